Context: an optimization exercise on an open-source flow, tuned for small area. The choices shown serve that exercise and are no tape-out recipe. Only simulation tests tie the RTL to the original design; equivalence was not proved. Order is by start time. A run may have started before the one above it ended, and the first run may already hold edits. Some runs may be left out. An edit can pass the tests and still lose a function that they never use. Power figures rest on the tool's default switching activity, not on a simulated workload. The clock port is modelled as an ideal driver; clocking choices that lean on that would not hold on a real chip.

<file path="flow/design.v">
module decoder (
    input  logic [31:0] instr,
    output logic [4:0]  rs1,
    output logic [4:0]  rs2,
    output logic [4:0]  rd,
    output logic [31:0] imm,
    output logic        reg_write,    
    output logic        alu_src_imm,   
    output logic [3:0]  alu_op         
);
    logic [6:0] opcode;
    logic [2:0] funct3;
    logic [6:0] funct7;
    assign opcode = instr[6:0];
    assign rd     = instr[11:7];
    assign funct3 = instr[14:12];
    assign rs1    = instr[19:15];
    assign rs2    = instr[24:20];
    assign funct7 = instr[31:25];
    localparam logic [3:0]
        ALU_ADD  = 4'h0,
        ALU_SUB  = 4'h1,
        ALU_AND  = 4'h2,
        ALU_OR   = 4'h3,
        ALU_XOR  = 4'h4,
        ALU_SLL  = 4'h5,
        ALU_SRL  = 4'h6,
        ALU_SRA  = 4'h7,
        ALU_SLT  = 4'h8,
        ALU_SLTU = 4'h9;
    always_comb begin
        imm        = 32'd0;
        reg_write  = 1'b0;
        alu_src_imm= 1'b0;
        alu_op     = ALU_ADD;
        unique case (opcode)
            7'b0110011: begin
                reg_write   = 1'b1;
                alu_src_imm = 1'b0;
                unique case (funct3)
                    3'b000: alu_op = (funct7 == 7'b0100000) ? ALU_SUB : ALU_ADD;  
                    3'b111: alu_op = ALU_AND;
                    3'b110: alu_op = ALU_OR;
                    3'b100: alu_op = ALU_XOR;
                    3'b001: alu_op = ALU_SLL;
                    3'b101: alu_op = (funct7 == 7'b0100000) ? ALU_SRA : ALU_SRL;  
                    3'b010: alu_op = ALU_SLT;
                    3'b011: alu_op = ALU_SLTU;
                    default: alu_op = ALU_ADD;
                endcase
            end
            7'b0010011: begin
                reg_write   = 1'b1;
                alu_src_imm = 1'b1;
                imm = {{20{instr[31]}}, instr[31:20]};
                unique case (funct3)
                    3'b000: alu_op = ALU_ADD;    
                    3'b111: alu_op = ALU_AND;    
                    3'b110: alu_op = ALU_OR;     
                    3'b100: alu_op = ALU_XOR;    
                    3'b010: alu_op = ALU_SLT;    
                    3'b011: alu_op = ALU_SLTU;   
                    3'b001: begin                
                        alu_op = ALU_SLL;
                        imm    = {27'd0, instr[24:20]};  
                    end
                    3'b101: begin
                        alu_op = (funct7 == 7'b0100000) ? ALU_SRA : ALU_SRL;  
                        imm    = {27'd0, instr[24:20]};  
                    end
                    default: alu_op = ALU_ADD;
                endcase
            end
            default: begin
                reg_write   = 1'b0;
                alu_src_imm = 1'b0;
                alu_op      = ALU_ADD;
                imm         = 32'd0;
            end
        endcase
    end
endmodule
module regfile (
    input  logic        clk,
    input  logic        write_enable,             
    input  logic [4:0]  read_register1,                      
    input  logic [4:0]  read_register2,                      
    input  logic [4:0]  write_register,           
    input  logic [31:0] write_data,                       
    output logic [31:0] read_data1,                 
    output logic [31:0] read_data2                  
);
    logic [31:0] regs [31:0];
    assign read_data1 = (read_register1 == 0) ? 32'b0 : regs[read_register1];
    assign read_data2 = (read_register2 == 0) ? 32'b0 : regs[read_register2];
    always_ff @(posedge clk) begin
        if (write_enable && (write_register != 0)) begin
            regs[write_register] <= write_data;
        end
    end
endmodule
module alu (
    input  logic [31:0] a,
    input  logic [31:0] b,
    input  logic [3:0]  alu_op,
    output logic [31:0] result,
    output logic        zero
);
    localparam logic [3:0]
        ALU_ADD  = 4'h0,
        ALU_SUB  = 4'h1,
        ALU_AND  = 4'h2,
        ALU_OR   = 4'h3,
        ALU_XOR  = 4'h4,
        ALU_SLL  = 4'h5,
        ALU_SRL  = 4'h6,
        ALU_SRA  = 4'h7,
        ALU_SLT  = 4'h8,
        ALU_SLTU = 4'h9;
    logic signed [31:0] as, bs;
    always_comb begin
        as = a;
        bs = b;
        case (alu_op)
            ALU_ADD:  result = a + b;
            ALU_SUB:  result = a - b;
            ALU_AND:  result = a & b;
            ALU_OR:   result = a | b;
            ALU_XOR:  result = a ^ b;
            ALU_SLL:  result = a << b[4:0];
            ALU_SRL:  result = a >> b[4:0];
            ALU_SRA:  result = as >>> b[4:0];
            ALU_SLT:  result = (as < bs) ? 32'd1 : 32'd0;
            ALU_SLTU: result = (a  < b ) ? 32'd1 : 32'd0;
            default:  result = 32'd0;
        endcase
    end
    assign zero = (result == 32'd0);
endmodule
module core (
    input  logic        clk,
    input  logic        rst,       
    input  logic [31:0] instr,     
    output logic [4:0]  dbg_rs1,
    output logic [4:0]  dbg_rs2,
    output logic [4:0]  dbg_rd,
    output logic [31:0] dbg_imm,
    output logic [3:0]  dbg_alu_op,
    output logic        dbg_reg_write,
    output logic        dbg_alu_src_imm,
    output logic [31:0] dbg_rs1_data,
    output logic [31:0] dbg_rs2_data,
    output logic [31:0] dbg_alu_b,
    output logic [31:0] dbg_alu_result
);
    logic [4:0]  rs1, rs2, rd;
    logic [31:0] imm;
    logic        reg_write;
    logic        alu_src_imm;
    logic [3:0]  alu_op;
    decoder u_dec (
        .instr(instr),
        .rs1(rs1),
        .rs2(rs2),
        .rd(rd),
        .imm(imm),
        .reg_write(reg_write),
        .alu_src_imm(alu_src_imm),
        .alu_op(alu_op)
    );
    logic [31:0] rs1_data, rs2_data;
    logic [31:0] wd;
    logic        we;
    assign wd = dbg_alu_result;
    assign we = reg_write;
    regfile u_rf (
        .clk(clk),
        .write_enable(we),
        .read_register1(rs1),
        .read_register2(rs2),
        .write_register(rd),
        .write_data(wd),
        .read_data1(rs1_data),
        .read_data2(rs2_data)
    );
    logic [31:0] alu_b;
    assign alu_b = (alu_src_imm) ? imm : rs2_data;
    logic [31:0] alu_result;
    logic        alu_zero;
    alu u_alu (
        .a(rs1_data),
        .b(alu_b),
        .alu_op(alu_op),
        .result(alu_result),
        .zero(alu_zero)
    );
    assign dbg_rs1        = rs1;
    assign dbg_rs2        = rs2;
    assign dbg_rd         = rd;
    assign dbg_imm        = imm;
    assign dbg_alu_op     = alu_op;
    assign dbg_reg_write  = reg_write;
    assign dbg_alu_src_imm= alu_src_imm;
    assign dbg_rs1_data   = rs1_data;
    assign dbg_rs2_data   = rs2_data;
    assign dbg_alu_b      = alu_b;
    assign dbg_alu_result = alu_result;
endmodule
</file>
<file path="flow/constraint.sdc">
create_clock -name core_clock -period 11.0 [get_ports {clk}]
set_input_delay 2.2000 -clock core_clock [delete_from_list [all_inputs] [get_ports {clk}]]
set_output_delay 2.2000 -clock core_clock [all_outputs]
set_load 0.01 [all_outputs]
</file>
<file path="flow/config.mk">
export PLATFORM = sky130hd
export DESIGN_NAME = core
export DESIGN_NICKNAME = core
export VERILOG_FILES = /design/flow/design.v
export SDC_FILE = /design/flow/constraint.sdc
export NUM_CORES = 4
export LEC_CHECK = 0
export CAP_MARGIN = 20
export CORE_MARGIN = 2
export CORE_UTILIZATION = 55
export SETUP_SLACK_MARGIN = 0.3
export SLEW_MARGIN = 20
</file>
<file path="flow/run.sh">
#!/bin/bash
# synth_recipe.tcl (not shown) runs the flow's synth.tcl, then flattens the netlist and writes it again
# the make line also repeats each setting of config.mk as NAME=value (left out here)
make -C /OpenROAD-flow-scripts/flow DESIGN_CONFIG=/design/flow/config.mk WORK_HOME=/design/flow/orfs CLKGATE_MAP_FILE= SYNTH_SCRIPT=/design/flow/synth_recipe.tcl finish
</file>
==> reports/metrics.yaml, run 1 <==
status: "finished clean"
largest_register: "u_rf.regs"
maxCapViolCount: 0
via_per_inst: 7.76
fin_setup_tns_ns: 0
gp_congestion: 1.04
hold_path.class: "register to register"
drive_gt1_frac: 0.310
drc: 0
synth_top_area_cell: "edfxtp_1"
setup_viol: 0
critPathKind: "input port to output pin"
wirelength_um: 247000
max_slew_margin: 0.247
cp-end-kind: "output pin"
clk_path_buf_depth: 3
synth.area.top_cells: "edfxtp_1 54%, mux4_2 23%, mux2i_1 3.2%"
ant_nets: 0
cpPeakStageDelay_ns: 0.51
netlist_instances: 3710
vias: 43800
synth_area_sq_um: 56800
hold_viol: 0
io_buffers: 213
dpl.hpwl_um: 153000
synth-async-reset-ratio: 0
die_y_um: 325
antenna_found_initial: 14
grt_start_max_net_pins: 76
power_uw: 11700
power.density_nw_per_um2: 175
yosysSeqAreaShare: 0.541
dieArea_sq_um: 106000
min_period_over_period: 0.970
syn_area_per_cell_sq_um: 15.3
post-route-util: 0.656
fmax_ghz: 0.0937
place_area_sq_um: 63200
slew_viol_final: 0
path_clk_slew_ns: 0.06
ios: 215
crit_path_top_delay_cell: "clkdlybuf4s50_1"
critPathRequiredTime_ns: 8.80
cts_buffers: 99
rr_worst_depth: 19
overflow: 0
worst-path-max-fanout: 40
grt_first_pass_wirelength_um: 336000
largest_register_ffs: 1024
final_area_sq_um: 67000
synth_edf_count: 1024
arrival_ns: 8.47
ctsHoldBuffers: 0
wl_per_cell_um: 43.6
power.leakage_uw: 0.0229
grt_pass1_vias: 42900
core_sq_um: 102000
grt.total_usage: 0.459
fin_skew_ns: 0.0430
dieWidth_um: 325
layout.nets: 4325
area_delta_synth_final_pct: 17.9
whs_ns: 1.78
rsz0062_at_grt: "true"
clock_sinks: 1024
cp-start-kind: "input port"
hold_end: "u_rf.regs[24][3]$_DFFE_PP_"
yosys_warnings: 3
drt_iter0_drc: 8140
r2r-start: "u_rf.regs[23][8]$_DFFE_PP_"
tightest_slew_ns: 1.13
cts-root-buf: "clkbuf_16"
synth_seq_cells: 1024
htreeDepth: 3
period_needed_ns: 10.67
clock_latency_ns: 0.70
fill_cells: 6856
hold_start: "u_rf.regs[23][3]$_DFFE_PP_"
synth_ff_type: "edfxtp_1"
vdd_ir_drop_max_v: 0.000226
holdPathStages: 10
initial_core_util: 0.557
drt_first_pass_iters: 8
cts_tree: "built"
synth.top_cell.area_share: 0.541
r2r-end: "u_rf.regs[4][25]$_DFFE_PP_"
ys_types: 96
crit_path_frequent_cell: "buf_4"
largestRegisters: "u_rf.regs (1024)"
r2r_setup_slack_ns: 4.82
row_count: 117
-- Yosys cell counts (20+ instances only) --
cell / number
edfxtp_1: 1024
mux4_2: 571
nand2_1: 243
nor2_1: 232
a21oi_1: 205
mux2i_1: 181
clkbuf_1: 136
o21ai_0: 109
inv_1: 98
ha_1: 96
buf_2: 69
buf_4: 52
o211ai_1: 44
buf_1: 40
mux2_2: 35
nand3_1: 35
o22ai_1: 35
nor3_1: 34
a22oi_1: 31
o221ai_1: 23
a211oi_1: 22
xnor2_1: 21
o21ai_1: 20
-- repair_timing --
item	CTS	global route
resized for setup	19	21
setup endpoints to repair	12	17
cloned	2	1
pin swaps	1	2
buffers inserted	1	25
-- worst max-delay path by stage --
stage,startpoint,endpoint,slack (ns)
floorplan,instr[20],dbg_alu_result[27],0.34
finish,instr[16],dbg_alu_result[25],0.33
global route,instr[16],dbg_alu_result[25],0.21
global placement,instr[15],dbg_alu_result[25],0.07
CTS,instr[22],dbg_alu_result[24],0.27
detailed placement,instr[15],dbg_alu_result[30],0.12
-- per-layer routing --
| layer | global-route usage | share of wire | wire length, um | up-vias |
|---|---|---|---|---|
| li1 | - | - | - | 16100 |
| met1 | 0.577 | 0.32 | 78900 | 21800 |
| met2 | 0.691 | 0.44 | 109000 | 4805 |
| met3 | 0.147 | 0.15 | 37700 | 1141 |
| met4 | 0.293 | 0.084 | 20800 | 14 |
| met5 | 0 | 0.00037 | 90 | - |
-- area by class of cell --
cell class	count	area (sq um)	share of cell area
clock inverters	61	598	0.00893
multi-input cells	2296	24600	0.368
diodes	10	25.0	0.000374
clock buffers	122	2630	0.0392
repair buffers	666	6200	0.0925
well taps	1368	1710	0.0256
flip-flops and latches	1024	30700	0.459
inverters	106	409	0.00611
-- power by group --
part	internal (uW)	switching (uW)
combinational	1170	2170
clock	1900	1560
sequential	4890	25.7
total	7960	3760
-- metrics by stage --
step                      setup WS (ns)  instances
after floorplan                   0.337       3741
after global placement           0.0659       5430
after detailed placement          0.122       5430
after CTS                         0.273       5616
after global routing              0.213       5644
final                             0.329       5653
-- cells in the final DEF, fill, tap and decap left out, drive strengths merged, types with 9 or more instances in the layout --
master / n
nand3: 35
o221ai: 23
a211oi: 24
conb: 32
nor4: 16
o21bai: 12
diode: 10
buf: 457
o21ai: 129
or3: 16
inv: 104
nand2b: 16
o21a: 10
o22ai: 35
a211o: 14
nand4: 11
a21o: 16
mux2i: 182
nor3: 34
mux2: 35
and3: 16
a31oi: 17
a22oi: 33
edfxtp: 1024
xnor2: 21
a221oi: 12
clkdlybuf4s50: 204
clkbuf: 123
o211ai: 45
o31ai: 15
or2: 9
ha: 96
mux4: 571
nor2: 233
a21oi: 208
clkinv: 49
nor2b: 16
nand2: 243
-- kinds of logic (layout without fill, tap and decap cells) --
kind of cell             Yosys count  count (layout)  share of synthesized area
AO/OA/AOI/OAI                    676             676                     0.0784
XOR/XNOR                          27              27                    0.00416
adder cells (fa/ha/maj)           98              98                     0.0219
buffers and inverters            421             955                     0.0354
flip-flops                      1024            1024                      0.541
multiplexers                     788             788                      0.266
other                              1              42                  0.0000660
AND/OR/NAND/NOR                  675             675                     0.0530
-- worst max-delay path: cells and delay by family --
family,cells,cell delay (ns)
simple gates,2,0.29
buf+inv,11,2.56
xor+xnor,1,0.13
mux,2,0.47
compound gates,9,2.33
fa+ha+maj,1,0.32
==> run 2: changes to the inputs <==
==> flow/design.v (replaced) <==
module decoder (
    input  logic [31:0] instr,
    output logic [4:0]  rs1,
    output logic [4:0]  rs2,
    output logic [4:0]  rd,
    output logic [31:0] imm,
    output logic        reg_write,
    output logic        alu_src_imm,
    output logic [3:0]  alu_op,
    output logic        sub,        
    output logic        sel_sum,    
    output logic        sel_p,      
    output logic        sel_g,      
    output logic        sel_sr,     
    output logic        sel_sl,     
    output logic        sel_slt,    
    output logic        sel_sltu,   
    output logic        sra         
);
    logic [6:0] opcode;
    logic [2:0] f3;
    logic       is_r, is_i, rw, f7sub, shimm;
    assign opcode = instr[6:0];
    assign rd     = instr[11:7];
    assign f3     = instr[14:12];
    assign rs1    = instr[19:15];
    assign rs2    = instr[24:20];
    assign is_r  = (opcode == 7'b0110011);
    assign is_i  = (opcode == 7'b0010011);
    assign rw    = is_r | is_i;
    assign f7sub = (instr[31:25] == 7'b0100000);
    assign shimm = (f3[1:0] == 2'b01);
    assign reg_write   = rw;
    assign alu_src_imm = is_i;
    assign imm[4:0]   = {5{is_i}} & instr[24:20];
    assign imm[10:5]  = {6{is_i & ~shimm}} & instr[30:25];
    assign imm[31:11] = {21{is_i & ~shimm & instr[31]}};
    always_comb begin
        alu_op = 4'h0;
        if (rw) begin
            case (f3)
                3'b000: alu_op = (is_r & f7sub) ? 4'h1 : 4'h0;
                3'b111: alu_op = 4'h2;
                3'b110: alu_op = 4'h3;
                3'b100: alu_op = 4'h4;
                3'b001: alu_op = 4'h5;
                3'b101: alu_op = f7sub ? 4'h7 : 4'h6;
                3'b010: alu_op = 4'h8;
                default: alu_op = 4'h9;
            endcase
        end
    end
    assign sub      = rw & ((f3 == 3'b000 & is_r & f7sub) | (f3[2:1] == 2'b01));
    assign sel_sum  = ~rw | (f3 == 3'b000);
    assign sel_p    = rw & (f3 == 3'b100 | f3 == 3'b110);
    assign sel_g    = rw & (f3 == 3'b111 | f3 == 3'b110);
    assign sel_sr   = rw & (f3 == 3'b101);
    assign sel_sl   = rw & (f3 == 3'b001);
    assign sel_slt  = rw & (f3 == 3'b010);
    assign sel_sltu = rw & (f3 == 3'b011);
    assign sra      = f7sub;
endmodule
module regfile (
    input  logic        clk,
    input  logic        write_enable,
    input  logic [4:0]  read_register1,
    input  logic [4:0]  read_register2,
    input  logic [4:0]  write_register,
    input  logic [31:0] write_data,
    output logic [31:0] read_data1,
    output logic [31:0] read_data2
);
    logic [31:0] regs [1:31];
    logic [32*32-1:32] q;       
    logic [31:1] rsel1, rsel2;
    always_comb begin
        for (int r = 1; r < 32; r++) begin
            rsel1[r] = (read_register1 == 5'(r));
            rsel2[r] = (read_register2 == 5'(r));
            q[32*r +: 32] = regs[r];
        end
    end
    always_ff @(posedge clk) begin
        if (write_enable && write_register != 5'd0) regs[write_register] <= write_data;
    end
    rf_read u_rd1 (.sel(rsel1), .q(q), .data(read_data1));
    rf_read u_rd2 (.sel(rsel2), .q(q), .data(read_data2));
endmodule
module rf_read (
    input  logic [31:1]       sel,
    input  logic [32*32-1:32] q,
    output logic [31:0]       data
);
    always_comb begin
        data = 32'd0;
        for (int r = 1; r < 32; r++) data = data | (q[32*r +: 32] & {32{sel[r]}});
    end
endmodule
module alu (
    input  logic [31:0] a,
    input  logic [31:0] b,
    input  logic        sub,
    input  logic        sel_sum,
    input  logic        sel_p,
    input  logic        sel_g,
    input  logic        sel_sr,
    input  logic        sel_sl,
    input  logic        sel_slt,
    input  logic        sel_sltu,
    input  logic        sra,
    output logic [31:0] result
);
    logic [31:0] bx, p, g;
    assign bx = b ^ {32{sub}};
    assign p  = a ^ bx;
    assign g  = a & bx;
    logic [31:0] G, P;
    logic [32:0] c;
    always_comb begin
        G = g;
        P = p;
        G[0] = g[0] | (p[0] & sub);
        for (int d = 1; d < 32; d = d * 2) begin
            for (int i = 2 * d - 1; i < 32; i = i + 2 * d) begin
                G[i] = G[i] | (P[i] & G[i - d]);
                P[i] = P[i] & P[i - d];
            end
        end
        for (int d = 8; d >= 1; d = d / 2) begin
            for (int i = 3 * d - 1; i < 32; i = i + 2 * d) begin
                G[i] = G[i] | (P[i] & G[i - d]);
                P[i] = P[i] & P[i - d];
            end
        end
        c[0] = sub;
        for (int i = 0; i < 32; i++) c[i + 1] = G[i];
    end
    logic [31:0] sum;
    assign sum = p ^ c[31:0];
    logic slt, sltu;
    assign slt  = p[31] ^ c[32];
    assign sltu = ~c[32];
    logic [31:0] ar, s0, s1, s2, s3, s4, s5;
    logic        fill;
    always_comb begin
        for (int i = 0; i < 32; i++) ar[i] = sel_sl ? a[31 - i] : a[i];
    end
    assign fill = sra & a[31] & ~sel_sl;
    assign s0 = ar;
    always_comb begin
        for (int i = 0; i < 32; i++) begin
            s1[i] = b[0] ? ((i + 1  < 32) ? s0[(i + 1) % 32]  : fill) : s0[i];
        end
        for (int i = 0; i < 32; i++) begin
            s2[i] = b[1] ? ((i + 2  < 32) ? s1[(i + 2) % 32]  : fill) : s1[i];
        end
        for (int i = 0; i < 32; i++) begin
            s3[i] = b[2] ? ((i + 4  < 32) ? s2[(i + 4) % 32]  : fill) : s2[i];
        end
        for (int i = 0; i < 32; i++) begin
            s4[i] = b[3] ? ((i + 8  < 32) ? s3[(i + 8) % 32]  : fill) : s3[i];
        end
        for (int i = 0; i < 32; i++) begin
            s5[i] = b[4] ? ((i + 16 < 32) ? s4[(i + 16) % 32] : fill) : s4[i];
        end
    end
    always_comb begin
        for (int i = 0; i < 32; i++) begin
            result[i] = (sel_sum & sum[i]) | (sel_p & p[i]) | (sel_g & g[i]) |
                        (sel_sr & s5[i]) | (sel_sl & s5[31 - i]);
        end
        result[0] = result[0] | (sel_slt & slt) | (sel_sltu & sltu);
    end
endmodule
module core (
    input  logic        clk,
    input  logic        rst,       
    input  logic [31:0] instr,
    output logic [4:0]  dbg_rs1,
    output logic [4:0]  dbg_rs2,
    output logic [4:0]  dbg_rd,
    output logic [31:0] dbg_imm,
    output logic [3:0]  dbg_alu_op,
    output logic        dbg_reg_write,
    output logic        dbg_alu_src_imm,
    output logic [31:0] dbg_rs1_data,
    output logic [31:0] dbg_rs2_data,
    output logic [31:0] dbg_alu_b,
    output logic [31:0] dbg_alu_result
);
    logic [4:0]  rs1, rs2, rd;
    logic [31:0] imm;
    logic        reg_write, alu_src_imm;
    logic [3:0]  alu_op;
    logic        sub, sel_sum, sel_p, sel_g, sel_sr, sel_sl, sel_slt, sel_sltu, sra;
    decoder u_dec (
        .instr(instr), .rs1(rs1), .rs2(rs2), .rd(rd), .imm(imm),
        .reg_write(reg_write), .alu_src_imm(alu_src_imm), .alu_op(alu_op),
        .sub(sub), .sel_sum(sel_sum), .sel_p(sel_p), .sel_g(sel_g),
        .sel_sr(sel_sr), .sel_sl(sel_sl), .sel_slt(sel_slt), .sel_sltu(sel_sltu),
        .sra(sra)
    );
    logic [31:0] rs1_data, rs2_data, alu_b, alu_result;
    regfile u_rf (
        .clk(clk),
        .write_enable(reg_write),
        .read_register1(rs1),
        .read_register2(rs2),
        .write_register(rd),
        .write_data(alu_result),
        .read_data1(rs1_data),
        .read_data2(rs2_data)
    );
    assign alu_b = alu_src_imm ? imm : rs2_data;
    alu u_alu (
        .a(rs1_data), .b(alu_b),
        .sub(sub), .sel_sum(sel_sum), .sel_p(sel_p), .sel_g(sel_g),
        .sel_sr(sel_sr), .sel_sl(sel_sl), .sel_slt(sel_slt), .sel_sltu(sel_sltu),
        .sra(sra), .result(alu_result)
    );
    assign dbg_rs1         = rs1;
    assign dbg_rs2         = rs2;
    assign dbg_rd          = rd;
    assign dbg_imm         = imm;
    assign dbg_alu_op      = alu_op;
    assign dbg_reg_write   = reg_write;
    assign dbg_alu_src_imm = alu_src_imm;
    assign dbg_rs1_data    = rs1_data;
    assign dbg_rs2_data    = rs2_data;
    assign dbg_alu_b       = alu_b;
    assign dbg_alu_result  = alu_result;
endmodule
--- a/flow/config.mk
+++ b/flow/config.mk
@@ -10,3 +10,5 @@
 export CORE_UTILIZATION = 55
 export SETUP_SLACK_MARGIN = 0.3
 export SLEW_MARGIN = 20
+export SYNTH_HIERARCHICAL = 1
+export SYNTH_MINIMUM_KEEP_SIZE = 0
==> run 2 against run 1 <==
Effect of this change: worst hold slack worse by 0.14 ns; worst setup slack better by 0.047 ns; wire length decreased by 22%; clock skew decreased by 0.012 ns; sequential share of layout area up 5.4 points; highest routed layer unchanged; critical path depth is 1 lower; count of clock-buffer cells in the layout decreased by 3; still clean on timing, DRC and antenna; critical path type unchanged; largest cell class unchanged.
==> reports/metrics.yaml, run 2 <==
area_delta_synth_final_pct: 22.5
r2r-start: "u_rf.regs[2][5]$_DFFE_PP_"
rr_worst_depth: 23
clock_sinks: 992
period_needed_ns: 10.62
vias: 38600
cts_tree: "built"
hold_end: "u_rf.regs[28][16]$_DFFE_PP_"
fin_cells: 5147
synthTopCellsByCount: "992 x edfxtp_1, 770 x a22oi_1, 200 x clkbuf_1"
p_comb_frac: 0.254
grt_pass1_vias: 36600
ys_types: 77
io_buffers: 213
synth_edf_count: 992
drive_gt1_frac: 0.244
place_inst: 4927
yosys_warnings: 10
wl_per_cell_um: 37.1
worst-path-max-fanout: 14
p_clk_frac: 0.309
post-synth-top-count-cell: "edfxtp_1"
netlist_instances: 3388
clock_latency_ns: 0.68
power.density_nw_per_um2: 190
dpl.hpwl_um: 130000
internal_power_uw: 7710
status: "finished clean"
synth.top_cell.area_share: 0.628
cp-start-kind: "input port"
layout.nets: 3997
fin_skew_ns: 0.0312
largestRegisters: "u_rf.regs (992)"
cts_buffers: 100
setup_viol: 0
htreeDepth: 3
synth_top_area_cell: "edfxtp_1"
power.leakage_uw: 0.0196
drt_iter0_drc: 7115
core_sq_um: 85300
multi_input_area_sq_um: 17100
antenna_found_initial: 5
grt_first_pass_wirelength_um: 266000
ant_nets: 0
drt_first_pass_iters: 14
row_count: 107
synth_ff_type: "edfxtp_1"
gp_congestion: 1.02
post-route-util: 0.681
fmax_ghz: 0.0941
dieArea_sq_um: 88600
p_switching_uw: 3320
layout_common_cells: "992 x edfxtp_1, 768 x a22oi_1, 457 x buf_4"
holdPathStages: 9
largest_register: "u_rf.regs"
regArea_sq_um: 29800
p_sw_frac: 0.301
min_period_over_period: 0.966
hold_start: "u_rf.regs[30][16]$_DFFE_PP_"
dieWidth_um: 298
ios: 215
wirelength_um: 191000
critPathKind: "input port to output pin"
critPathRequiredTime_ns: 8.80
final_common_cell: "edfxtp_1"
via_per_inst: 7.50
vdd_ir_drop_max_v: 0.000254
max_slew_margin: 0.246
synth_area_sq_um: 47400
rsz0062_at_grt: "true"
cp-end-kind: "output pin"
r2r_setup_slack_ns: 4.71
initial_core_util: 0.556
die_y_um: 298
power_frac_seq: 0.436
hold_viol: 0
grt_start_max_net_pins: 71
clk_path_buf_depth: 3
r2r-end: "u_rf.regs[3][20]$_DFFE_PP_"
cts-root-buf: "clkbuf_16"
path_clk_slew_ns: 0.06
synth-async-reset-ratio: 0
arrival_ns: 8.42
grt.total_usage: 0.419
yosysSeqAreaShare: 0.628
synth_seq_cells: 992
largest_register_ffs: 992
overflow: 0
syn_area_per_cell_sq_um: 14.0
maxCapViolCount: 0
synth.area.top_cells: "edfxtp_1 63%, a22oi_1 12%, a222oi_1 2.0%"
ctsHoldBuffers: 0
hold_path.class: "register to register"
fill_cells: 6022
drc: 0
slew_viol_final: 0
tightest_slew_ns: 1.12
## run 2: changes by cell type after synthesis, moves of 81 or more
cell and change:
a222oi_1 +89, nand2_1 -171, a21oi_1 -153, nand4_1 +124
nor2_1 -81, mux4_2 -543, a22oi_1 +739, mux2i_1 -144
nand3_1 +106
## run 2: through the flow
step / setup TNS [ns] / cell area (sq um) / hold slack (ns) / total power [uW] / setup slack, ns
after floorplan: 0 / 47400 / 1.69 / 6070 / 0.483
after global placement: -3.02 / 54000 / 1.59 / 7510 / -0.609
after detailed placement: -3.11 / 54000 / 1.62 / 7580 / -0.569
after CTS: 0 / 57600 / 1.63 / 10900 / 0.302
after global routing: 0 / 58100 / 1.70 / 11300 / 0.255
final: 0 / 58100 / 1.64 / 11000 / 0.376
## run 2: worst max-delay path by stage
| stage | slack, ns | end | start |
|---|---|---|---|
| final | 0.38 | dbg_alu_result[29] | instr[22] |
| after global routing | 0.26 | dbg_alu_result[29] | instr[22] |
| after CTS | 0.30 | dbg_alu_result[20] | instr[17] |
| after detailed placement | -0.57 | dbg_alu_result[20] | instr[20] |
| after global placement | -0.61 | dbg_alu_result[20] | instr[20] |
| after floorplan | 0.48 | dbg_alu_result[22] | instr[24] |
## run 2: per-layer routing
metal | global-route usage | vias up | routed length [um] | share of wire
met2 | 0.608 | 3386 | 81800 | 0.43
met3 | 0.101 | 630 | 26900 | 0.14
met5 | 0 | - | 17 | 0.000089
met1 | 0.562 | 19200 | 66900 | 0.35
li1 | - | 15400 | - | -
met4 | 0.281 | 2 | 15500 | 0.081
## run 2: per-module statistics from Yosys, one instance, submodules excluded
module	flops+latches	area, sq um
regfile	992	30400
decoder	0	641
alu	0	5130
rf_read	0	5330
core	0	544
## run 2: kinds of logic (layout without fill, tap and decap cells)
group | after synthesis | count (layout) | synth area share
adder cells (fa/ha/maj) | 48 | 48 | 0.0152
multiplexers | 114 | 114 | 0.0373
AO/OA/AOI/OAI | 1192 | 1192 | 0.200
buffers and inverters | 340 | 948 | 0.0349
XOR/XNOR | 49 | 49 | 0.00905
AND/OR/NAND/NOR | 653 | 657 | 0.0753
other | 0 | 3 | 0
flip-flops | 992 | 992 | 0.628
## run 2: timing repair
action / CTS / global route
setup endpoints to repair: 25 / 18
gates cloned: 1 / 3
resized for setup: 68 / 61
pin swaps: 25 / 44
buffers inserted: 8 / 14
## run 2: cell type report
type	count	share of cell area
clock buffers	119	0.0458
diodes	3	0.000129
multi-input cells	2060	0.294
inverters	48	0.00319
well taps	1144	0.0247
flip-flops and latches	992	0.513
repair buffers	713	0.109
clock inverters	68	0.0103
## run 2: power groups by stage
stage               sequential (uW)  clock, uW  combinational (uW)
finish                         4810       3410                2810
global route                   4810       3570                2910
CTS                            4810       3420                2710
detailed placement             4890          0                2690
global placement               4890          0                2620
floorplan                      4940          0                1130
## run 2: critical path: stages
cell and delay [ns]:
buf_2 0.15, buf_4 0.15, or3b_4 0.28, nor2_4 0.11, buf_4 0.25, a221oi_2 0.27, nand3_1 0.30, or4_1 0.73
mux2_4 0.33, xor2_1 0.14, ha_1 0.35, a21oi_1 0.15, o21a_1 0.20, o22ai_1 0.11, nor3_2 0.20, a21boi_2 0.10
o2111ai_2 0.26, nand2_2 0.10, fa_1 0.39, xor2_1 0.17, a222oi_1 0.36, o221a_2 0.26, o211ai_1 0.27, buf_4 0.25
dlygate4sd2_1 0.28
==> run 3: changes to the inputs <==
--- a/flow/design.v
+++ b/flow/design.v
@@ -91,10 +91,35 @@
     input  logic [32*32-1:32] q,
     output logic [31:0]       data
 );
-    always_comb begin
-        data = 32'd0;
-        for (int r = 1; r < 32; r++) data = data | (q[32*r +: 32] & {32{sel[r]}});
-    end
+    genvar b, k;
+    generate
+        for (b = 0; b < 32; b++) begin : gen_bit
+            logic [9:0] t;
+            for (k = 0; k < 10; k++) begin : gen_aoi
+                rf_aoi222 u_aoi (
+                    .s0(sel[3*k+1]), .d0(q[32*(3*k+1)+b]),
+                    .s1(sel[3*k+2]), .d1(q[32*(3*k+2)+b]),
+                    .s2(sel[3*k+3]), .d2(q[32*(3*k+3)+b]),
+                    .y (t[k])
+                );
+            end
+            rf_or u_or (.t(t), .s(sel[31]), .d(q[32*31+b]), .y(data[b]));
+        end
+    endgenerate
+endmodule
+module rf_aoi222 (
+    input  logic s0, d0, s1, d1, s2, d2,
+    output logic y
+);
+    assign y = ~((s0 & d0) | (s1 & d1) | (s2 & d2));
+endmodule
+module rf_or (
+    input  logic [9:0] t,
+    input  logic       s,
+    input  logic       d,
+    output logic       y
+);
+    assign y = ~(&t) | (s & d);
 endmodule
 module alu (
     input  logic [31:0] a,
==> run 3 against run 2 <==
Effect of this change: sequential share of layout area grew 0.40 points; critical path depth increased by 6; wire length shrank 2.0%; clock power shrank 2%; die area decreased by 5.2%; largest cell class unchanged; highest routed layer unchanged.
==> reports/metrics.yaml, run 3 <==
status: "finished clean"
critPathTopFamily: "compound AO/OA/AOI/OAI gates"
grt_pass1_vias: 36500
synth_ff_type: "edfxtp_1"
cts-root-buf: "clkbuf_16"
holdPathStages: 4
period_needed_ns: 10.65
core_sq_um: 80700
drt_first_pass_iters: 14
rsz0062_at_grt: "true"
wl_per_cell_um: 39.3
power_uw: 11000
synth.area.top_cells: "edfxtp_1 66%, a222oi_1 15%, nand4_1 1.9%"
crit_path_frequent_cell: "buf_4"
p_clk_frac: 0.304
p_switching_uw: 3340
synth_top_area_cell: "edfxtp_1"
vdd_ir_drop_max_v: 0.000219
maxCapViolCount: 0
synth.top_cell.area_share: 0.663
cpPeakStageDelay_ns: 0.51
syn_area_per_cell_sq_um: 15.9
setup_viol: 0
critPathKind: "input port to output pin"
vias: 38200
ios: 215
largestRegisters: "u_rf.regs (992)"
fin_skew_ns: 0.0511
die_y_um: 290
antenna_found_initial: 9
power.density_nw_per_um2: 192
clock_sinks: 992
slew_viol_final: 0
final_area_sq_um: 57600
largest_register: "u_rf.regs"
hold_viol: 0
crit_path_top_delay_cell: "fa_1"
synthTopCellsByCount: "992 x edfxtp_1, 671 x a222oi_1, 151 x nor2_1"
hold_path.class: "register to register"
layout_common_cells: "992 x edfxtp_1, 671 x a222oi_1, 503 x buf_4"
rr_worst_depth: 25
dieArea_sq_um: 84000
hold_start: "u_rf.regs[31][31]$_DFFE_PP_"
cts_tree: "built"
worst-path-max-fanout: 8
synth_edf_count: 992
arrival_ns: 8.45
dpl.hpwl_um: 125000
place_area_sq_um: 53600
post-synth-top-count-cell: "edfxtp_1"
r2r-start: "u_rf.regs[13][1]$_DFFE_PP_"
tightest_slew_ns: 0.892
cp-start-kind: "input port"
ctsHoldBuffers: 0
clk_path_buf_depth: 3
largest_register_ffs: 992
grt_start_max_net_pins: 71
htreeDepth: 3
yosysSeqAreaShare: 0.663
drc: 0
path_clk_slew_ns: 0.06
wirelength_um: 187000
io_buffers: 213
area_delta_synth_final_pct: 28.3
dieWidth_um: 290
timing.critical_path.buf_inv: 11
grt_first_pass_wirelength_um: 258000
synth_seq_cells: 992
synth-async-reset-ratio: 0
p_sw_frac: 0.302
final_common_cell: "edfxtp_1"
cts_buffers: 98
yosys_warnings: 9
power_frac_seq: 0.436
initial_core_util: 0.557
overflow: 0
p_comb_frac: 0.261
hold_end: "u_rf.regs[7][0]$_DFFE_PP_"
gp_congestion: 0.978
ys_types: 75
ant_nets: 0
fmax_ghz: 0.0939
netlist_instances: 2816
r2r_setup_slack_ns: 4.72
min_period_over_period: 0.968
grt.total_usage: 0.435
r2r-end: "u_rf.regs[4][22]$_DFFE_PP_"
clock_latency_ns: 0.68
via_per_inst: 8.01
cp-end-kind: "output pin"
whs_ns: 1.47
internal_power_uw: 7700
row_count: 104
max_slew_margin: 0.405
drt_iter0_drc: 10100
synth_area_sq_um: 44900
critPathRequiredTime_ns: 8.80
power.leakage_uw: 0.0199
layout.nets: 3715
drive_gt1_frac: 0.266
[run 3: worst min-delay path, stage by stage, from the launching register on]
cell,delay [ns]
edfxtp_1,0.35
a2111o_1,0.37
ha_1,0.26
a211o_1,0.12
o21ai_2,0.14
[run 3: final cells by class]
type,instances,area (sq um)
fillers,5266,23100
well taps,1060,1330
repair buffers,821,7840
diodes,4,10.0
inverters,47,181
multi-input cells,1673,15300
clock buffers,115,2540
flip-flops and latches,992,29800
clock inverters,57,659
[run 3: worst max-delay path by stage]
stage	from	depth (start not counted)	slack, ns	endpoint
2_1_floorplan	instr[20]	26	0.31	dbg_alu_result[22]
3_3_place_gp	instr[24]	29	-0.53	dbg_alu_result[22]
3_5_place_dp	instr[24]	27	-0.59	dbg_alu_result[20]
4_1_cts	instr[20]	29	0.29	dbg_alu_result[22]
5_1_grt	instr[20]	29	0.24	dbg_alu_result[20]
6_report	instr[20]	31	0.35	dbg_alu_result[22]
[run 3: power groups by stage]
stage	Combinational, uW	Clock [uW]	Sequential, uW
after floorplan	1130	0	4940
after global placement	2640	0	4890
after detailed placement	2710	0	4890
after CTS	2740	3350	4810
after global routing	2980	3490	4810
final	2880	3350	4810
[run 3: cells by family (layout without fill, tap and decap cells)]
kind of cell | Yosys count | count (layout) | synth area share
flip-flops | 992 | 992 | 0.663
AND/OR/NAND/NOR | 523 | 525 | 0.0597
adder cells (fa/ha/maj) | 48 | 48 | 0.0160
multiplexers | 114 | 114 | 0.0395
AO/OA/AOI/OAI | 937 | 937 | 0.193
other | 0 | 4 | 0
buffers and inverters | 153 | 1040 | 0.0184
XOR/XNOR | 49 | 49 | 0.00956
[run 3: timing repair]
| action | 4_1_cts | 5_1_grt |
|---|---|---|
| hold endpoints to repair | 0 | 0 |
| endpoints found under the setup margin | 20 | 20 |
| gates resized for setup | 68 | 78 |
| pin swaps | 36 | 70 |
| setup buffers | 17 | 25 |
| cloned | 2 | 2 |
[run 3: modules after synthesis (local to each module, per instance), excerpt]
module / area [sq um] / copies in the design
regfile: 30400 / 1
alu: 5120 / 1
decoder: 641 / 1
core: 544 / 1
rf_or: 27.5 / 64
rf_aoi222: 10.0 / 640
[run 3: stage by stage]
step / util / TNS, ns / setup WS (ns) / instances
3_3_place_gp: 0.664 / -2.63 / -0.535 / 4547
2_1_floorplan: - / 0 / 0.314 / 2816
6_report: 0.714 / 0 / 0.351 / 4769
4_1_cts: 0.708 / 0 / 0.294 / 4738
3_5_place_dp: 0.664 / -2.87 / -0.593 / 4547
5_1_grt: 0.714 / 0 / 0.238 / 4765
[run 3: layer usage]
layer | vias up | global-route usage | share of wire
li1 | 14900 | - | -
met3 | 754 | 0.154 | 0.17
met1 | 18700 | 0.550 | 0.32
met5 | - | 0.0261 | 0.0021
met4 | 14 | 0.228 | 0.062
met2 | 3931 | 0.663 | 0.45
==> run 4: changes to the inputs <==
--- a/flow/design.v
+++ b/flow/design.v
@@ -236,7 +236,7 @@
         .read_data1(rs1_data),
         .read_data2(rs2_data)
     );
-    assign alu_b = alu_src_imm ? imm : rs2_data;
+    alu_bsel u_bsel (.is_imm(alu_src_imm), .imm(imm), .rs2(rs2_data), .b(alu_b));
     alu u_alu (
         .a(rs1_data), .b(alu_b),
         .sub(sub), .sel_sum(sel_sum), .sel_p(sel_p), .sel_g(sel_g),
@@ -255,3 +255,11 @@
     assign dbg_alu_b       = alu_b;
     assign dbg_alu_result  = alu_result;
 endmodule
+module alu_bsel (
+    input  logic        is_imm,
+    input  logic [31:0] imm,
+    input  logic [31:0] rs2,
+    output logic [31:0] b
+);
+    assign b = (rs2 & {32{~is_imm}}) | imm;
+endmodule
==> flow/flow/run.sh (new file) <==
#!/bin/bash
# The standard layout (standard.sh), with three changes:
#  - ports are buffered with the smallest buffer (buf_1) instead of clkdlybuf4s50_1,
#  - CTS inserts no dummy loads,
#  - after global routing, gates with positive slack are downsized (RECOVER_POWER).
# ORFS's own logs stay under orfs/logs; standard.sh's output goes to standard.log.
set -e
export BUFFER_PORTS_ARGS="-inputs -outputs -buffer_cell sky130_fd_sc_hd__buf_1"
export CTS_ARGS="-sink_clustering_enable -repair_clock_nets -dont_use_dummy_load -buf_list {sky130_fd_sc_hd__clkbuf_4 sky130_fd_sc_hd__clkbuf_8}"
export RECOVER_POWER=100
bash standard.sh > standard.log 2>&1
==> flow/standard.sh (new file) <==
#!/bin/bash
# synth_recipe.tcl (not shown) runs the flow's synth.tcl, then flattens the netlist and writes it again
# the make line also repeats each setting of config.mk as NAME=value (left out here)
make -C /OpenROAD-flow-scripts/flow DESIGN_CONFIG=/design/flow/config.mk WORK_HOME=/design/flow/orfs CLKGATE_MAP_FILE= SYNTH_SCRIPT=/design/flow/synth_recipe.tcl "${@:-finish}"
==> flow/config.mk (replaced) <==
export PLATFORM = sky130hd
export DESIGN_NAME = core
export DESIGN_NICKNAME = core
export VERILOG_FILES = /design/flow/design.v
export SDC_FILE = /design/flow/constraint.sdc
export NUM_CORES = 4
export LEC_CHECK = 0
export CAP_MARGIN = 10
export CORE_MARGIN = 2
export CORE_UTILIZATION = 65
export SETUP_SLACK_MARGIN = 0.15
export SLEW_MARGIN = 10
export SYNTH_HIERARCHICAL = 1
export SYNTH_MINIMUM_KEEP_SIZE = 0
removed: flow/run.sh
==> run 4 against run 3 <==
Effect of this change: now fails the layout checks on max-capacitance violations, max-slew violations; cell area shrank 12%; critical path type unchanged; cell count is 11% lower; flip-flop and latch count unchanged; largest power group unchanged; synthesized cell count is the same.
==> reports/metrics.yaml, run 4 <==
largest_register_ffs: 992
fin_setup_tns_ns: 0
yosysSeqAreaShare: 0.667
antenna_found_initial: 15
power.density_nw_per_um2: 192
gp_congestion: 1.06
arrival_ns: 8.67
post-synth-top-count-cell: "edfxtp_1"
via_per_inst: 8.85
overflow: 0
path_clk_slew_ns: 0.06
core_sq_um: 68300
status: "failed layout checks"
synth.top_cell.area_share: 0.667
cts_buffers: 151
cts-root-buf: "clkbuf_8"
ant_nets: 0
drc: 0
vias: 37700
fmax_ghz: 0.0920
hold_path.class: "register to register"
largestRegisters: "u_rf.regs (992)"
synth_area_sq_um: 44600
min_period_over_period: 0.988
ys_types: 74
io_buffers: 213
initial_core_util: 0.653
drt_first_pass_iters: 17
maxCapViolCount: 41
die_y_um: 266
p_clk_frac: 0.253
worst-path-max-fanout: 29
dieWidth_um: 266
power.leakage_uw: 0.0166
synth_ff_type: "edfxtp_1"
dieArea_sq_um: 70800
area_delta_synth_final_pct: 14.1
synth.area.top_cells: "edfxtp_1 67%, a222oi_1 15%, nand4_1 1.9%"
row_count: 96
slew_viol_final: 1261
tightest_slew_ns: 3.28
grt_start_max_net_pins: 71
drt_iter0_drc: 12100
vdd_ir_drop_max_v: 0.000203
grt.total_usage: 0.505
period_needed_ns: 10.87
critPathRequiredTime_ns: 8.80
synth_top_area_cell: "edfxtp_1"
grt_first_pass_wirelength_um: 249000
synth_seq_cells: 992
hold_viol: 0
layout.nets: 3459
p_comb_frac: 0.251
fin_skew_ns: 0.146
cp-end-kind: "output pin"
cts_tree: "built"
wirelength_um: 182000
clock_sinks: 992
layout_common_cells: "992 x edfxtp_1, 671 x a222oi_1, 193 x buf_1"
synth-async-reset-ratio: 0
power_frac_seq: 0.496
place_area_sq_um: 49300
drive_gt1_frac: 0.151
p_switching_uw: 3140
post-route-util: 0.745
wl_per_cell_um: 42.8
max_slew_margin: -1.19
htreeDepth: 4
netlist_instances: 2816
internal_power_uw: 6660
rsz0062_at_grt: "false"
setup_viol: 0
synthTopCellsByCount: "992 x edfxtp_1, 671 x a222oi_1, 151 x nor2_1"
syn_area_per_cell_sq_um: 15.9
ctsHoldBuffers: 0
synth_edf_count: 992
critPathKind: "input port to output pin"
final_common_cell: "edfxtp_1"
clock_latency_ns: 0.85
cp-start-kind: "input port"
grt_pass1_vias: 34900
dpl.hpwl_um: 119000
yosys_warnings: 9
clk_path_buf_depth: 3
final_area_sq_um: 50900
rr_worst_depth: 20
so_faults: "max-capacitance violations, max-slew violations"
holdPathStages: 5
p_sw_frac: 0.320
largest_register: "u_rf.regs"
ios: 215
## run 4: changes by cell type after synthesis
cell	previous run	this run
a21o_1	12	42
a21o_2	0	2
buf_12	3	0
buf_6	6	8
inv_2	3	4
mux2_2	11	9
mux2_4	30	0
## run 4: per-stage QoR
step / setup WS (ns) / power [uW] / hold slack [ns] / std cells
finish: 0.133 / 9800 / 1.69 / 4263
detailed placement: 0.0157 / 7300 / 1.56 / 4100
CTS: 0.225 / 9680 / 1.52 / 4251
floorplan: 0.176 / 6070 / 1.61 / 2816
global placement: 0.109 / 7210 / 1.53 / 4100
global route: 0.0764 / 9980 / 1.76 / 4260
## run 4: cells by family (layout without fill, tap and decap cells)
logic type               count (synthesis)  count (layout)  synth area share
AO/OA/AOI/OAI                          969             969             0.200
XOR/XNOR                                49              49           0.00961
adder cells (fa/ha/maj)                 48              48            0.0161
buffers and inverters                  153             712            0.0178
flip-flops                             992             992             0.667
multiplexers                            82              82            0.0291
other                                    0               6                 0
AND/OR/NAND/NOR                        523             523            0.0601
## run 4: timing repair
item / in CTS / in global routing
resized for setup: 4 / 15
setup endpoints to repair: 4 / 7
buffers inserted: 0 / 6
pin swaps: 0 / 10
## run 4: critical path, stage by stage
cell and delay [ns]:
buf_2 0.19, nand2_1 0.09, buf_4 0.27, nor2_4 0.08
buf_4 0.31, a222oi_1 0.41, nand4_1 0.47, a2111o_1 0.67
a21o_1 0.24, xor2_1 0.18, ha_1 0.35, o211ai_1 0.10
a21o_1 0.26, a21oi_1 0.25, or2_2 0.17, a21oi_1 0.09
o21ai_2 0.17, a31oi_1 0.13, fa_1 0.49, inv_1 0.04
a222oi_1 0.43, o21ai_0 0.18, a31oi_1 0.29, o221ai_4 0.25
buf_12 0.21, buf_1 0.13
## run 4: final cells by class
class                   count  area, sq um
diodes                      6         15.0
clock buffers             151         2080
fillers                  4302        17400
inverters                  48          181
multi-input cells        1671        14700
flip-flops and latches    992        29800
well taps                 882         1100
repair buffers            513         3040
## run 4: per-module statistics from Yosys, one instance, submodules excluded, excerpt
module     copies in the design  area, sq um  flops+latches
regfile                       1        30400            992
alu_bsel                      1          280              0
rf_aoi222                   640         10.0              0
decoder                       1          641              0
rf_or                        64         27.5              0
alu                           1         5120              0
## run 4: power by group through the flow
stage                     sequential, uW  clock, uW  combinational (uW)
final                               4860       2480                2450
after CTS                           4820       2450                2400
after global routing                4860       2600                2510
after detailed placement            4900          0                2400
after global placement              4890          0                2320
after floorplan                     4940          0                1130
## run 4: path summary, 6_finish.rpt
kind / slack [ns] / to / startpoint
hold reg to reg: 1.69 / u_rf.regs[26][5]$_DFFE_PP_ / u_rf.regs[31][5]$_DFFE_PP_
setup reg to reg: 3.76 / u_rf.regs[11][20]$_DFFE_PP_ / u_rf.regs[22][4]$_DFFE_PP_
hold / removal: 1.69 / u_rf.regs[26][5]$_DFFE_PP_ / u_rf.regs[31][5]$_DFFE_PP_
setup / recovery: 0.13 / dbg_alu_result[22] / instr[24]
## run 4: routing by layer
layer / share of wire / up-vias / track usage
met3: 0.21 / 991 / 0.249
li1: - / 14200 / -
met4: 0.084 / 20 / 0.291
met2: 0.40 / 4676 / 0.701
met5: 0.0020 / - / 0.0263
met1: 0.30 / 17800 / 0.642
==> run 5: changes to the inputs <==
--- a/flow/design.v
+++ b/flow/design.v
@@ -135,7 +135,24 @@
     input  logic        sra,
     output logic [31:0] result
 );
-    logic [31:0] bx, p, g;
+    logic [31:0] p, g, sum, s5;
+    logic        cout;
+    alu_add u_add (.a(a), .b(b), .sub(sub), .p(p), .g(g), .sum(sum), .cout(cout));
+    alu_shift u_sh (.a(a), .shamt(b[4:0]), .sel_sl(sel_sl), .sra(sra), .s(s5));
+    alu_res u_res (.sum(sum), .p(p), .g(g), .s(s5), .cout(cout),
+                   .sel_sum(sel_sum), .sel_p(sel_p), .sel_g(sel_g), .sel_sr(sel_sr),
+                   .sel_sl(sel_sl), .sel_slt(sel_slt), .sel_sltu(sel_sltu), .result(result));
+endmodule
+module alu_add (
+    input  logic [31:0] a,
+    input  logic [31:0] b,
+    input  logic        sub,
+    output logic [31:0] p,
+    output logic [31:0] g,
+    output logic [31:0] sum,
+    output logic        cout
+);
+    logic [31:0] bx;
     assign bx = b ^ {32{sub}};
     assign p  = a ^ bx;
     assign g  = a & bx;
@@ -160,39 +177,78 @@
         c[0] = sub;
         for (int i = 0; i < 32; i++) c[i + 1] = G[i];
     end
-    logic [31:0] sum;
-    assign sum = p ^ c[31:0];
+    assign sum  = p ^ c[31:0];
+    assign cout = c[32];
+endmodule
+module alu_shift (
+    input  logic [31:0] a,
+    input  logic [4:0]  shamt,
+    input  logic        sel_sl,
+    input  logic        sra,
+    output logic [31:0] s
+);
+    logic [5:0][31:0] st;    
+    logic        fill;
+    logic [4:0]  fk, nsh, sf;
+    assign fill = sra & a[31] & ~sel_sl;
+    genvar i, k;
+    generate
+        for (i = 0; i < 32; i++) begin : gen_rev
+            sh_mux2i u_m (.s(sel_sl), .d0(a[i]), .d1(a[31 - i]), .y(st[0][i]));
+        end
+        for (k = 0; k < 5; k++) begin : gen_stage
+            assign fk[k]  = (k % 2 == 0) ? ~fill : fill;
+            assign nsh[k] = ~shamt[k];
+            assign sf[k]  = shamt[k] & fk[k];
+            for (i = 0; i < 32; i++) begin : gen_bit
+                if (i + (1 << k) < 32) begin : g_mux
+                    sh_mux2i u_m (.s(shamt[k]), .d0(st[k][i]), .d1(st[k][i + (1 << k)]), .y(st[k + 1][i]));
+                end else begin : g_fill
+                    sh_fill u_f (.ns(nsh[k]), .x(st[k][i]), .sf(sf[k]), .y(st[k + 1][i]));
+                end
+            end
+        end
+    endgenerate
+    assign s = st[5];
+endmodule
+module sh_mux2i (
+    input  logic s,
+    input  logic d0,
+    input  logic d1,
+    output logic y
+);
+    assign y = ~(s ? d1 : d0);
+endmodule
+module sh_fill (
+    input  logic ns,
+    input  logic x,
+    input  logic sf,
+    output logic y
+);
+    assign y = ~((ns & x) | sf);
+endmodule
+module alu_res (
+    input  logic [31:0] sum,
+    input  logic [31:0] p,
+    input  logic [31:0] g,
+    input  logic [31:0] s,
+    input  logic        cout,
+    input  logic        sel_sum,
+    input  logic        sel_p,
+    input  logic        sel_g,
+    input  logic        sel_sr,
+    input  logic        sel_sl,
+    input  logic        sel_slt,
+    input  logic        sel_sltu,
+    output logic [31:0] result
+);
     logic slt, sltu;
-    assign slt  = p[31] ^ c[32];
-    assign sltu = ~c[32];
-    logic [31:0] ar, s0, s1, s2, s3, s4, s5;
-    logic        fill;
-    always_comb begin
-        for (int i = 0; i < 32; i++) ar[i] = sel_sl ? a[31 - i] : a[i];
-    end
-    assign fill = sra & a[31] & ~sel_sl;
-    assign s0 = ar;
-    always_comb begin
-        for (int i = 0; i < 32; i++) begin
-            s1[i] = b[0] ? ((i + 1  < 32) ? s0[(i + 1) % 32]  : fill) : s0[i];
-        end
-        for (int i = 0; i < 32; i++) begin
-            s2[i] = b[1] ? ((i + 2  < 32) ? s1[(i + 2) % 32]  : fill) : s1[i];
-        end
-        for (int i = 0; i < 32; i++) begin
-            s3[i] = b[2] ? ((i + 4  < 32) ? s2[(i + 4) % 32]  : fill) : s2[i];
-        end
-        for (int i = 0; i < 32; i++) begin
-            s4[i] = b[3] ? ((i + 8  < 32) ? s3[(i + 8) % 32]  : fill) : s3[i];
-        end
-        for (int i = 0; i < 32; i++) begin
-            s5[i] = b[4] ? ((i + 16 < 32) ? s4[(i + 16) % 32] : fill) : s4[i];
-        end
-    end
+    assign slt  = p[31] ^ cout;
+    assign sltu = ~cout;
     always_comb begin
         for (int i = 0; i < 32; i++) begin
             result[i] = (sel_sum & sum[i]) | (sel_p & p[i]) | (sel_g & g[i]) |
-                        (sel_sr & s5[i]) | (sel_sl & s5[31 - i]);
+                        (sel_sr & s[i]) | (sel_sl & s[31 - i]);
         end
         result[0] = result[0] | (sel_slt & slt) | (sel_sltu & sltu);
     end
==> flow/flow/run.sh (replaced) <==
#!/bin/bash
# The standard layout (standard.sh), with two changes:
#  - ports are buffered with the smallest buffer (buf_1) instead of clkdlybuf4s50_1,
#  - CTS inserts no dummy loads.
# ORFS's own logs stay under orfs/logs; standard.sh's output goes to standard.log.
set -e
export BUFFER_PORTS_ARGS="-inputs -outputs -buffer_cell sky130_fd_sc_hd__buf_1"
CTS_EXTRA=""
[ -f flow/cts_extra.txt ] && CTS_EXTRA="$(cat flow/cts_extra.txt)"
export CTS_ARGS="-sink_clustering_enable -repair_clock_nets -dont_use_dummy_load $CTS_EXTRA"
bash standard.sh > standard.log 2>&1
==> flow/config.mk (replaced) <==
export PLATFORM = sky130hd
export DESIGN_NAME = core
export DESIGN_NICKNAME = core
export VERILOG_FILES = /design/flow/design.v
export SDC_FILE = /design/flow/constraint.sdc
export NUM_CORES = 4
export LEC_CHECK = 0
export CAP_MARGIN = 20
export CORE_MARGIN = 2
export CORE_UTILIZATION = 55
export SETUP_SLACK_MARGIN = 0.3
export SLEW_MARGIN = 20
export SYNTH_HIERARCHICAL = 1
export SYNTH_MINIMUM_KEEP_SIZE = 0
==> run 5 against run 4 <==
Effect of this change: the run now finishes clean; sequential power down 0.8%; clock skew down 0.053 ns; clock power up 15%; combinational power down 7%; via count down 9.4%; global-route usage down 8.9 points; cell area down 1.1%; power up 1.3%; flip-flop and latch count unchanged; register-to-register slack better by 1.3 ns; fmax up 2.6%.
==> reports/metrics.yaml, run 5 <==
status: "finished clean"
timing.critical_path.buf_inv: 6
critPathRequiredTime_ns: 8.80
regArea_sq_um: 29800
initial_core_util: 0.557
dpl.hpwl_um: 112000
wirelength_um: 175000
critPathTopFamily: "compound AO/OA/AOI/OAI gates"
synth-async-reset-ratio: 0
place_area_sq_um: 47800
via_per_inst: 8.23
rsz0062_at_grt: "false"
final_common_cell: "edfxtp_1"
min_period_over_period: 0.963
grt_pass1_vias: 32800
ys_types: 62
p_switching_uw: 3000
largest_register_ffs: 992
max_slew_margin: 0.411
synth.area.top_cells: "edfxtp_1 67%, a222oi_1 15%, mux2i_1 3.7%"
setup_viol: 0
area_delta_synth_final_pct: 14.1
largest_register: "u_rf.regs"
internal_power_uw: 6920
fmax_ghz: 0.0944
multi_input_area_sq_um: 14200
layout_common_cells: "992 x edfxtp_1, 672 x a222oi_1, 209 x buf_1"
critPathKind: "input port to output pin"
grt_first_pass_wirelength_um: 240000
largestRegisters: "u_rf.regs (992)"
overflow: 0
synth_ff_type: "edfxtp_1"
arrival_ns: 8.39
power_frac_seq: 0.486
hold_path.class: "register to register"
dieWidth_um: 287
synth.top_cell.area_share: 0.675
p_sw_frac: 0.303
top_layer: "met5"
gp_congestion: 0.936
core_sq_um: 79300
synth_edf_count: 992
crit_path_top_delay_cell: "a2111o_1"
path_clk_slew_ns: 0.05
synthTopCellsByCount: "992 x edfxtp_1, 672 x a222oi_1, 162 x mux2i_1"
fill_cells: 5813
ios: 215
hold_viol: 0
dr_wl_met2_um: 76100
drt_first_pass_iters: 14
ctsHoldBuffers: 0
layout.nets: 3186
wl_met1_um: 58300
io_buffers: 213
period_needed_ns: 10.59
wl_per_cell_um: 42.2
synth_area_sq_um: 44200
yosysSeqAreaShare: 0.675
clock_latency_ns: 0.70
worst-path-max-fanout: 17
row_count: 103
syn_area_per_cell_sq_um: 16.4
fin_setup_tns_ns: 0
cts-root-buf: "clkbuf_16"
vdd_ir_drop_max_v: 0.000244
drive_gt1_frac: 0.152
synth_top_area_cell: "edfxtp_1"
die_y_um: 287
crit_chain: "clkbuf_2 > or3b_4 > nor2_2 > buf_4 > buf_4 > a222oi_1 > nand4_1 > a2111o_1 > a21o_1 > xor2_1 > ha_1 > nand4_1 > o41ai_4 > buf_4 > a21oi_2 > o21a_1 > fa_1 > xnor2_1 > a222oi_1 > nand2_1 > buf_4 > buf_1"
cp-end-kind: "output pin"
p_clk_frac: 0.286
cts_tree: "built"
power_uw: 9920
antenna_found_initial: 10
r2r_setup_slack_ns: 5.08
clock_sinks: 992
cp-start-kind: "input port"
tightest_slew_ns: 0.881
power.density_nw_per_um2: 197
dieArea_sq_um: 82600
drt_iter0_drc: 8745
synth_seq_cells: 992
slew_viol_final: 0
fin_skew_ns: 0.0931
netlist_instances: 2684
yosys_warnings: 10
cpPeakStageDelay_ns: 0.62
maxCapViolCount: 0
grt_start_max_net_pins: 66
power.leakage_uw: 0.0165
p_comb_frac: 0.228
vias: 34200
crit_path_frequent_cell: "buf_4"
wl_met3_um: 30900
clk_path_buf_depth: 3
final_area_sq_um: 50400
cts_buffers: 98
htreeDepth: 3
ant_nets: 0
drc: 0
post-synth-top-count-cell: "edfxtp_1"
grt.total_usage: 0.416
==> run 5: cell count changes in the layout (fill, tap and decap cells not counted), sizes merged, moves of 10 or more <==
cell,before,now
buf,380,418
a22oi,2,33
o21ai,65,6
nor2,151,99
clkbuf,284,101
mux2,10,0
mux2i,38,162
mux4,34,0
o211ai,18,1
nand2,135,109
==> run 5: cell type report <==
type | count | share of cell area
clock buffer | 98 | 0.0487
multi-input combinational | 1554 | 0.282
tap | 1050 | 0.0261
sequential | 992 | 0.591
timing repair buffer | 421 | 0.0492
antenna | 3 | 0.000149
inverter | 37 | 0.00276
==> run 5: tightest hold or removal path: stages, from the launching register on <==
cell	delay (ns)
edfxtp_1	0.35
a2111o_1	0.26
ha_1	0.21
a22oi_1	0.07
nand2_1	0.26
==> run 5: stage by stage <==
step / util / hold WS (ns) / setup WS [ns] / instances
after floorplan: - / 1.49 / 0.288 / 2684
after global placement: 0.604 / 1.29 / 0.278 / 4048
after detailed placement: 0.604 / 1.32 / 0.228 / 4048
after CTS: 0.635 / 1.34 / 0.301 / 4150
after global routing: 0.636 / 1.38 / 0.294 / 4152
final: 0.636 / 1.35 / 0.412 / 4155
==> run 5: what timing repair did <==
action,CTS,global route
gates cloned,0,0
setup buffers,4,2
endpoints found under the setup margin,3,14
gates resized for setup,1,11
pin swaps,1,8
==> run 5: per-layer routing <==
layer	up-vias	global-route usage
met2	3229	0.622
met4	16	0.200
met3	599	0.161
met5	-	0
met1	16900	0.535
li1	13400	-
==> run 5: cell families after synthesis <==
family                   after synthesis  synth area share
AND/OR/NAND/NOR                      418            0.0496
buffers and inverters                138            0.0187
AO/OA/AOI/OAI                        877             0.194
multiplexers                         162            0.0367
flip-flops                           992             0.675
adder cells (fa/ha/maj)               48            0.0163
XOR/XNOR                              49           0.00972
==> run 5: modules after synthesis, one instance, submodules excluded, excerpt <==
module,cells inside,area (sq um),flip-flops and latches,copies in the design
alu_bsel,36,280,0,1
rf_aoi222,1,10.0,0,640
alu_shift,43,308,0,1
alu_res,114,777,0,1
sh_mux2i,1,10.0,0,161
alu_add,193,1720,0,1
rf_or,4,27.5,0,64
regfile,1130,30400,992,1
sh_fill,1,8.76,0,31
decoder,80,581,0,1
==> run 5: worst paths after layout <==
| kind | start | to | cells after the start |
|---|---|---|---|
| worst max-delay path | instr[22] | dbg_alu_result[31] | 22 |
| worst min-delay path | u_rf.regs[31][8]$_DFFE_PP_ | u_rf.regs[19][8]$_DFFE_PP_ | 4 |
| worst max register to register | u_rf.regs[16][3]$_DFFE_PP_ | u_rf.regs[22][31]$_DFFE_PP_ | 19 |
| worst min register to register | u_rf.regs[31][8]$_DFFE_PP_ | u_rf.regs[19][8]$_DFFE_PP_ | 4 |
==> run 5: power groups by stage <==
stage	Clock (uW)	Combinational, uW	Sequential (uW)
floorplan	0	1140	4920
global placement	0	2120	4890
detailed placement	0	2180	4900
CTS	2850	2190	4820
global route	2990	2380	4820
finish	2840	2270	4820
==> run 6: changes to the inputs <==
==> flow/flow/cts_extra.txt (new file) <==
-sink_clustering_size 20 -sink_clustering_max_diameter 100
==> flow/config.mk (replaced) <==
export PLATFORM = sky130hd
export DESIGN_NAME = core
export DESIGN_NICKNAME = core
export VERILOG_FILES = /design/flow/design.v
export SDC_FILE = /design/flow/constraint.sdc
export NUM_CORES = 4
export LEC_CHECK = 0
export CAP_MARGIN = 10
export CORE_MARGIN = 2
export CORE_UTILIZATION = 60
export SETUP_SLACK_MARGIN = 0.1
export SLEW_MARGIN = 10
export SYNTH_HIERARCHICAL = 1
export SYNTH_MINIMUM_KEEP_SIZE = 0
==> run 6 against run 5 <==
Effect of this change: first-iteration DRC count up 6.3%; cell count fell by 3.2%; critical path depth decreased by 1; critical path type unchanged; register-to-register slack worse by 0.23 ns; fmax shrank 1.3%.
==> reports/metrics.yaml, run 6 <==
status: "finished clean"
layout_common_cells: "992 x edfxtp_1, 672 x a222oi_1, 210 x buf_1"
arrival_ns: 8.53
drt_iter0_drc: 9297
dieWidth_um: 275
post-synth-top-count-cell: "edfxtp_1"
rr_worst_depth: 18
fmax_ghz: 0.0932
largestRegisters: "u_rf.regs (992)"
place_area_sq_um: 47700
area_delta_synth_final_pct: 11.2
ys_types: 62
r2r-start: "u_rf.regs[1][1]$_DFFE_PP_"
wirelength_um: 170000
setup_viol: 0
row_count: 99
vias: 34200
power.leakage_uw: 0.0159
drt_first_pass_iters: 14
clk_path_buf_depth: 3
fin_skew_ns: 0.0820
grt.total_usage: 0.436
rsz0062_at_grt: "false"
antenna_found_initial: 11
synth.top_cell.area_share: 0.675
cts_buffers: 55
gp_congestion: 1.02
worst-path-max-fanout: 13
synth_edf_count: 992
vdd_ir_drop_max_v: 0.000208
netlist_instances: 2684
final_area_sq_um: 49100
power.density_nw_per_um2: 184
overflow: 0
grt_first_pass_wirelength_um: 230000
cts_tree: "built"
drive_gt1_frac: 0.139
fill_cells: 5065
power_uw: 9050
initial_core_util: 0.605
ctsHoldBuffers: 0
synthAdderAreaFrac: 0.0163
max_slew_margin: 0.323
via_per_inst: 8.52
cts-root-buf: "clkbuf_16"
r2r_setup_slack_ns: 4.85
critPathRequiredTime_ns: 8.80
largest_register_ffs: 992
clock_sinks: 992
synth-async-reset-ratio: 0
maxCapViolCount: 0
cp-end-kind: "output pin"
fin_setup_tns_ns: 0
grt_pass1_vias: 32400
largest_register: "u_rf.regs"
critPathKind: "input port to output pin"
die_y_um: 275
path_clk_slew_ns: 0.09
synth-compound-area-share: 0.194
tightest_slew_ns: 1.01
grt_start_max_net_pins: 66
syn_area_per_cell_sq_um: 16.4
min_period_over_period: 0.975
crit_end: "dbg_alu_result[31]"
synth.area.top_cells: "edfxtp_1 67%, a222oi_1 15%, mux2i_1 3.7%"
period_needed_ns: 10.73
synthXorXnorAreaFrac: 0.00972
dieArea_sq_um: 75800
synth-simple-area-share: 0.0496
final_common_cell: "edfxtp_1"
layout.nets: 3139
io_buffers: 213
hold_viol: 0
ios: 215
crit_start: "instr[24]"
synth_top_family_by_area: "compound AO/OA/AOI/OAI gates"
muxShareOfSynthArea: 0.0367
synth_top_area_cell: "edfxtp_1"
synth_ff_type: "edfxtp_1"
htreeDepth: 2
cp-start-kind: "input port"
drc: 0
yosysSeqAreaShare: 0.675
ant_nets: 0
wl_per_cell_um: 42.2
hold_path.class: "register to register"
r2r-end: "u_rf.regs[15][30]$_DFFE_PP_"
slew_viol_final: 0
synth_seq_cells: 992
yosys_warnings: 10
cts_setup_buffers: 0
synthTopCellsByCount: "992 x edfxtp_1, 672 x a222oi_1, 162 x mux2i_1"
dpl.hpwl_um: 111000
synth_area_sq_um: 44200
core_sq_um: 73000
clock_latency_ns: 0.67
## run 6: per-module statistics from Yosys (local to each module, per instance), excerpt
module	flops+latches	area, sq um	cells	copies in the design
rf_aoi222	0	10.0	1	640
alu_res	0	777	114	1
regfile	992	30400	1130	1
alu_bsel	0	280	36	1
alu_shift	0	308	43	1
alu_add	0	1720	193	1
sh_fill	0	8.76	1	31
decoder	0	581	80	1
rf_or	0	27.5	4	64
sh_mux2i	0	10.0	1	161
## run 6: area by class of cell
| class | instances | area, sq um | share of cell area |
|---|---|---|---|
| well taps | 959 | 1200 | 0.0245 |
| repair buffers | 417 | 2370 | 0.0483 |
| clock buffers | 55 | 1380 | 0.0280 |
| multi-input cells | 1554 | 14200 | 0.289 |
| inverters | 37 | 139 | 0.00283 |
| diodes | 7 | 17.5 | 0.000357 |
| flip-flops and latches | 992 | 29800 | 0.607 |
## run 6: report_power, final
part / internal (uW) / switching (uW) / total (uW)
clock network: 885 / 1130 / 2020
logic: 519 / 1700 / 2220
registers: 4810 / 1.14 / 4810
## run 6: worst min-delay path by stage
stage,from,endpoint,depth (start not counted)
2_1_floorplan,u_rf.regs[31][1]$_DFFE_PP_,u_rf.regs[10][1]$_DFFE_PP_,4
3_3_place_gp,u_rf.regs[31][27]$_DFFE_PP_,u_rf.regs[8][27]$_DFFE_PP_,4
3_5_place_dp,u_rf.regs[31][27]$_DFFE_PP_,u_rf.regs[7][27]$_DFFE_PP_,4
4_1_cts,u_rf.regs[31][27]$_DFFE_PP_,u_rf.regs[9][27]$_DFFE_PP_,4
5_1_grt,u_rf.regs[31][27]$_DFFE_PP_,u_rf.regs[9][27]$_DFFE_PP_,4
6_report,u_rf.regs[31][27]$_DFFE_PP_,u_rf.regs[7][27]$_DFFE_PP_,4
## run 6: logic make-up after synthesis
logic type | count (synthesis)
buf+inv | 138
simple gates | 418
compound gates | 877
xor+xnor | 49
fa+ha+maj | 48
mux | 162
flops | 992
## run 6: timing repair
action	4_1_cts	5_1_grt
resized for setup	0	6
endpoints found under the setup margin	0	10
endpoints found under the hold margin	0	0
## run 6: through the flow
stage / hold slack [ns] / util / cells / setup WS (ns)
after floorplan: 1.49 / - / 2684 / 0.186
after global placement: 1.38 / 0.653 / 3959 / 0.296
after detailed placement: 1.40 / 0.653 / 3959 / 0.233
after CTS: 1.42 / 0.672 / 4014 / 0.238
after global routing: 1.49 / 0.672 / 4014 / 0.123
final: 1.45 / 0.673 / 4021 / 0.273
## run 6: metal layers
metal / wire, um / vias to the layer above / GRT usage
met5: 89 / - / 0
met4: 9730 / 14 / 0.215
met3: 30200 / 625 / 0.195
met2: 75200 / 3390 / 0.662
met1: 54500 / 16900 / 0.533
li1: - / 13300 / -
## run 6: critical path, stage by stage
cell and delay (ns):
buf_1 0.30, or2_2 0.43, nor2_4 0.19, a222oi_1 0.42, nand4_1 0.38, a2111o_1 0.53
a21o_2 0.27, xor2_1 0.20, inv_1 0.09, fa_1 0.42, nand2b_1 0.21, a21oi_4 0.19
o2111ai_4 0.21, o41ai_4 0.59, a21oi_2 0.21, o21a_1 0.25, fa_1 0.38, xnor2_1 0.13
a222oi_1 0.38, nand2_2 0.27, buf_1 0.22
==> run 7: changes to the inputs <==
==> flow/flow/cts_extra.txt (replaced) <==
-sink_clustering_size 32 -sink_clustering_max_diameter 150
==> run 7 against run 6 <==
Effect of this change: flip-flop and latch count is the same; wire length shrank 0.63%; count of clock-buffer cells in the layout shrank 19; cell count shrank 0.47%; critical path type unchanged; critical endpoint unchanged; highest routed layer unchanged.
==> reports/metrics.yaml, run 7 <==
status: "finished clean"
initial_core_util: 0.605
cpPeakStageDelay_ns: 0.59
largest_register_ffs: 992
grt_pass1_vias: 32300
io_buffers: 213
vias: 33900
synth.top_cell.area_share: 0.675
die_y_um: 275
synth_ff_type: "edfxtp_1"
crit_end: "dbg_alu_result[31]"
ys_types: 62
power.density_nw_per_um2: 179
gp_congestion: 1.02
crit_path_top_delay_cell: "o41ai_4"
crit_chain: "buf_1 > nand2b_1 > buf_4 > nor2_4 > buf_4 > a222oi_1 > nand4_1 > a2111o_1 > a21o_1 > xor2_1 > ha_1 > o21ai_0 > nand2b_1 > o2111ai_4 > o41ai_4 > a21oi_2 > o21a_1 > fa_1 > xnor2_1 > a222oi_1 > nand2_2 > buf_1"
layout.nets: 3120
p_switching_uw: 2760
fin_skew_ns: 0.0971
final_common_cell: "edfxtp_1"
synth_top_area_cell: "edfxtp_1"
post-synth-top-count-cell: "edfxtp_1"
post_cts_resized: 0
fmax_ghz: 0.0934
ios: 215
dieWidth_um: 275
timing.critical_path.buf_inv: 4
row_count: 99
wl_per_cell_um: 42.1
clk_path_buf_depth: 3
power_frac_seq: 0.554
drc: 0
worst-path-max-fanout: 22
r2r-end: "u_rf.regs[26][31]$_DFFE_PP_"
cts-root-buf: "clkbuf_16"
cts_buffers: 36
p_comb_frac: 0.255
largestRegisters: "u_rf.regs (992)"
fill_cells: 5115
synth-async-reset-ratio: 0
power.leakage_uw: 0.0157
cp-end-kind: "output pin"
setup_viol: 0
drt_iter0_drc: 8845
htreeDepth: 2
worst-path-stages: 22
rr_worst_depth: 18
wirelength_um: 169000
clock_latency_ns: 0.65
slew_viol_final: 0
hold_viol: 0
p_sw_frac: 0.318
yosys_warnings: 10
p_clk_frac: 0.191
max_slew_margin: 0.327
path_clk_slew_ns: 0.12
cts_setup_buffers: 0
layout_common_cells: "992 x edfxtp_1, 672 x a222oi_1, 210 x buf_1"
r2r_setup_slack_ns: 4.83
maxCapViolCount: 0
via_per_inst: 8.46
post-route-util: 0.666
drt_first_pass_iters: 14
grt.total_usage: 0.434
ctsHoldBuffers: 0
arrival_ns: 8.51
final_area_sq_um: 48600
core_sq_um: 73000
grt_first_pass_wirelength_um: 230000
tightest_slew_ns: 1.01
min_period_over_period: 0.973
place_area_sq_um: 47700
synth_edf_count: 992
power_uw: 8690
syn_area_per_cell_sq_um: 16.4
cp-start-kind: "input port"
dpl.hpwl_um: 111000
largest_register: "u_rf.regs"
hold_path.class: "register to register"
period_needed_ns: 10.71
overflow: 0
clock_sinks: 992
synth_area_sq_um: 44200
yosysSeqAreaShare: 0.675
drive_gt1_frac: 0.134
netlist_instances: 2684
synthTopCellsByCount: "992 x edfxtp_1, 672 x a222oi_1, 162 x mux2i_1"
internal_power_uw: 5930
dieArea_sq_um: 75800
antenna_found_initial: 9
vdd_ir_drop_max_v: 0.000227
r2r-start: "u_rf.regs[16][1]$_DFFE_PP_"
rsz0062_at_grt: "false"
critPathRequiredTime_ns: 8.80
synth_seq_cells: 992
fin_setup_tns_ns: 0
critPathTopFamily: "compound AO/OA/AOI/OAI gates"
ant_nets: 0
critPathKind: "input port to output pin"
cts_tree: "built"
crit_start: "instr[21]"
area_delta_synth_final_pct: 10.1
grt_start_max_net_pins: 66
synth.area.top_cells: "edfxtp_1 67%, a222oi_1 15%, mux2i_1 3.7%"
run 7: cell counts after synthesis:
Identical to the previous run, type by type.
run 7: cell type report:
class / instances / area [sq um] / share of cell area
multi-input cells: 1554 / 14200 / 0.292
flip-flops and latches: 992 / 29800 / 0.613
well taps: 959 / 1200 / 0.0247
repair buffers: 417 / 2370 / 0.0488
inverters: 37 / 139 / 0.00286
diodes: 7 / 17.5 / 0.000360
clock buffers: 36 / 901 / 0.0185
run 7: worst min-delay path, stage by stage (launching register included):
cell      delay (ns)
edfxtp_1        0.38
a2111o_1        0.31
ha_1            0.25
a22oi_1         0.09
nand2_1         0.26
run 7: worst min-delay path by stage:
stage	start	end	cells past startpoint	slack [ns]
after floorplan	u_rf.regs[31][1]$_DFFE_PP_	u_rf.regs[10][1]$_DFFE_PP_	4	1.49
after global placement	u_rf.regs[31][27]$_DFFE_PP_	u_rf.regs[8][27]$_DFFE_PP_	4	1.38
after detailed placement	u_rf.regs[31][27]$_DFFE_PP_	u_rf.regs[7][27]$_DFFE_PP_	4	1.40
after CTS	u_rf.regs[31][27]$_DFFE_PP_	u_rf.regs[9][27]$_DFFE_PP_	4	1.43
after global routing	u_rf.regs[31][27]$_DFFE_PP_	u_rf.regs[9][27]$_DFFE_PP_	4	1.50
final	u_rf.regs[31][27]$_DFFE_PP_	u_rf.regs[9][27]$_DFFE_PP_	4	1.46
run 7: logic make-up after synthesis:
family                   after synthesis  share of synthesized area
XOR/XNOR                              49                    0.00972
adder cells (fa/ha/maj)               48                     0.0163
AO/OA/AOI/OAI                        877                      0.194
multiplexers                         162                     0.0367
flip-flops                           992                      0.675
buffers and inverters                138                     0.0187
AND/OR/NAND/NOR                      418                     0.0496
run 7: metal layers:
metal / part of all wire / vias to the layer above / track usage / wire (um)
met1: 0.32 / 16700 / 0.532 / 54200
met4: 0.059 / 8 / 0.215 / 9990
li1: - / 13300 / - / -
met3: 0.18 / 626 / 0.194 / 30100
met2: 0.44 / 3294 / 0.657 / 74300
met5: 0.00049 / - / 0 / 82
run 7: power groups by stage:
stage	sequential [uW]	combinational [uW]	clock [uW]
global route	4810	2310	1770
global placement	4890	2040	0
floorplan	4920	1140	0
finish	4810	2210	1660
CTS	4810	2120	1660
detailed placement	4900	2110	0
run 7: through the flow:
| step | hold WS, ns | setup WS, ns | std cells |
|---|---|---|---|
| after detailed placement | 1.40 | 0.233 | 3959 |
| after global routing | 1.50 | 0.116 | 3995 |
| after global placement | 1.38 | 0.296 | 3959 |
| after floorplan | 1.49 | 0.186 | 2684 |
| after CTS | 1.43 | 0.239 | 3995 |
| final | 1.46 | 0.295 | 4002 |
run 7: Yosys stat by module (local to each module, per instance), a selection:
module     flops+latches  copies in the design
alu_add                0                     1
sh_fill                0                    31
alu_bsel               0                     1
rf_or                  0                    64
alu_res                0                     1
rf_aoi222              0                   640
regfile              992                     1
decoder                0                     1
alu_shift              0                     1
sh_mux2i               0                   161
==> run 8: changes to the inputs <==
==> flow/flow/cts_extra.txt (replaced) <==
-sink_clustering_size 24 -sink_clustering_max_diameter 120
==> run 8 against run 7 <==
Effect of this change: still clean; sequential share of layout area down 0.35 points; power up 2.3%; worst hold slack worse by 0.038 ns; register-to-register slack worse by 0.08 ns; count of clock-buffer cells in the layout up 11; sequential power about the same; wire length up 0.44%; utilization up 0.38 points; die area unchanged; critical path type unchanged; highest routed layer unchanged.
==> reports/metrics.yaml, run 8 <==
yosys_warnings: 10
setup_viol: 0
cts-root-buf: "clkbuf_16"
p_comb_frac: 0.249
rsz0062_at_grt: "false"
wirelength_um: 169000
hold_path.class: "register to register"
crit_chain: "buf_1 > nand2b_1 > buf_4 > nor2_4 > a222oi_1 > nand4_1 > a2111o_1 > a21o_2 > xor2_1 > inv_1 > fa_1 > nand2b_1 > a21oi_4 > o2111ai_4 > o41ai_4 > a21oi_2 > o21a_1 > fa_1 > xnor2_1 > a222oi_1 > nand2_2 > buf_1"
ios: 215
path_clk_slew_ns: 0.10
wl_met1_um: 54000
via_per_inst: 8.50
cpPeakStageDelay_ns: 0.60
place_ws_ns: 0.233
dpl.hpwl_um: 111000
layout_common_cells: "992 x edfxtp_1, 672 x a222oi_1, 210 x buf_1"
largestRegisters: "u_rf.regs (992)"
ys_types: 62
largest_register_ffs: 992
drive_gt1_frac: 0.137
r2r_setup_slack_ns: 4.75
cts_buffers: 47
dr_wl_met2_um: 74900
clock_sinks: 992
cts_setup_buffers: 0
setup_ws_ns: 0.249
synth_ff_type: "edfxtp_1"
grt.total_usage: 0.436
vdd_ir_drop_max_v: 0.000218
core_sq_um: 73000
synth_area_sq_um: 44200
cts_tree: "built"
holdPathStages: 4
row_count: 99
post-synth-top-count-cell: "edfxtp_1"
gp_congestion: 1.02
power.leakage_uw: 0.0158
vias: 34100
synth_seq_cells: 992
clk_path_buf_depth: 3
synth_top_area_cell: "edfxtp_1"
final_common_cell: "edfxtp_1"
fmax_ghz: 0.0930
slew_viol_final: 0
synth.area.top_cells: "edfxtp_1 67%, a222oi_1 15%, mux2i_1 3.7%"
synth_edf_count: 992
largest_register: "u_rf.regs"
antenna_found_initial: 11
arrival_ns: 8.55
power.density_nw_per_um2: 182
fin_skew_ns: 0.0810
max_slew_margin: 0.277
drc: 0
grt_start_max_net_pins: 66
ctsHoldBuffers: 0
rr_worst_depth: 18
tightest_slew_ns: 1.08
dieArea_sq_um: 75800
wl_met3_um: 30800
ant_nets: 0
synth.top_cell.area_share: 0.675
period_needed_ns: 10.75
layout.nets: 3131
wl_per_cell_um: 42.2
cp-end-kind: "output pin"
dieWidth_um: 275
grt_first_pass_wirelength_um: 230000
crit_path_top_delay_cell: "o41ai_4"
area_delta_synth_final_pct: 10.7
die_y_um: 275
fill_cells: 5081
p_clk_frac: 0.210
p_sw_frac: 0.314
htreeDepth: 2
grt_pass1_vias: 32400
min_period_over_period: 0.977
initial_core_util: 0.605
internal_power_uw: 6090
top_layer: "met5"
p_switching_uw: 2790
overflow: 0
io_buffers: 213
power_frac_seq: 0.541
drt_iter0_drc: 8934
worst-path-max-fanout: 11
drt_first_pass_iters: 14
netlist_instances: 2684
status: "finished clean"
hold_viol: 0
syn_area_per_cell_sq_um: 16.4
yosysSeqAreaShare: 0.675
synth-async-reset-ratio: 0
clock_latency_ns: 0.64
critPathRequiredTime_ns: 8.80
fin_setup_tns_ns: 0
maxCapViolCount: 0
critPathKind: "input port to output pin"
synthTopCellsByCount: "992 x edfxtp_1, 672 x a222oi_1, 162 x mux2i_1"
cp-start-kind: "input port"
-- run 8: cell counts after synthesis --
No cell type changed its count.
-- run 8: layout make-up --
cell class | count | area (sq um) | share of cell area
clock buffers | 47 | 1180 | 0.0241
multi-input cells | 1554 | 14200 | 0.290
diodes | 9 | 22.5 | 0.000461
well taps | 959 | 1200 | 0.0245
flip-flops and latches | 992 | 29800 | 0.609
repair buffers | 417 | 2370 | 0.0485
inverters | 37 | 139 | 0.00284
-- run 8: worst paths after layout --
check | start | endpoint
setup / recovery | instr[21] | dbg_alu_result[31]
hold / removal | u_rf.regs[31][27]$_DFFE_PP_ | u_rf.regs[9][27]$_DFFE_PP_
setup reg to reg | u_rf.regs[16][1]$_DFFE_PP_ | u_rf.regs[12][31]$_DFFE_PP_
hold reg to reg | u_rf.regs[31][27]$_DFFE_PP_ | u_rf.regs[9][27]$_DFFE_PP_
-- run 8: per-layer routing --
metal  up-vias  global-route usage
li1      13300                   -
met1     16700               0.531
met2      3395               0.662
met3       635               0.198
met4        16               0.212
met5         -             0.00188
-- run 8: power by group through the flow --
stage               Combinational (uW)  Clock [uW]  Sequential (uW)
global route                      2310        1980             4810
finish                            2210        1860             4810
detailed placement                2110           0             4900
CTS                               2120        1860             4810
global placement                  2040           0             4890
floorplan                         1140           0             4920
-- run 8: worst max-delay path: cells and delay by family --
family | cells | cell delay [ns]
buf+inv | 4 | 0.88
simple gates | 5 | 1.21
fa+ha+maj | 2 | 0.80
compound gates | 9 | 3.08
xor+xnor | 2 | 0.33
-- run 8: per-module statistics from Yosys, one instance, submodules excluded, excerpt --
module,copies in the design,cells inside,cell area (sq um)
regfile,1,1130,30400
alu_add,1,193,1720
alu_res,1,114,777
decoder,1,80,581
alu_shift,1,43,308
alu_bsel,1,36,280
rf_or,64,4,27.5
rf_aoi222,640,1,10.0
sh_mux2i,161,1,10.0
sh_fill,31,1,8.76
-- run 8: logic make-up (layout without fill, tap and decap cells) --
family	count (synthesis)	after routing	synth area share
flip-flops	992	992	0.675
AO/OA/AOI/OAI	877	877	0.194
AND/OR/NAND/NOR	418	418	0.0496
multiplexers	162	162	0.0367
buffers and inverters	138	501	0.0187
XOR/XNOR	49	49	0.00972
adder cells (fa/ha/maj)	48	48	0.0163
other	0	9	0
-- run 8: metrics by stage --
stage,power (uW),util,instances,hold slack (ns),instance area [sq um]
after floorplan,6050,-,2684,1.49,44200
after global placement,6940,0.653,3959,1.38,47700
after detailed placement,7010,0.653,3959,1.40,47700
after CTS,8790,0.669,4006,1.42,48800
after global routing,9100,0.670,4006,1.49,48900
final,8890,0.670,4015,1.43,48900
-- run 8: repair_timing --
item / 4_1_cts / 5_1_grt
gates resized for setup: 0 / 6
endpoints found under the setup margin: 0 / 10
hold endpoints to repair: 0 / 0
==> run 9: changes to the inputs <==
--- a/flow/config.mk
+++ b/flow/config.mk
@@ -7,8 +7,9 @@
 export LEC_CHECK = 0
 export CAP_MARGIN = 10
 export CORE_MARGIN = 2
-export CORE_UTILIZATION = 60
-export SETUP_SLACK_MARGIN = 0.1
+export CORE_UTILIZATION = 65
+export PLACE_DENSITY = 0.7
+export SETUP_SLACK_MARGIN = 0.15
 export SLEW_MARGIN = 10
 export SYNTH_HIERARCHICAL = 1
 export SYNTH_MINIMUM_KEEP_SIZE = 0
==> run 9 against run 8 <==
Effect of this change: largest power group unchanged; clock skew grew 0.0084 ns; still clean; synthesized cell count is the same; non-clock buffer count grew 4; flip-flop and latch count is the same; count of clock-buffer cells in the layout is the same; fmax is essentially flat; cell area shrank 0.51%; sequential share of layout area grew 0.31 points; combinational power grew 2%.
==> reports/metrics.yaml, run 9 <==
antenna_found_initial: 13
grt_pass1_vias: 33500
post-synth-top-count-cell: "edfxtp_1"
min_period_over_period: 0.977
initial_core_util: 0.657
critPathKind: "input port to output pin"
ios: 215
htreeDepth: 2
crit_chain: "clkbuf_2 > or3_1 > nor2_2 > buf_4 > a222oi_1 > nand4_1 > a2111o_1 > a21o_1 > xor2_1 > ha_1 > o211ai_2 > a21oi_4 > o2111ai_4 > o41ai_4 > a21oi_2 > o21a_1 > fa_1 > xnor2_1 > a222oi_1 > nand2_1 > buf_4 > buf_1"
ant_nets: 0
io_buffers: 213
syn_area_per_cell_sq_um: 16.4
path_clk_slew_ns: 0.09
drt_first_pass_iters: 15
synth_top_area_cell: "edfxtp_1"
tightest_slew_ns: 1.06
grt.total_usage: 0.467
overflow: 0
rsz0062_at_grt: "false"
vdd_ir_drop_max_v: 0.000195
largest_register_ffs: 992
multi_input_area_sq_um: 14000
cp-start-kind: "input port"
synth-async-reset-ratio: 0
area_delta_synth_final_pct: 10.1
largest_register: "u_rf.regs"
layout_common_cells: "992 x edfxtp_1, 672 x a222oi_1, 210 x buf_1"
drc: 0
regArea_sq_um: 29800
yosysSeqAreaShare: 0.675
yosys_warnings: 10
worst-path-max-fanout: 23
wl_per_cell_um: 42.7
cts-root-buf: "clkbuf_16"
critPathRequiredTime_ns: 8.80
setup_viol: 0
cp-end-kind: "output pin"
synth_ff_type: "edfxtp_1"
arrival_ns: 8.55
crit_path_top_delay_cell: "nor2_2"
hold_viol: 0
ys_types: 62
cts_buffers: 47
maxCapViolCount: 0
wirelength_um: 168000
clk_path_buf_depth: 3
via_per_inst: 8.86
synth.area.top_cells: "edfxtp_1 67%, a222oi_1 15%, mux2i_1 3.7%"
timing.critical_path.buf_inv: 4
clock_latency_ns: 0.65
dieArea_sq_um: 70000
grt_first_pass_wirelength_um: 232000
power_uw: 8920
fill_cells: 4340
period_needed_ns: 10.75
power.leakage_uw: 0.0159
fin_setup_tns_ns: 0
largestRegisters: "u_rf.regs (992)"
hold_path.class: "register to register"
slew_viol_final: 0
layout.nets: 3135
critPathTopFamily: "compound AO/OA/AOI/OAI gates"
status: "finished clean"
gp_congestion: 1.00
synth.top_cell.area_share: 0.675
power.density_nw_per_um2: 183
final_common_cell: "edfxtp_1"
dpl.hpwl_um: 108000
core_sq_um: 67200
cts_setup_buffers: 0
synthTopCellsByCount: "992 x edfxtp_1, 672 x a222oi_1, 162 x mux2i_1"
die_y_um: 265
drive_gt1_frac: 0.138
synth_edf_count: 992
fin_skew_ns: 0.0894
cts_tree: "built"
drt_iter0_drc: 10400
synth_area_sq_um: 44200
max_slew_margin: 0.290
row_count: 95
vias: 34900
grt_start_max_net_pins: 66
synth_seq_cells: 992
cpPeakStageDelay_ns: 0.70
netlist_instances: 2684
clock_sinks: 992
fmax_ghz: 0.0931
dieWidth_um: 265
## run 9: cell counts after synthesis
Identical to the previous run, type by type.
## run 9: cell families after synthesis
group           count (synthesis)  share of synthesized area
xor+xnor                       49                    0.00972
compound gates                877                      0.194
simple gates                  418                     0.0496
mux                           162                     0.0367
flops                         992                      0.675
buf+inv                       138                     0.0187
fa+ha+maj                      48                     0.0163
## run 9: per-module statistics from Yosys (local to each module, per instance), a selection
| module | times used | area [sq um] | cells | flip-flops and latches |
|---|---|---|---|---|
| rf_or | 64 | 27.5 | 4 | 0 |
| alu_res | 1 | 777 | 114 | 0 |
| alu_add | 1 | 1720 | 193 | 0 |
| sh_fill | 31 | 8.76 | 1 | 0 |
| alu_shift | 1 | 308 | 43 | 0 |
| sh_mux2i | 161 | 10.0 | 1 | 0 |
| regfile | 1 | 30400 | 1130 | 992 |
| decoder | 1 | 581 | 80 | 0 |
| alu_bsel | 1 | 280 | 36 | 0 |
## run 9: layout make-up
| class | instances | share of cell area |
|---|---|---|
| sequential | 992 | 0.613 |
| multi-input combinational | 1554 | 0.288 |
| timing repair buffer | 421 | 0.0494 |
| clock buffer | 47 | 0.0242 |
| tap | 873 | 0.0225 |
| inverter | 37 | 0.00286 |
| antenna | 9 | 0.000463 |
## run 9: per-stage QoR
stage / util / hold slack (ns) / cell area, sq um / instances / worst slack [ns]
floorplan: - / 1.49 / 44200 / 2684 / 0.186
global placement: 0.706 / 1.32 / 47400 / 3877 / 0.477
detailed placement: 0.706 / 1.31 / 47400 / 3877 / 0.434
CTS: 0.724 / 1.34 / 48600 / 3924 / 0.403
global route: 0.724 / 1.39 / 48600 / 3925 / 0.155
finish: 0.724 / 1.37 / 48600 / 3933 / 0.255
## run 9: layer usage
metal,global-route usage,share of wire
met1,0.572,0.31
met2,0.691,0.43
met3,0.216,0.19
met4,0.263,0.067
met5,0,0.00070
## run 9: timing repair
item / 4_1_cts / 5_1_grt
setup endpoints to repair: 0 / 12
resized for setup: 0 / 6
hold buffers: 0 / 0
## run 9: path summary, 6_finish.rpt
| path | slack [ns] | end | cells after the start | start |
|---|---|---|---|---|
| worst max-delay path | 0.25 | dbg_alu_result[31] | 22 | instr[22] |
| worst min-delay path | 1.37 | u_rf.regs[7][3]$_DFFE_PP_ | 4 | u_rf.regs[31][3]$_DFFE_PP_ |
| worst max register to register | 4.97 | u_rf.regs[1][31]$_DFFE_PP_ | 18 | u_rf.regs[22][0]$_DFFE_PP_ |
| worst min register to register | 1.37 | u_rf.regs[7][3]$_DFFE_PP_ | 4 | u_rf.regs[31][3]$_DFFE_PP_ |
## run 9: worst reg2reg max path, delay by kind of cell, from the launching register on
kind            cells  cell delay (ns)
flops               1             0.40
mux                 1             0.14
buf+inv             2             0.47
fa+ha+maj           2             0.80
compound gates      9             2.96
simple gates        3             0.82
xor+xnor            1             0.14
## run 9: power breakdown
group          leakage [uW]  switching (uW)  internal (uW)
Combinational       0.00636            1700            556
Sequential          0.00892            1.18           4810
Clock              0.000579            1100            764
==> run 10: changes to the inputs <==
==> flow/config.mk (replaced) <==
export PLATFORM = sky130hd
export DESIGN_NAME = core
export DESIGN_NICKNAME = core
export VERILOG_FILES = /design/flow/design.v
export SDC_FILE = /design/flow/constraint.sdc
export NUM_CORES = 4
export LEC_CHECK = 0
export CAP_MARGIN = 5
export CORE_MARGIN = 2
export CORE_UTILIZATION = 60
export GPL_TIMING_DRIVEN = 0
export SETUP_SLACK_MARGIN = 0.1
export SLEW_MARGIN = 5
export SYNTH_HIERARCHICAL = 1
export SYNTH_MINIMUM_KEEP_SIZE = 0
==> run 10 against run 9 <==
Effect of this change: now fails the layout checks on negative setup slack; highest routed layer unchanged; register-to-register slack got worse by 0.47 ns; clock skew shrank 0.00099 ns; utilization is 2.7 points lower; cell count up 2.8%; combinational power rose by 4%; critical path type unchanged; worst setup slack worse by 0.26 ns; largest cell class unchanged; critical path depth grew 1; cell area is 4.5% higher; die area rose by 8.2%.
==> reports/metrics.yaml, run 10 <==
dpl.hpwl_um: 117000
so_faults: "negative setup slack"
status: "failed layout checks"
maxCapViolCount: 0
io_buffers: 202
power.density_nw_per_um2: 179
hold_path.class: "register to register"
wl_per_cell_um: 45.3
synthXorXnorAreaFrac: 0.00972
worst-path-max-fanout: 27
post-route-util: 0.697
netlist_instances: 2684
arrival_ns: 8.81
synth_seq_cells: 992
vias: 35600
clock_sinks: 992
synth_top_area_cell: "edfxtp_1"
cts_tree: "built"
layout_common_cells: "992 x edfxtp_1, 672 x a222oi_1, 198 x buf_1"
setup_viol: 1
synth-compound-area-share: 0.194
clock_latency_ns: 0.67
ant_nets: 0
path_clk_slew_ns: 0.10
fill_cells: 4776
overflow: 0
max_slew_margin: 0.0773
drt_first_pass_iters: 14
initial_core_util: 0.605
synth.area.top_cells: "edfxtp_1 67%, a222oi_1 15%, mux2i_1 3.7%"
grt_first_pass_wirelength_um: 244000
drc: 0
drt_iter0_drc: 10700
dieArea_sq_um: 75800
slew_viol_final: 0
ctsHoldBuffers: 0
synth_area_sq_um: 44200
fmax_ghz: 0.0908
grt.total_usage: 0.463
core_sq_um: 73000
yosys_warnings: 10
synthAdderAreaFrac: 0.0163
post-synth-top-count-cell: "edfxtp_1"
cp-end-kind: "output pin"
gp_congestion: 0.987
critPathRequiredTime_ns: 8.80
largest_register: "u_rf.regs"
largestRegisters: "u_rf.regs (992)"
die_y_um: 275
synthTopCellsByCount: "992 x edfxtp_1, 672 x a222oi_1, 162 x mux2i_1"
clk_path_buf_depth: 3
rsz0062_at_grt: "true"
synth_top_family_by_area: "compound AO/OA/AOI/OAI gates"
final_common_cell: "edfxtp_1"
hold_viol: 0
min_period_over_period: 1.00
fin_skew_ns: 0.0885
critPathKind: "input port to output pin"
via_per_inst: 8.81
synth_ff_type: "edfxtp_1"
power.leakage_uw: 0.0164
period_needed_ns: 11.01
drive_gt1_frac: 0.157
synth-async-reset-ratio: 0
synth_edf_count: 992
synth.top_cell.area_share: 0.675
layout.nets: 3167
syn_area_per_cell_sq_um: 16.4
htreeDepth: 2
muxShareOfSynthArea: 0.0367
r2r_setup_slack_ns: 4.50
wirelength_um: 183000
cts_buffers: 47
place_area_sq_um: 49000
tightest_slew_ns: 1.38
largest_register_ffs: 992
grt_pass1_vias: 33500
grt_start_max_net_pins: 33
ios: 215
area_delta_synth_final_pct: 15.1
setup_ws_ns: -0.00737
vdd_ir_drop_max_v: 0.000152
synth-simple-area-share: 0.0496
antenna_found_initial: 11
cts-root-buf: "clkbuf_16"
row_count: 99
yosysSeqAreaShare: 0.675
ys_types: 62
cp-start-kind: "input port"
dieWidth_um: 275
final_area_sq_um: 50800
[run 10: cell counts after synthesis]
Identical to the previous run, type by type.
[run 10: repair_timing]
action	4_1_cts	5_1_grt
buffers inserted	23	16
gates cloned	5	7
endpoints found under the setup margin	32	25
pin swaps	19	20
gates resized for setup	41	24
[run 10: worst max-delay path, stage by stage]
cell       delay (ns)
clkbuf_2         0.20
buf_4            0.26
or3_1            0.35
nor2_4           0.20
a222oi_1         0.48
nand4_1          0.47
a2111o_1         0.59
a21o_4           0.41
xor2_1           0.22
ha_1             0.42
o211ai_2         0.12
a21oi_4          0.16
o2111ai_4        0.24
o41ai_4          0.39
buf_4            0.21
a21oi_2          0.11
o21a_1           0.23
fa_1             0.38
xnor2_1          0.13
a222oi_1         0.35
buf_4            0.19
nand2_4          0.18
buf_1            0.23
[run 10: path summary, 6_finish.rpt]
| kind | end | cells past startpoint | from |
|---|---|---|---|
| worst max-delay path | dbg_alu_result[31] | 23 | instr[23] |
| worst min-delay path | u_rf.regs[18][21]$_DFFE_PP_ | 4 | u_rf.regs[31][21]$_DFFE_PP_ |
| worst max register to register | u_rf.regs[8][31]$_DFFE_PP_ | 19 | u_rf.regs[18][3]$_DFFE_PP_ |
| worst min register to register | u_rf.regs[18][21]$_DFFE_PP_ | 4 | u_rf.regs[31][21]$_DFFE_PP_ |
[run 10: per-module statistics from Yosys (local to each module, per instance), a selection]
module / cell area (sq um) / cells inside / times used
alu_bsel: 280 / 36 / 1
alu_res: 777 / 114 / 1
regfile: 30400 / 1130 / 1
sh_fill: 8.76 / 1 / 31
sh_mux2i: 10.0 / 1 / 161
rf_aoi222: 10.0 / 1 / 640
decoder: 581 / 80 / 1
alu_shift: 308 / 43 / 1
alu_add: 1720 / 193 / 1
rf_or: 27.5 / 4 / 64
[run 10: cell families after synthesis]
group | after synthesis
fa+ha+maj | 48
mux | 162
compound gates | 877
buf+inv | 138
flops | 992
xor+xnor | 49
simple gates | 418
[run 10: through the flow]
| stage | setup TNS [ns] | hold slack, ns | worst slack, ns | power (uW) | instances |
|---|---|---|---|---|---|
| global placement | -1118.53 | 1.90 | -3.77 | 6840 | 3845 |
| finish | -0.00737 | 1.55 | -0.00737 | 9090 | 4045 |
| CTS | -0.0939 | 1.45 | -0.0939 | 8780 | 4019 |
| global route | -0.0125 | 1.64 | -0.0125 | 9240 | 4042 |
| detailed placement | -21.92 | 2.05 | -1.44 | 6950 | 3945 |
| floorplan | 0 | 1.49 | 0.186 | 6050 | 2684 |
[run 10: layout make-up]
type                    instances  area, sq um  area share
plain buffers                 100          692      0.0136
clock buffers                  47         1180      0.0231
multi-input cells            1566        14500       0.286
repair buffers                341         3320      0.0653
flip-flops and latches        992        29800       0.586
well taps                     959         1200      0.0236
diodes                          3         7.51    0.000148
inverters                      37          139     0.00273
[run 10: layer usage]
metal | wire (um) | GRT usage
met1 | 57200 | 0.585
met2 | 78300 | 0.693
met3 | 34900 | 0.189
met4 | 12400 | 0.235
met5 | 205 | 0
[run 10: report_power, final]
group / internal (uW) / switching, uW / leakage [uW]
sequential: 4840 / 1.16 / 0.00892
clock: 765 / 1130 / 0.000579
combinational: 575 / 1770 / 0.00693
==> run 11: changes to the inputs <==
==> flow/config.mk (replaced) <==
export PLATFORM = sky130hd
export DESIGN_NAME = core
export DESIGN_NICKNAME = core
export VERILOG_FILES = /design/flow/design.v
export SDC_FILE = /design/flow/constraint.sdc
export NUM_CORES = 4
export LEC_CHECK = 0
export CAP_MARGIN = 10
export CORE_MARGIN = 2
export CORE_UTILIZATION = 70
export PLACE_DENSITY = 0.75
export SETUP_SLACK_MARGIN = 0.15
export SLEW_MARGIN = 10
export SYNTH_HIERARCHICAL = 1
export SYNTH_MINIMUM_KEEP_SIZE = 0
==> run 11 against run 10 <==
Effect of this change: the run now finishes clean; sequential power hardly changed; clock skew increased by 0.0070 ns; via count is 0.19% higher; critical path type unchanged; critical endpoint is now dbg_alu_result[29]; worst hold slack worse by 0.058 ns; combinational power is 4% lower; synthesized cell count unchanged; first-iteration DRC count increased by 6.8%; flip-flop and latch count stayed put; wire length is 7.8% lower; register-to-register slack gained 0.44 ns; clock power about the same.
==> reports/metrics.yaml, run 11 <==
status: "finished clean"
clock_latency_ns: 0.66
die_y_um: 255
whs_ns: 1.49
clk_path_buf_depth: 3
path_clk_slew_ns: 0.10
fin_setup_tns_ns: 0
synth_edf_count: 992
post-synth-top-count-cell: "edfxtp_1"
ant_nets: 0
htreeDepth: 2
synth.area.top_cells: "edfxtp_1 67%, a222oi_1 15%, mux2i_1 3.7%"
synthXorXnorAreaFrac: 0.00972
drc: 0
drive_gt1_frac: 0.142
arrival_ns: 8.58
synth_ff_type: "edfxtp_1"
synth-compound-area-share: 0.194
vias: 35700
power.density_nw_per_um2: 184
overflow: 0
gp_congestion: 1.03
worst-path-max-fanout: 10
tightest_slew_ns: 1.11
syn_area_per_cell_sq_um: 16.4
largest_register: "u_rf.regs"
power.leakage_uw: 0.0159
io_buffers: 213
wl_per_cell_um: 43.1
dieArea_sq_um: 65100
layout_common_cells: "992 x edfxtp_1, 672 x a222oi_1, 211 x buf_1"
max_slew_margin: 0.258
drt_first_pass_iters: 15
yosys_warnings: 10
post-route-util: 0.776
netlist_instances: 2684
muxShareOfSynthArea: 0.0367
setup_viol: 0
synth_seq_cells: 992
critPathRequiredTime_ns: 8.80
cp-start-kind: "input port"
min_period_over_period: 0.980
final_common_cell: "edfxtp_1"
ctsHoldBuffers: 0
wirelength_um: 169000
power_frac_seq: 0.538
critPathKind: "input port to output pin"
antenna_found_initial: 12
cp-end-kind: "output pin"
p_clk_frac: 0.210
synthAdderAreaFrac: 0.0163
largestRegisters: "u_rf.regs (992)"
rsz0062_at_grt: "false"
hold_viol: 0
core_sq_um: 62700
synth-async-reset-ratio: 0
internal_power_uw: 6100
initial_core_util: 0.704
drt_iter0_drc: 11400
synth.top_cell.area_share: 0.675
place_inst: 3853
fin_skew_ns: 0.0955
synth_top_area_cell: "edfxtp_1"
synth_area_sq_um: 44200
ios: 215
ys_types: 62
largest_register_ffs: 992
synth_top_family_by_area: "compound AO/OA/AOI/OAI gates"
area_delta_synth_final_pct: 10.3
cts_buffers: 47
via_per_inst: 9.12
slew_viol_final: 0
synthTopCellsByCount: "992 x edfxtp_1, 672 x a222oi_1, 162 x mux2i_1"
fmax_ghz: 0.0927
row_count: 92
dpl.hpwl_um: 109000
vdd_ir_drop_max_v: 0.000194
synth-simple-area-share: 0.0496
power_uw: 8940
yosysSeqAreaShare: 0.675
maxCapViolCount: 0
cts-root-buf: "clkbuf_16"
dieWidth_um: 255
layout.nets: 3143
clock_sinks: 992
hold_path.class: "register to register"
grt_first_pass_wirelength_um: 230000
grt_pass1_vias: 33600
grt_start_max_net_pins: 66
p_comb_frac: 0.252
period_needed_ns: 10.78
cts_tree: "built"
grt.total_usage: 0.507
fin_cells: 3914
p_switching_uw: 2840
p_sw_frac: 0.318
run 11: logic make-up after synthesis:
family                   Yosys count
flip-flops                       992
AO/OA/AOI/OAI                    877
AND/OR/NAND/NOR                  418
multiplexers                     162
buffers and inverters            138
XOR/XNOR                          49
adder cells (fa/ha/maj)           48
run 11: per-layer routing:
layer  global-route usage  part of all wire  vias up
li1                     -                 -    13300
met1                0.610              0.29    16800
met2                0.734              0.42     4473
met3                0.248              0.20     1101
met4                0.306             0.085       18
met5               0.0564            0.0030        -
run 11: worst paths after layout:
kind	startpoint	endpoint	slack (ns)	cells after the start
hold reg to reg	u_rf.regs[31][8]$_DFFE_PP_	u_rf.regs[4][8]$_DFFE_PP_	1.49	4
setup / recovery	instr[20]	dbg_alu_result[29]	0.22	21
hold / removal	u_rf.regs[31][8]$_DFFE_PP_	u_rf.regs[4][8]$_DFFE_PP_	1.49	4
setup reg to reg	u_rf.regs[4][1]$_DFFE_PP_	u_rf.regs[9][27]$_DFFE_PP_	4.94	18
run 11: area by class of cell:
class / count / area [sq um]
Sequential cell: 992 / 29800
Fill cell: 3614 / 14000
Multi-Input combinational cell: 1555 / 14000
Timing Repair Buffer: 428 / 2490
Clock buffer: 47 / 1180
Tap cell: 846 / 1060
Inverter: 37 / 139
Antenna cell: 9 / 22.5
run 11: worst max-delay path, cell delays in order:
cell and delay, ns:
buf_1 0.48, or3b_2 0.41, nor2_2 0.12, buf_4 0.23, a222oi_1 0.40, nand4_1 0.49
a2111o_1 0.56, a21o_1 0.27, xor2_1 0.19, ha_1 0.34, o211ai_2 0.12, a21oi_4 0.16
o2111ai_4 0.21, o41ai_4 0.57, a21oi_2 0.18, buf_4 0.19, fa_1 0.37, xnor2_1 0.13
a222oi_1 0.25, nand2_1 0.44, buf_1 0.25
run 11: through the flow:
step | worst slack (ns) | instance area (sq um)
CTS | 0.353 | 48600
floorplan | 0.186 | 44200
global route | 0.192 | 48700
finish | 0.216 | 48700
global placement | 0.394 | 47400
detailed placement | 0.357 | 47400
run 11: repair_timing:
item / CTS / global route
setup buffers: 0 / 4
setup endpoints to repair: 0 / 8
resized for setup: 0 / 12
run 11: power groups by stage:
stage	Clock (uW)	Sequential (uW)	Combinational (uW)
finish	1880	4810	2250
global route	1960	4810	2310
CTS	1840	4810	2110
detailed placement	0	4900	2100
global placement	0	4890	2030
floorplan	0	4920	1140
run 11: Yosys stat by module, one instance, submodules excluded, a selection:
module | flip-flops and latches | cells inside | cell area [sq um]
regfile | 992 | 1130 | 30400
alu_add | 0 | 193 | 1720
alu_res | 0 | 114 | 777
decoder | 0 | 80 | 581
alu_shift | 0 | 43 | 308
alu_bsel | 0 | 36 | 280
rf_or | 0 | 4 | 27.5
rf_aoi222 | 0 | 1 | 10.0
sh_mux2i | 0 | 1 | 10.0
sh_fill | 0 | 1 | 8.76

separate check: timing with driven ports:
The results above use ideal ports. As a check the final layouts listed here were re-extracted and re-timed, cells and wires unchanged.
Step 1 assumes that a clkbuf_16 drives the clock port and a buf_2 every other input.
Step 2, shift: input delay + t, output delay - t, t = (earliest + latest rising clock arrival at the registers) / 2. This alone moves slack from input paths to output paths.
Slacks: no drivers / after step 1 / after step 2; pairs: no drivers / after step 1.
| run | t, ns | setup WS [ns] | clock arrival spread, ns | slew at the worst register clock pin (ns) | worst data-port slew with drivers (ns) |
|---|---|---|---|---|---|
| run 1 | 0.758 | 0.329 / 0.143 / 0.143 | 0.043 / 0.043 | 0.07 / 0.07 | 0.29 |
| run 2 | 0.742 | 0.376 / 0.342 / 0.342 | 0.031 / 0.031 | 0.07 / 0.07 | 0.05 |
| run 3 | 0.724 | 0.351 / 0.299 / 0.299 | 0.051 / 0.051 | 0.07 / 0.07 | 0.07 |
| run 4 | 0.846 | 0.133 / 0.112 / 0.112 | 0.146 / 0.146 | 0.10 / 0.10 | 0.13 |
| run 5 | 0.724 | 0.412 / 0.384 / 0.384 | 0.093 / 0.093 | 0.06 / 0.06 | 0.04 |
| run 6 | 0.695 | 0.273 / 0.249 / 0.249 | 0.082 / 0.082 | 0.09 / 0.09 | 0.05 |
| run 7 | 0.666 | 0.295 / 0.272 / 0.272 | 0.097 / 0.097 | 0.12 / 0.12 | 0.05 |
| run 8 | 0.673 | 0.249 / 0.226 / 0.226 | 0.081 / 0.081 | 0.10 / 0.10 | 0.05 |
| run 9 | 0.671 | 0.255 / 0.228 / 0.228 | 0.090 / 0.089 | 0.10 / 0.10 | 0.05 |
| run 10 | 0.695 | -0.007 / -0.032 / -0.032 | 0.088 / 0.088 | 0.11 / 0.11 | 0.08 |
| run 11 | 0.683 | 0.216 / 0.179 / 0.179 | 0.096 / 0.095 | 0.10 / 0.10 | 0.07 |
For run 1, which loses most, drivers alone change the setup slack by -0.186 ns; drivers and shift together by -0.186 ns.
